Context: an optimization exercise on an open-source flow, tuned for small area, a short achievable clock period and few clock cycles. The choices shown serve that exercise and are no tape-out recipe. Where RTL was checked, it was by simulation tests only, not by an equivalence proof against the original. Order is by start time. A run may have started before the one above it ended, and the first run may already hold edits. Some runs may be left out. An edit can pass the tests and still lose a function that they never use. For runs 1 and 3 to 7, only the layout was checked, not whether the RTL still works. Power figures rest on the tool's default switching activity, not on a simulated workload.

==> constraint.sdc <==
create_clock -name core_clock -period 10.0 [get_ports {clk}]
set_input_delay 2.0000 -clock core_clock [delete_from_list [all_inputs] [get_ports {clk}]]
set_output_delay 2.0000 -clock core_clock [all_outputs]
set_load 0.01 [all_outputs]
==> run.sh <==
#!/bin/bash
# synth_recipe.tcl (not shown) runs the flow's synth.tcl, then flattens the netlist and writes it again
# the make line also repeats each setting of config.mk as NAME=value (left out here)
make -C /OpenROAD-flow-scripts/flow DESIGN_CONFIG=/design/flow/config.mk WORK_HOME=/design/flow/orfs CLKGATE_MAP_FILE= SYNTH_SCRIPT=/design/flow/synth_recipe.tcl finish
==> config.mk <==
export PLATFORM = sky130hd
export DESIGN_NAME = crack
export DESIGN_NICKNAME = crack
export VERILOG_FILES = /design/flow/design.v
export SDC_FILE = /design/flow/constraint.sdc
export NUM_CORES = 4
export LEC_CHECK = 0
export CAP_MARGIN = 20
export CORE_MARGIN = 2
export CORE_UTILIZATION = 40
export SLEW_MARGIN = 20
==> design.v <==
module s_mem(input logic [7:0] address, input logic clock, input logic [7:0] data,
             input logic wren, output logic [7:0] q);
    logic [7:0] mem [0:255];
    logic [7:0] addr_q;
    always @(posedge clock) begin
        if (wren)
            mem[address] <= data;
        addr_q <= address;
    end
    assign q = mem[addr_q];
endmodule
module init(input logic clk, input logic rst_n,
            input logic en, output logic rdy,
            output logic [7:0] addr, output logic [7:0] wrdata, output logic wren);
logic done;
always @(posedge clk or negedge rst_n) begin
    if (rst_n == 0) begin
        addr <= 0;
        done <= 0;
    end else begin
        if (en == 1 && done == 0) begin
            if (addr == 255)
                done <= 1;
            else
                addr <= addr + 1;
        end
    end
end
assign wren = ~done;
assign wrdata = addr;
assign rdy = done;
endmodule
module ksa(input logic clk, input logic rst_n,
           input logic en, output logic rdy,
           input logic [23:0] key,
           output logic [7:0] addr, input logic [7:0] rddata, output logic [7:0] wrdata, output logic wren);
reg [4:0] seq_flag;
reg addr_plus_flag;
reg write_or_nah;
reg [7:0] j, j_new, temp_addr, si, sj, count;
reg stop;
always @(posedge clk or negedge rst_n) begin 
    if (rst_n == 0) begin
        stop <= 0;
        count =0;
        write_or_nah <=0;
        j <= 0;
        temp_addr <=0;
        si <= 8'b00000000;
        sj <= 8'b00000000;
        addr <= 8'b00000000;
        rdy <= 1'b0;
        wrdata <= 0;
        seq_flag <= 0;
        addr_plus_flag <= 0;
        addr <= 0;
    end else begin
    if (rdy == 1'b1) begin
        if (seq_flag == 31) begin
            seq_flag <= 0;
            addr_plus_flag <= 1;
            if (count == 255) begin
            rdy <= 1'b0;
            stop <= 1;
            write_or_nah <= 0;
            end else begin
            addr <= addr + 1;
            count <= count + 1;
            rdy <= 1'b0;
            write_or_nah <= 0;
            end
        end
        if (seq_flag < 31) begin
            if (seq_flag%5 ==4||seq_flag%5 ==3||seq_flag%5 ==2||seq_flag%5 ==1)
            rdy <= 1'b0;
            else
            rdy <= 1'b1;
            addr_plus_flag <= 0;
            seq_flag <= seq_flag + 1;
        end 
    end else begin
        if (addr <= 255 && en == 1 && stop == 0) begin
           if (seq_flag == 0) begin
           rdy <=1;
           if (en == 1) begin
           seq_flag <= seq_flag + 1;
           write_or_nah <= 0;
           end
           end 
           else if (seq_flag == 5) begin
           rdy <=1;
           if (en == 1) begin
           si <= rddata;
           seq_flag <= seq_flag + 1;
           write_or_nah <= 0;
           end
           end
           else if (seq_flag == 10) begin
           rdy <=1;
           if (en == 1) begin
           if (addr%3 == 0)
                j <= (j + si + key[23:16])%256;
           else if (addr%3 == 1)
                j <= (j + si + key[15:8])%256;
           else  
                j <= (j + si + key[7:0])%256;
           seq_flag <= seq_flag + 1;
           write_or_nah <= 0;
           end
           end
           else if (seq_flag == 15) begin 
           rdy <=1;
           if (en == 1) begin
           temp_addr <= addr;
           addr <= j;
           seq_flag <= seq_flag + 1;
           write_or_nah <= 0;
           end
           end
           else if (seq_flag == 20) begin
           rdy <=1;
           if (en == 1) begin
           sj <= rddata; 
           seq_flag <= seq_flag + 1;
           write_or_nah <= 0;
           end
           end
           else if (seq_flag == 25) begin
           rdy <=1;
           if (en == 1) begin
           wrdata <= si;
           seq_flag <= seq_flag + 1;
           write_or_nah <= 1;
           end
           end
           else if (seq_flag == 30) begin
           rdy <=1;
           if (en == 1) begin
           addr <= temp_addr;
           wrdata <= sj;
           seq_flag <= seq_flag + 1;
           write_or_nah <= 1;
           end
           end
           else if (seq_flag !=30 &&seq_flag !=25&&seq_flag !=20 &&seq_flag !=15 &&seq_flag !=10 &&seq_flag !=5 &&seq_flag !=0) begin
           if (en == 1) begin
           seq_flag <= seq_flag + 1;
           write_or_nah <= 0;
           end
           end
end
end
end
end
always_comb begin
    if ( en == 1'b1 && write_or_nah == 1'b1)
        wren = 1'b1;
    else 
        wren = 1'b0;
end
endmodule
module prga(input logic clk, input logic rst_n,
            input logic en, output logic rdy,
            input logic [23:0] key,
            output logic [7:0] s_addr, input logic [7:0] s_rddata, output logic [7:0] s_wrdata, output logic s_wren,
            output logic [7:0] ct_addr, input logic [7:0] ct_rddata,
            output logic [7:0] pt_addr, input logic [7:0] pt_rddata, output logic [7:0] pt_wrdata, output logic pt_wren);
reg [6:0] seq_flag;
reg write_or_nah_pt, write_or_nah_s;
reg [7:0] i, j, k, temp_addr, comb_addr, si, sj, scomb_add, ciphertext;
reg [7:0] pad;
assign s_wren = write_or_nah_s? 1:0;
assign pt_wren = write_or_nah_pt? 1:0;
always @(posedge clk or negedge rst_n) begin 
    if (rst_n == 0) begin
        rdy <= 1'b0;
        write_or_nah_pt <= 0;
        write_or_nah_s <= 0;
        i <= 8'b00000000;
        j <= 8'b00000000;
        k <= 8'b00000010;
        seq_flag <= 6'b000000;
        temp_addr <= 8'b00000000;
        si <= 8'b00000000;
        sj <= 8'b00000000;
        scomb_add <= 8'b00000000;
        s_addr <= 8'b00000000;
        ct_addr <= 8'b00000001;
        pt_addr <= 8'b00000001;
        comb_addr <= 8'b00000000;
        s_wrdata <= 8'b00000000;
        pt_wrdata <= 8'b00000000;
    end else begin
    if (rdy == 1'b1) begin
        if (seq_flag == 126) begin
            seq_flag <= 0;
            s_addr <= s_addr + 1;
            ct_addr <= ct_addr + 1;
            pt_addr <= pt_addr + 1;
            rdy <= 1'b0;
            write_or_nah_pt <= 0;
            write_or_nah_s <= 0;
        end
        if (seq_flag < 126) begin
            if (seq_flag%5 ==4||seq_flag%5 ==3||seq_flag%5 ==2||seq_flag%5 ==1)
            rdy <= 1'b0;
            else
            rdy <= 1'b1;
            seq_flag <= seq_flag + 1;
        end 
    end else begin
        if (ct_addr <= k && en == 1) begin
           if (seq_flag == 0) begin
           rdy <=1;
           if (en == 1) begin
           temp_addr <= ct_addr;
           seq_flag <= seq_flag + 1;
           write_or_nah_pt <= 0;
           write_or_nah_s <= 0;
           end
           end 
           else if (seq_flag == 5) begin
           rdy <=1;
           if (en == 1) begin
           ct_addr <= 0;
           seq_flag <= seq_flag + 1;
           write_or_nah_pt <= 0;
           write_or_nah_s <= 0;
           end
           end 
           else if (seq_flag == 10) begin
           rdy <=1;
           if (en == 1) begin
           k <= ct_rddata;
           seq_flag <= seq_flag + 1;
           write_or_nah_pt <= 0;
           write_or_nah_s <= 0;
           end
           end 
           else if (seq_flag == 15) begin
           rdy <=1;
           if (en == 1) begin
           ct_addr <= temp_addr;
           i <= (i + 1)%256;
           seq_flag <= seq_flag + 1;
           write_or_nah_pt <= 0;
           write_or_nah_s <= 0;
           end
           end 
           else if (seq_flag == 20) begin
           rdy <=1;
           if (en == 1) begin
           s_addr <= i;
           seq_flag <= seq_flag + 1;
           write_or_nah_pt <= 0;
           write_or_nah_s <= 0;
           end
           end 
           else if (seq_flag == 25) begin
           rdy <=1;
           if (en == 1) begin
           si <= s_rddata;
           seq_flag <= seq_flag + 1;
           write_or_nah_pt <= 0;
           write_or_nah_s <= 0;
           end
           end
           else if (seq_flag == 30) begin
           rdy <=1;
           if (en == 1) begin
           j <= (j + si)%256;
           seq_flag <= seq_flag + 1;
           write_or_nah_pt <= 0;
           write_or_nah_s <= 0;
           end
           end
           else if (seq_flag == 35) begin
           rdy <=1;
           if (en == 1) begin
           s_addr <= j;
           seq_flag <= seq_flag + 1;
           write_or_nah_pt <= 0;
           write_or_nah_s <= 0;
           end
           end 
           else if (seq_flag == 40) begin
           rdy <=1;
           if (en == 1) begin
           sj <= s_rddata;
           seq_flag <= seq_flag + 1;
           write_or_nah_pt <= 0;
           write_or_nah_s <= 0;
           end
           end 
           else if (seq_flag == 45) begin
           rdy <=1;
           if (en == 1) begin
           s_wrdata <= si;
           seq_flag <= seq_flag + 1;
           write_or_nah_pt <= 0;
           write_or_nah_s <= 1;
           end
           end
           else if (seq_flag == 50) begin
           rdy <=1;
           if (en == 1) begin
           s_addr <= i;
           s_wrdata <= sj;
           seq_flag <= seq_flag + 1;
           write_or_nah_pt <= 0;
           write_or_nah_s <= 1;
           end
           end
           else if (seq_flag == 55) begin
           rdy <=1;
           if (en == 1) begin
           ct_addr <= temp_addr;
           seq_flag <= seq_flag + 1;
           write_or_nah_pt <= 0;
           write_or_nah_s <= 0;
           end
           end
           else if (seq_flag == 60) begin
           rdy <=1;
           if (en == 1) begin
           s_addr <= i;
           seq_flag <= seq_flag + 1;
           write_or_nah_pt <= 0;
           write_or_nah_s <= 0;
           end
           end 
           else if (seq_flag == 65) begin
           rdy <=1;
           if (en == 1) begin
           si <= s_rddata;
           seq_flag <= seq_flag + 1;
           write_or_nah_pt <= 0;
           write_or_nah_s <= 0;
           end
           end
           else if (seq_flag == 70) begin
           rdy <=1;
           if (en == 1) begin
           s_addr <= j;
           seq_flag <= seq_flag + 1;
           write_or_nah_pt <= 0;
           write_or_nah_s <= 0;
           end
           end 
           else if (seq_flag == 75) begin
           rdy <=1;
           if (en == 1) begin
           sj <= s_rddata;
           seq_flag <= seq_flag + 1;
           write_or_nah_pt <= 0;
           write_or_nah_s <= 0;
           end
           end
           else if (seq_flag == 80) begin
           rdy <=1;
           if (en == 1) begin
           comb_addr <= si + sj;
           seq_flag <= seq_flag + 1;
           write_or_nah_pt <= 0;
           write_or_nah_s <= 0;
           end
           end
           else if (seq_flag == 85) begin
           rdy <=1;
           if (en == 1) begin
           s_addr <= comb_addr;
           seq_flag <= seq_flag + 1;
           write_or_nah_pt <= 0;
           write_or_nah_s <= 0;
           end
           end
           else if (seq_flag == 90) begin
           rdy <=1;
           if (en == 1) begin
           scomb_add <= s_rddata;
           seq_flag <= seq_flag + 1;
           write_or_nah_pt <= 0;
           write_or_nah_s <= 0;
           end
           end
           else if (seq_flag == 95) begin
           rdy <=1;
           if (en == 1) begin
           ct_addr <= temp_addr;
           pad <= scomb_add;
           seq_flag <= seq_flag + 1;
           write_or_nah_pt <= 0;
           write_or_nah_s <= 0;
           end
           end
           else if (seq_flag == 100) begin
           rdy <=1;
           if (en == 1) begin
           ciphertext <= ct_rddata;
           seq_flag <= seq_flag + 1;
           write_or_nah_pt <= 0;
           write_or_nah_s <= 0;
           end
           end
           else if (seq_flag == 105) begin
           rdy <=1;
           if (en == 1) begin
           pt_wrdata <= pad ^ ciphertext;
           seq_flag <= seq_flag + 1;
           write_or_nah_pt <= 1;
           write_or_nah_s <= 0;
           end
           end
           else if (seq_flag == 110) begin
           rdy <=1;
           if (en == 1) begin
           temp_addr <= pt_addr;
           seq_flag <= seq_flag + 1;
           write_or_nah_pt <= 0;
           write_or_nah_s <= 0;
           end
           end
           else if (seq_flag == 115) begin
           rdy <=1;
           if (en == 1) begin
           ct_addr <= 0;
           pt_addr <= 0;
           seq_flag <= seq_flag + 1;
           write_or_nah_pt <= 0;
           write_or_nah_s <= 0;
           end
           end
           else if (seq_flag == 120) begin
           rdy <=1;
           if (en == 1) begin
           pt_wrdata <= k;
           seq_flag <= seq_flag + 1;
           write_or_nah_pt <= 1;
           write_or_nah_s <= 0;
           end
           end
           else if (seq_flag == 125) begin
           rdy <=1;
           if (en == 1) begin
           pt_addr <= temp_addr;
           ct_addr <= temp_addr;
           seq_flag <= seq_flag + 1;
           write_or_nah_pt <= 0;
           write_or_nah_s <= 0;
           end
           end
           else if (seq_flag !=125 &&
                    seq_flag !=120 && seq_flag !=115 && seq_flag !=110 && seq_flag !=105 &&
                    seq_flag !=100 && seq_flag !=95 && seq_flag !=90 && seq_flag !=85 && seq_flag !=80 &&
                    seq_flag !=75 && seq_flag !=70 && seq_flag !=65 &&
                    seq_flag !=60 && seq_flag !=55 && seq_flag !=50 &&
                    seq_flag !=45 && seq_flag !=40 && seq_flag !=35 &&
                    seq_flag !=30 && seq_flag !=25 && seq_flag !=20 &&
                    seq_flag !=15 && seq_flag !=10 && seq_flag !=5 &&
                    seq_flag !=0) begin
           if (en == 1) begin
           seq_flag <= seq_flag + 1;
           write_or_nah_pt <= 0;
           write_or_nah_s <= 0;
           end
           end
end
end
end
end
endmodule
module arc4(input logic clk, input logic rst_n,
            input logic en, output logic rdy,
            input logic [23:0] key,
            output logic [7:0] ct_addr, input logic [7:0] ct_rddata,
            output logic [7:0] pt_addr, input logic [7:0] pt_rddata, output logic [7:0] pt_wrdata, output logic pt_wren);
    wire ksa_en, prga_en;
    wire [7:0] s_addr, s_wrdata, q;
    wire s_wren;
    wire rdy_init, wren_init;
    wire [7:0] addr_init, wrdata_init;
    wire rdy_ksa, wren_ksa;
    wire [7:0] addr_ksa, wrdata_ksa;
    wire rdy_prga, wren_prga;
    wire [7:0] addr_prga, wrdata_prga;
    wire [9:0] counter_out;
    counter counter1(counter_out, wren_ksa, rst_n, clk);
    s_mem s(s_addr, clk, s_wrdata, s_wren, q);
    init i(clk, rst_n, en, rdy_init, 
           addr_init, wrdata_init, wren_init);
    ksa k(clk, rst_n, ksa_en, rdy_ksa, 
           key, addr_ksa, q, wrdata_ksa, wren_ksa);
    prga p(clk, rst_n, prga_en, 
           rdy_prga, key, addr_prga,
           q, wrdata_prga, wren_prga,
           ct_addr, ct_rddata, pt_addr,
           pt_rddata, pt_wrdata, pt_wren);
    assign ksa_en = wren_init ? 0 : 1;
    assign prga_en = (counter_out > 767)? 1 : 0;
    assign s_addr = (wren_init == 1)? addr_init: ((counter_out > 767)? addr_prga: addr_ksa);
    assign s_wrdata = (wren_init == 1)? wrdata_init: ((counter_out > 767)? wrdata_prga: wrdata_ksa);
    assign s_wren = (wren_init == 1)? wren_init: ((counter_out > 767)? wren_prga: wren_ksa);
endmodule
module counter(out, enable, reset, clk);
input enable, reset, clk;
output reg [9:0] out;
always @(posedge clk) begin
    if (reset == 1'b0) begin
        out <= 10'b0000000000;
    end else begin
        if (enable == 1) begin
        out <= out + 1;
        end 
        end
end
endmodule
module crack(input logic clk, input logic rst_n,
             input logic en, output logic rdy,
             input logic [23:0] key_start,
             output logic [23:0] key, output logic key_valid,
             output logic [7:0] ct_addr, input logic [7:0] ct_rddata);
    logic [7:0] pt_addr, pt_wrdata, pt_rddata, temp_addr;
    logic pt_wren, drop_out, arc_en, we_good, arc_rdy, start_flag, reset_arc;
    logic [10:0] str_len;
    integer maxval;
    assign maxval = 24'b111111111111111111111111;
    reg [3:0] present_state, next_state;
    reg [23:0] key_next;
    reg [10:0] str_len_next;
    assign pt_rddata = 8'b0;
    logic reset_arc_q;
    always@ (posedge clk or negedge rst_n) begin
        if (rst_n == 0)
            reset_arc_q <= 1;
        else
            reset_arc_q <= (next_state != 4'b0010) && (next_state != 4'b0100);
    end
    arc4 a4(clk, (rst_n && reset_arc_q), arc_en, 
            arc_rdy, key, ct_addr, 
            ct_rddata, pt_addr, pt_rddata,
            pt_wrdata, pt_wren);
    always@ (posedge clk or negedge rst_n) begin
    if (rst_n == 0) begin
        present_state <= 4'b0000;
        key <= 0;
        str_len <=0;
    end else begin
        present_state <= next_state;
        key <= key_next;
        str_len <= str_len_next;
end
end
  always@(*) begin
    case (present_state)
            4'b0000: if (en == 1) begin
                        next_state = 4'b0001;
                    end else begin
                        next_state = 4'b0000;
                        end
           4'b0001: if ((pt_addr == 0) && (pt_wren ==1)) begin  
                            next_state = 4'b0010;
                            end else begin
                            next_state = 4'b0001;
                        end
           4'b0010: next_state = 4'b0011;
           4'b0011: if (key == maxval && (pt_wrdata<'h20 || pt_wrdata>'h7E)&&(pt_addr != 0) && (pt_wren ==1)) begin
                            next_state = 4'b0111;
                        end else begin
                        if ((pt_wrdata <'h20 || pt_wrdata>'h7E) && (pt_addr != 0) && (pt_wren ==1)) begin
                            next_state = 4'b0100;
                        end else begin
                        if (pt_addr == str_len && pt_wrdata>='h20 && pt_wrdata<='h7E && (pt_wren ==1)) begin
                            next_state = 4'b0101;
                        end else begin
                            next_state = 4'b0011;
                end
                end
                end
           4'b0100: next_state = 4'b0011;
           4'b0101: if (rst_n == 0)
                        next_state = 4'b0000;
                    else
                        next_state = 4'b0101;
           4'b0111: if (rst_n == 0)
                        next_state = 4'b0000;
                    else
                        next_state = 4'b0111;
            default: next_state = 4'b0000;
    endcase
end
always_comb begin
    case (present_state)
            4'b0000: begin
            rdy = 0;
            arc_en = 0;
            key_valid = 0;
            str_len_next = 0;
            key_next = key_start;
            reset_arc = 1;
            end
            4'b0001: begin
            rdy = 0;
            arc_en = 1;
            key_valid = 0;
            str_len_next = pt_wrdata;
            key_next = key;
            reset_arc = 1;
            end
            4'b0010: begin
            rdy = 0;
            arc_en = 1;
            key_valid = 0;
            str_len_next = str_len;
            key_next = key;
            reset_arc = 0;
            end
           4'b0011: begin
            rdy = 0;
            arc_en = 1;
            key_valid = 0;
            str_len_next = str_len;
            key_next = key;
            reset_arc = 1;
            end
            4'b0100: begin
            rdy = 0;
            arc_en = 0;
            key_valid = 0;
            str_len_next = str_len;
            key_next = key + 1;
            reset_arc = 0;  
            end
           4'b0101: begin
            rdy = 1;
            arc_en = 1;
            key_valid = 1;
            str_len_next = str_len;
            key_next = key;
            reset_arc = 1;
            end
           4'b0111: begin
            rdy = 1;
            arc_en = 1;
            key_valid = 0;
            str_len_next = str_len;
            key_next = key;
            reset_arc = 1;
            end
            default: begin
            rdy = 0;
            arc_en = 0;
            key_valid = 0;
            str_len_next = 0;  
            key_next = 0;
            reset_arc = 1;
            end
    endcase
end
endmodule
==> flow_summary_export.csv, run 1 <==
group,metric,value,unit
run_status,status,"complete, no violations",
global_routing,antenna_found_initial,4,
synth,ys_top_cells_by_area,"edfxtp_1 (65%), mux4_2 (16%), dfrtp_1 (5.7%), nor2_1 (1.7%), nand2_1 (1.0%)",
route,routedWlPerCell,25.4,µm
setup_path,cp_common_cell,"ha_1",
global_routing,grt_pass1_wl,327000,µm
finish,regMostFlops,"a4.s.mem",
timing,max-slew-margin-rel,20.4,%
global_routing,gr-total-overflow,0,
clock_network,clockBufferDepth,3,
clock_network,cts_resized,0,
synth,synth_compound_area_share,3.39,%
synth,synth_fa_ha_area_share,1.01,%
route,vias,48524,
floorplanning,coreArea,238000,µm²
route,drtIter0Drc,4523,
synth,yosys-top-cells-count,"edfxtp_1 (2064), mux4_2 (680), nor2_1 (430)",
clock_network,clk_latency,0.89,ns
clock_network,hold_buffers,0,
timing,rsz0062_at_grt,"no",
setup_path,crit_arrival,8.79,ns
run,max_cap_viol_count,0,
clock_network,cts_max_level,4,
timing,timing.final.crit_share,80.0,%
finish,fin_util,45.2,%
setup_path,start_kind,"flop",
route,firstDrtPassIters,5,
floorplanning,start_util,40.2,%
timing,slew_violations,0,
timing,fmaxAchievable,125,MHz
timing,tns,0,ns
timing,finalSetupViolations,0,
synth,yosysSeqAreaShare,71.2,%
route,antenna_left,0,
timing,min_period,8.00,ns
clock_network,clock_sinks,2305,
finish,reg.largest.list,"a4.s.mem (2048), key (24), a4.counter1.out (10)",
synth,syn_area_per_cell,18.5,µm²
finish,syn2layout_area_growth,12.4,%
synth,synth_edf_count,2064,
floorplanning,num_rows,179,
global_routing,grt_pass1_vias,48474,
clock_network,postCtsSetupBuffers,0,
synth,synth_warnings,6,
synth,yosys.area_share.xor_xnor,0.861,%
timing,worstMarginPinSlew,1.19,ns
clock_network,cts_tree,"done",
finish,finalNetCount,5347,
synth,synth.area.mux_share,17.5,%
synth,ys_ff_latch,2305,
timing,fin_skew,0.0992,ns
setup_path,worst_setup_path_end_kind,"flop",
timing,timing_hold_violations_final,0,
global_routing,grt_max_degree,256,
finish,fillers,19981,
placement,dp_hpwl,132000,µm
synth,yosys.area.top_type,"edfxtp_1",
placement,port_buffers,68,
placement,gp_congestion,0.817,
clock_network,cts-root-buf,"clkbuf_16",
clock_network,clkSlewWorstSetupHoldPaths,0.06,ns
global_routing,global_route.usage.total,17.9,%
setup_path,cp.required,10.79,ns
synth,syn_nets,5259,
synth,synth-main-ff-cell,"edfxtp_1",
route,drc_errors,0,
setup_path,crit_fanout,16,
route,routed_wl,219000,µm
floorplanning,design.die.area,243000,µm²
clock_network,numCtsBuffers,232,
finish,largest_reg_flops,2048,
min_path,min_path_type,"flop to flop",
floorplanning,die_x,493,µm
synth,yosysMostFrequentCell,"edfxtp_1",
route,avgViaCountPerCell,5.64,
synth,synth-simple-area-share,4.67,%
synth,syn_area,95500,µm²
synth,yosysTopAreaCellShare,64.9,%
floorplanning,ioPinCount,69,
synth,ys_types,90,
setup_path,slowest_delay,0.69,ns
timing,worst_hold_slack,0.447,ns
finish,drive_gt1_share,22.4,%
synth,synth_top_family_by_area,"multiplexers",
floorplanning,die_h,493,µm
setup_path,slowest_stage,"dfrtp_1",
synth,async_flop_share,9.67,%
setup_path,worstSetupPathType,"flop to flop",
synth,syn_inst,5149,
==> worst max-delay path: cells and delay by family, from the launching register on <==
family	cells	cell delay, ns
XOR/XNOR	3	0.40
adder cells (fa/ha/maj)	4	1.20
multiplexers	2	0.64
AO/OA/AOI/OAI	14	2.88
flip-flops	1	0.69
buffers and inverters	1	0.09
AND/OR/NAND/NOR	7	2.07
==> metal layers <==
layer  track usage [%]  wire length (µm)  up-vias
met5                 0                26        -
met4              4.33              4710        4
met3              2.42             11400      289
met2              29.2            108000     1468
met1              25.6             94900    25755
li1                  -                 -    21008
==> layout make-up <==
cell class | instances | area [µm²] | share of cell area, %
Inverter | 62 | 240 | 0.224
Clock inverter | 126 | 1190 | 1.11
Multi-Input combinational cell | 2492 | 26300 | 24.5
Sequential cell | 2305 | 67900 | 63.3
Antenna cell | 2 | 5.00 | 0.00466
Tap cell | 3167 | 3960 | 3.69
Timing Repair Buffer | 144 | 1440 | 1.34
Clock buffer | 302 | 6200 | 5.78
==> cell usage in the layout (no fill, tap or decap), types with 40 or more instances in the layout <==
cell type / instances
xnor2_1: 46
o21ai_0: 116
buf_4: 61
clkinv_1: 47
edfxtp_1: 2064
nor3_1: 40
mux2i_1: 44
nor2_1: 430
clkbuf_1: 58
mux2_2: 81
mux4_2: 680
clkinv_2: 43
a21oi_1: 160
nand2_1: 267
dfrtp_1: 218
clkdlybuf4s50_1: 67
a31oi_1: 47
clkbuf_16: 233
ha_1: 71
xor2_1: 46
nand3_1: 71
inv_1: 59
==> cell families after synthesis <==
family | Yosys count
flip-flops | 2305
AO/OA/AOI/OAI | 515
AND/OR/NAND/NOR | 1002
buffers and inverters | 352
XOR/XNOR | 93
multiplexers | 807
adder cells (fa/ha/maj) | 75
==> path summary, 6_finish.rpt <==
| check | startpoint | endpoint | slack, ns | depth (start not counted) |
|---|---|---|---|---|
| worst max-delay path | a4.k.addr[6] | a4.k.j[7] | 2.00 | 31 |
| worst min-delay path | a4.p.scomb_add[6] | a4.p.pad[6] | 0.45 | 0 |
| worst max register to register | a4.k.addr[6] | a4.k.j[7] | 2.00 | 31 |
| worst min register to register | a4.p.scomb_add[6] | a4.p.pad[6] | 0.45 | 0 |
| max in group asynchronous | rst_n | a4.k.addr[2] | 6.23 | 6 |
| min in group asynchronous | reset_arc_q | a4.p.s_addr[6] | 1.08 | 2 |
==> stage by stage <==
| step | worst slack, ns | cell area (µm²) | std cells |
|---|---|---|---|
| 2_1_floorplan | 2.63 | 95500 | 5149 |
| 3_3_place_gp | 2.18 | 99900 | 8168 |
| 3_5_place_dp | 2.09 | 99900 | 8168 |
| 4_1_cts | 2.12 | 107000 | 8596 |
| 5_1_grt | 1.23 | 107000 | 8599 |
| 6_report | 2.00 | 107000 | 8600 |
Power of run 1 is not shown: the default activity estimate is doubtful for this run.
==> run 2: changes to the inputs <==
==> design.v (replaced) <==
module s_mem(input logic clk,
             input logic init,
             input logic [7:0] r,        
             input logic [7:0] u,        
             output logic [7:0] a0,      
             output logic [7:0] a255,    
             output logic [7:0] sj,      
             output logic [7:0] ks);     
    logic [7:0] w [0:255];
    logic [255:0] d, e;
    always_comb begin
        for (int p = 0; p < 256; p++) begin
            d[p] = (r == p[7:0]);
            e[p] = (u == p[7:0]);
        end
    end
    always_comb begin
        sj = 8'h00;
        ks = 8'h00;
        for (int p = 0; p < 256; p++) begin
            sj = sj | ({8{d[p]}} & w[(p + 1) % 256]);
            ks = ks | ({8{e[p]}} & w[p]);
        end
    end
    assign a0 = w[0];
    assign a255 = w[255];
    genvar g;
    generate
        for (g = 0; g < 255; g++) begin : g_word
            always_ff @(posedge clk)
                if (init) w[g] <= g;
                else      w[g] <= d[g] ? w[0] : w[g + 1];
        end
    endgenerate
    always_ff @(posedge clk)
        if (init) w[255] <= 8'd255;
        else      w[255] <= sj;
endmodule
module crack(input logic clk, input logic rst_n,
             input logic en, output logic rdy,
             input logic [23:0] key_start,
             output logic [23:0] key, output logic key_valid,
             output logic [7:0] ct_addr, input logic [7:0] ct_rddata);
    localparam logic [1:0] IDLE = 2'd0, RUN = 2'd1, DONE = 2'd2;
    logic [1:0] state;
    logic [9:0] cnt;
    logic [1:0] m3;              
    logic [7:0] q, v, ksq, ctq;
    logic [9:0] tlast;           
    logic init, rot, ksa, prga, check;
    logic [7:0] si, sj, ks, a255, r, u, kb;
    logic [7:0] pt;
    logic good;
    assign init  = (state == IDLE) || (state == RUN && cnt == 10'd0);
    assign ksa   = (state == RUN) && (cnt >= 10'd1) && (cnt <= 10'd256);
    assign rot   = (cnt == 10'd257);
    assign prga  = (cnt >= 10'd258);
    assign check = (state == RUN) && (cnt >= 10'd260);
    s_mem s(.clk(clk), .init(init), .r(r), .u(u),
            .a0(si), .a255(a255), .sj(sj), .ks(ks));
    assign r = rot ? 8'hFF : q + si;
    assign u = v + a255;
    always_comb begin
        case (m3)
            2'd0:    kb = key[23:16];
            2'd1:    kb = key[15:8];
            default: kb = key[7:0];
        endcase
    end
    assign pt = ksq ^ ctq;
    assign good = (pt >= 8'h20) && (pt <= 8'h7E);
    always_ff @(posedge clk) begin
        ksq <= ks;
        ctq <= ct_rddata;
        v <= si - cnt[7:0];
        if (state == IDLE)
            q <= key_start[23:16] - 8'd1;
        else if (init)
            q <= key[23:16] - 8'd1;
        else if (ksa)
            q <= r + kb - 8'd1;
        else if (rot)
            q <= 8'hFE;
        else
            q <= r - 8'd1;
        if (init)
            m3 <= 2'd1;
        else if (ksa)
            m3 <= (m3 == 2'd2) ? 2'd0 : m3 + 2'd1;
        if (cnt == 10'd100)
            tlast <= {2'b00, ctq} + 10'd259;
        if (cnt >= 10'd257)
            ct_addr <= ct_addr + 8'd1;
        else
            ct_addr <= 8'd0;
    end
    always_ff @(posedge clk or negedge rst_n) begin
        if (!rst_n) begin
            state <= IDLE;
            cnt <= 10'd0;
            key <= 24'd0;
            rdy <= 1'b0;
            key_valid <= 1'b0;
        end else begin
            case (state)
                IDLE: if (en) begin
                    state <= RUN;
                    key <= key_start;
                    cnt <= 10'd1;
                end
                RUN: begin
                    if (check && !good) begin
                        if (key == 24'hFFFFFF) begin
                            state <= DONE;
                            rdy <= 1'b1;
                            key_valid <= 1'b0;
                        end else begin
                            key <= key + 24'd1;
                            cnt <= 10'd0;
                        end
                    end else if (check && cnt == tlast) begin
                        state <= DONE;
                        rdy <= 1'b1;
                        key_valid <= 1'b1;
                    end else begin
                        cnt <= cnt + 10'd1;
                    end
                end
                default: ;
            endcase
        end
    end
endmodule
==> run 2 against run 1 <==
Effect of this change:
- the flow now stops in global routing
- synthesized area is 15% higher
- synthesized cell count grew to 2.9 times the previous value
==> flow_summary_export.csv, run 2 <==
group,metric,value,unit
synth,syn_inst,14764,
floorplanning,start_util,40.3,%
synth,ys_ff_latch,2138,
synth,yosys.area.top_type,"dfxtp_1",
synth,synth_warnings,3,
synth,yosysMostFrequentCell,"nand2_1",
global_routing,global_route.usage.total,121,%
synth,yosysTopAreaCellShare,38.3,%
synth,syn_area,109000,µm²
synth,synth_edf_count,10,
synth,syn_nets,14852,
clock_network,cts_resized,0,
synth,yosys-top-cells-count,"nand2_1 (4407), dfxtp_1 (2090), a21oi_1 (1349)",
synth,synth-simple-area-share,27.4,%
synth,yosys.area_share.xor_xnor,0.620,%
clock_network,numCtsBuffers,223,
clock_network,hold_buffers,0,
synth,ys_types,106,
run_status,status,"aborted with a tool error",
floorplanning,num_rows,191,
synth,synth.area.mux_share,1.56,%
run_status,lastStage,"global routing",
synth,synth_compound_area_share,25.8,%
synth,synth_top_family_by_area,"simple AND/OR/NAND/NOR gates",
placement,gp_congestion,2.07,
synth,syn_area_per_cell,7.40,µm²
placement,placed_cell_area,122000,µm²
synth,synth_fa_ha_area_share,0.634,%
run_status,error,"[ERROR GRT-0116] Global routing finished with congestion. Check the congestion regions in the DRC Viewer.",
synth,ys_top_cells_by_area,"dfxtp_1 (38%), nand2_1 (15%), a21oi_1 (6.2%), a22oi_1 (5.1%), nand3_1 (5.0%)",
floorplanning,ioPinCount,69,
synth,yosysSeqAreaShare,39.4,%
synth,async_flop_share,1.78,%
clock_network,clockBufferDepth,4,
synth,synth-main-ff-cell,"dfxtp_1",
global_routing,grt_pass1_vias,173752,
clock_network,cts_max_level,4,
floorplanning,die_h,527,µm
global_routing,gr-total-overflow,51838,
placement,dp_slack,2.94,ns
floorplanning,die_x,527,µm
clock_network,cts-root-buf,"clkbuf_16",
clock_network,postCtsSetupBuffers,0,
global_routing,grt_pass1_wl,2190000,µm
clock_network,clock_sinks,2138,
global_routing,grt_max_degree,202,
placement,dp_hpwl,1280000,µm
placement,port_buffers,68,
## run 2: routing by layer
metal	global-route usage (%)	GRT overflow
met5	97.0	658
met4	112	5114
met3	108	6975
met2	146	27513
met1	113	11578
## run 2: metrics by stage
stage	utilization [%]	std cells
2_1_floorplan	-	14764
3_3_place_gp	44.7	18333
3_5_place_dp	44.9	18360
4_1_cts	47.7	18768
## run 2: power by group through the flow
stage               combinational [mW]  sequential [mW]  clock, mW
detailed placement                62.3             25.8          0
global placement                  62.3             25.9          0
CTS                               62.5             25.7       8.86
floorplan                         21.5             15.2          0
## run 2: kinds of logic after synthesis
group / Yosys count
DFF: 2138
muxes: 161
and+or+nand+nor: 6987
buffers and inverters: 1280
xor gates and xnor gates: 74
AOI/OAI and AO/OA: 4071
adders and majority gates: 53
## run 2: worst min path at each step
stage               slack, ns        start           to  cells past startpoint
global placement         0.45  s.w[186][6]  s.w[185][6]                      2
CTS                      0.43  s.w[101][3]  s.w[100][3]                      2
floorplan                0.44  s.w[184][6]  s.w[183][6]                      2
detailed placement       0.45  s.w[184][6]  s.w[183][6]                      2
Testbench counts for the RTL of run 2, summed over its fixed seeds: cycles 480,868.
==> run 3: changes to the inputs <==
--- a/design.v
+++ b/design.v
@@ -6,35 +6,51 @@
              output logic [7:0] a255,    
              output logic [7:0] sj,      
              output logic [7:0] ks);     
-    logic [7:0] w [0:255];
-    logic [255:0] d, e;
+    logic [7:0] sw [0:255];
+    logic [255:0] e, f, ne, nf, k;
+    logic [7:0] a0_t, a0_n;
     always_comb begin
         for (int p = 0; p < 256; p++) begin
-            d[p] = (r == p[7:0]);
-            e[p] = (u == p[7:0]);
+            e[p] = (r == p[7:0]) && !init;      
+            f[p] = (r != p[7:0]) && !init;      
+            ne[p] = !e[p];
+            nf[p] = !f[p];
+            k[p] = (u == p[7:0]);
         end
     end
+    logic [7:0] sj_ev, sj_od, ks_ev, ks_od;
     always_comb begin
-        sj = 8'h00;
-        ks = 8'h00;
-        for (int p = 0; p < 256; p++) begin
-            sj = sj | ({8{d[p]}} & w[(p + 1) % 256]);
-            ks = ks | ({8{e[p]}} & w[p]);
+        sj_ev = 8'h00; sj_od = 8'h00;
+        ks_ev = 8'h00; ks_od = 8'h00;
+        for (int p = 0; p < 256; p += 2) begin
+            sj_od = sj_od | ({8{e[p]}} & sw[p + 1]);
+            sj_ev = sj_ev | ({8{e[p + 1]}} & sw[(p + 2) % 256]);
+            ks_ev = ks_ev | ({8{k[p]}} & sw[p]);
+            ks_od = ks_od | ({8{k[p + 1]}} & sw[p + 1]);
         end
     end
-    assign a0 = w[0];
-    assign a255 = w[255];
-    genvar g;
+    assign sj = r[0] ? sj_ev : ~sj_od;
+    assign ks = u[0] ? ~ks_od : ks_ev;
+    assign a0_t = sw[0];
+    assign a0_n = ~sw[0];
+    assign a0 = a0_t;
+    assign a255 = ~sw[255];
+    genvar g, b;
     generate
         for (g = 0; g < 255; g++) begin : g_word
-            always_ff @(posedge clk)
-                if (init) w[g] <= g;
-                else      w[g] <= d[g] ? w[0] : w[g + 1];
+            for (b = 0; b < 8; b++) begin : g_bit
+                localparam bit INIT1 = ((g >> b) & 1) != (g & 1);
+                logic x;
+                assign x = (g & 1) ? a0_t[b] : a0_n[b];
+                always_ff @(posedge clk)
+                    if (INIT1) sw[g][b] <= !((e[g] && x) || (f[g] && sw[g + 1][b]));
+                    else       sw[g][b] <= !((ne[g] || x) && (nf[g] || sw[g + 1][b]));
+            end
         end
     endgenerate
     always_ff @(posedge clk)
-        if (init) w[255] <= 8'd255;
-        else      w[255] <= sj;
+        if (init) sw[255] <= 8'd0;
+        else      sw[255] <= ~sj;
 endmodule
 module crack(input logic clk, input logic rst_n,
              input logic en, output logic rdy,
--- a/config.mk
+++ b/config.mk
@@ -7,5 +7,5 @@
 export LEC_CHECK = 0
 export CAP_MARGIN = 20
 export CORE_MARGIN = 2
-export CORE_UTILIZATION = 40
+export CORE_UTILIZATION = 30
 export SLEW_MARGIN = 20
==> run 3 against run 2 <==
Effect of this change:
- the run again fails in global routing
- synthesized area decreased by 3.7%
- synthesized cell count down 12%
==> flow_summary_export.csv, run 3 <==
group,metric,value,unit
run_status,status,"aborted with a tool error",
run_status,lastStage,"global routing",
run_status,error,"[ERROR GRT-0116] Global routing finished with congestion. Check the congestion regions in the DRC Viewer.",
global_routing,gr-total-overflow,35499,
synth,synth-main-ff-cell,"dfxtp_1",
floorplanning,die_x,596,µm
synth,yosysSeqAreaShare,40.9,%
clock_network,clock_sinks,2138,
global_routing,global_route.usage.total,107,%
synth,ys_top_cells_by_area,"dfxtp_1 (40%), nand2_1 (7.1%), a22oi_1 (6.6%), nor2_1 (4.5%), a211oi_1 (4.4%)",
clock_network,cts_max_level,4,
synth,async_flop_share,1.78,%
synth,syn_inst,12948,
synth,syn_area,105000,µm²
floorplanning,num_rows,217,
synth,yosysTopAreaCellShare,39.8,%
placement,gp_congestion,1.64,
placement,dp_cells,17986,
synth,synth_fa_ha_area_share,0.659,%
floorplanning,die_h,596,µm
synth,synth_edf_count,10,
synth,ys_types,97,
global_routing,grt_max_degree,143,
synth,yosys.area.top_type,"dfxtp_1",
synth,synth_compound_area_share,29.3,%
global_routing,grt_pass1_vias,181383,
synth,synth_top_family_by_area,"compound AO/OA/AOI/OAI gates",
synth,yosys.area_share.xor_xnor,0.657,%
synth,syn_area_per_cell,8.13,µm²
floorplanning,start_util,30.1,%
placement,port_buffers,68,
synth,synth.area.mux_share,4.77,%
clock_network,clockBufferDepth,4,
clock_network,cts-root-buf,"clkbuf_16",
synth,ys_ff_latch,2138,
clock_network,hold_buffers,0,
placement,dp_hpwl,1460000,µm
floorplanning,ioPinCount,69,
clock_network,cts_resized,0,
synth,synth_warnings,3,
synth,yosys-top-cells-count,"dfxtp_1 (2090), nand2_1 (2000), nor2_1 (1249)",
clock_network,numCtsBuffers,240,
synth,syn_nets,13036,
placement,placed_cell_area,122000,µm²
synth,yosysMostFrequentCell,"dfxtp_1",
clock_network,postCtsSetupBuffers,0,
global_routing,grt_pass1_wl,2530000,µm
synth,synth-simple-area-share,19.4,%
run 3: cell types whose count changed after synthesis, moves of 107 or more:
| cell | change |
|---|---|
| o211ai_1 | -401 |
| nor2_1 | +733 |
| a22oi_1 | +183 |
| o21ai_0 | +477 |
| a21oi_1 | -734 |
| nand3_1 | -667 |
| mux2_2 | +347 |
| nand4_1 | -107 |
| clkbuf_1 | -114 |
| o22ai_1 | +248 |
| nand2_1 | -2407 |
| a211oi_1 | +558 |
run 3: cell families after synthesis:
family          Yosys count
simple gates           4661
compound gates         4407
buf+inv                1155
xor+xnor                 79
fa+ha+maj                53
flops                  2138
mux                     455
run 3: how the worst max path moves through the flow:
stage	endpoint	slack (ns)	depth (start not counted)
after floorplan	s.sw[255][3]	5.03	21
after global placement	s.sw[255][2]	2.43	18
after detailed placement	s.sw[255][0]	2.55	18
after CTS	s.sw[255][0]	2.49	18
run 3: stage by stage:
stage	hold slack [ns]	total power, mW	setup slack (ns)
2_1_floorplan	0.419	35.5	5.03
3_3_place_gp	0.431	96.4	2.43
3_5_place_dp	0.434	96.0	2.55
4_1_cts	0.433	106	2.49
run 3: power groups by stage:
stage,logic [mW],registers (mW),clock network (mW)
4_1_cts,69.3,26.7,9.76
3_3_place_gp,69.4,27.0,0
2_1_floorplan,20.4,15.1,0
3_5_place_dp,69.2,26.9,0
run 3: routing by layer:
layer  GRT overflow  track usage [%]
met1           5444              102
met2          20579              125
met3           4016             98.5
met4           5024              104
met5            436             89.7
==> run 4: changes to the inputs <==
--- a/design.v
+++ b/design.v
@@ -1,23 +1,66 @@
 module s_mem(input logic clk,
              input logic init,
-             input logic [7:0] r,        
-             input logic [7:0] u,        
+             input logic rot,
+             input logic [7:0] q,
+             input logic [7:0] v,
              output logic [7:0] a0,      
              output logic [7:0] a255,    
              output logic [7:0] sj,      
              output logic [7:0] ks);     
     logic [7:0] sw [0:255];
-    logic [255:0] e, f, ne, nf, k;
-    logic [7:0] a0_t, a0_n;
+    logic [7:0] s0, s1;
+    logic [3:0] za [0:7];
+    logic [3:0] zb [0:7];
+    logic [15:0] lo_a, lo_b;
+    logic [31:0] hi_a, hi_b;
+    assign s0 = a0;
+    assign s1 = a255;
+    always_comb begin
+        for (int i = 0; i < 8; i++) begin
+            for (int c = 0; c < 4; c++) begin
+                if (i == 0) begin
+                    za[i][c] = (q[0] ^ s0[0] ^ c[1]) == 1'b0;
+                    zb[i][c] = (v[0] ^ s1[0] ^ c[1]) == 1'b0;
+                end else begin
+                    za[i][c] = (q[i] ^ s0[i] ^ c[1]) ==
+                               ((q[i-1] & s0[i-1]) | ((q[i-1] | s0[i-1]) & !c[0]));
+                    zb[i][c] = (v[i] ^ s1[i] ^ c[1]) ==
+                               ((v[i-1] & s1[i-1]) | ((v[i-1] | s1[i-1]) & !c[0]));
+                end
+            end
+        end
+        for (int k = 0; k < 16; k++) begin
+            lo_a[k] = za[0][{k[0], 1'b0}] & za[1][k[1:0]] & za[2][k[2:1]] & za[3][k[3:2]];
+            lo_b[k] = zb[0][{k[0], 1'b0}] & zb[1][k[1:0]] & zb[2][k[2:1]] & zb[3][k[3:2]];
+        end
+        for (int m = 0; m < 32; m++) begin
+            hi_a[m] = za[4][m[1:0]] & za[5][m[2:1]] & za[6][m[3:2]] & za[7][m[4:3]];
+            hi_b[m] = zb[4][m[1:0]] & zb[5][m[2:1]] & zb[6][m[3:2]] & zb[7][m[4:3]];
+        end
+    end
+    logic [15:0] lo_r;
+    logic [31:0] hi_r, hi_e;
+    always_comb begin
+        for (int k = 0; k < 16; k++)
+            lo_r[k] = rot ? (k == 15) : lo_a[k];
+        for (int m = 0; m < 32; m++) begin
+            hi_r[m] = rot ? (m == 31) : hi_a[m];
+            hi_e[m] = hi_r[m] && !init;
+        end
+    end
+    logic [255:0] e, f, ne, nf, k2;
     always_comb begin
         for (int p = 0; p < 256; p++) begin
-            e[p] = (r == p[7:0]) && !init;      
-            f[p] = (r != p[7:0]) && !init;      
+            e[p] = lo_r[p % 16] && hi_e[p >> 3];           
+            f[p] = !(lo_r[p % 16] && hi_r[p >> 3]) && !init;  
             ne[p] = !e[p];
             nf[p] = !f[p];
-            k[p] = (u == p[7:0]);
+            k2[p] = lo_b[p % 16] && hi_b[p >> 3];
         end
     end
+    logic r0, u0;
+    assign r0 = rot | (q[0] ^ s0[0]);
+    assign u0 = v[0] ^ s1[0];
     logic [7:0] sj_ev, sj_od, ks_ev, ks_od;
     always_comb begin
         sj_ev = 8'h00; sj_od = 8'h00;
@@ -25,12 +68,13 @@
         for (int p = 0; p < 256; p += 2) begin
             sj_od = sj_od | ({8{e[p]}} & sw[p + 1]);
             sj_ev = sj_ev | ({8{e[p + 1]}} & sw[(p + 2) % 256]);
-            ks_ev = ks_ev | ({8{k[p]}} & sw[p]);
-            ks_od = ks_od | ({8{k[p + 1]}} & sw[p + 1]);
+            ks_ev = ks_ev | ({8{k2[p]}} & sw[p]);
+            ks_od = ks_od | ({8{k2[p + 1]}} & sw[p + 1]);
         end
     end
-    assign sj = r[0] ? sj_ev : ~sj_od;
-    assign ks = u[0] ? ~ks_od : ks_ev;
+    assign sj = r0 ? sj_ev : ~sj_od;
+    assign ks = u0 ? ~ks_od : ks_ev;
+    logic [7:0] a0_t, a0_n;
     assign a0_t = sw[0];
     assign a0_n = ~sw[0];
     assign a0 = a0_t;
@@ -62,20 +106,22 @@
     logic [9:0] cnt;
     logic [1:0] m3;              
     logic [7:0] q, v, ksq, ctq;
+    logic [7:0] kn0;             
     logic [9:0] tlast;           
-    logic init, rot, ksa, prga, check;
-    logic [7:0] si, sj, ks, a255, r, u, kb;
+    logic init, rot, ksa, check, reject, keymax;
+    logic [7:0] si, sj, ks, a255, kb;
     logic [7:0] pt;
     logic good;
-    assign init  = (state == IDLE) || (state == RUN && cnt == 10'd0);
-    assign ksa   = (state == RUN) && (cnt >= 10'd1) && (cnt <= 10'd256);
-    assign rot   = (cnt == 10'd257);
-    assign prga  = (cnt >= 10'd258);
-    assign check = (state == RUN) && (cnt >= 10'd260);
-    s_mem s(.clk(clk), .init(init), .r(r), .u(u),
+    assign ksa    = (cnt >= 10'd1) && (cnt <= 10'd256);
+    assign rot    = (cnt == 10'd257);
+    assign check  = (state == RUN) && (cnt >= 10'd260);
+    assign pt     = ksq ^ ctq;
+    assign good   = (pt >= 8'h20) && (pt <= 8'h7E);
+    assign keymax = (key == 24'hFFFFFF);
+    assign reject = check && !good && !keymax;
+    assign init   = (state == IDLE) || reject;
+    s_mem s(.clk(clk), .init(init), .rot(rot), .q(q), .v(v),
             .a0(si), .a255(a255), .sj(sj), .ks(ks));
-    assign r = rot ? 8'hFF : q + si;
-    assign u = v + a255;
     always_comb begin
         case (m3)
             2'd0:    kb = key[23:16];
@@ -83,22 +129,21 @@
             default: kb = key[7:0];
         endcase
     end
-    assign pt = ksq ^ ctq;
-    assign good = (pt >= 8'h20) && (pt <= 8'h7E);
     always_ff @(posedge clk) begin
         ksq <= ks;
         ctq <= ct_rddata;
         v <= si - cnt[7:0];
+        kn0 <= key[23:16] + {7'd0, key[15:0] == 16'hFFFF} - 8'd1;
         if (state == IDLE)
             q <= key_start[23:16] - 8'd1;
-        else if (init)
-            q <= key[23:16] - 8'd1;
+        else if (reject)
+            q <= kn0;
         else if (ksa)
-            q <= r + kb - 8'd1;
+            q <= q + si + (kb - 8'd1);
         else if (rot)
             q <= 8'hFE;
         else
-            q <= r - 8'd1;
+            q <= q + si - 8'd1;
         if (init)
             m3 <= 2'd1;
         else if (ksa)
@@ -126,13 +171,13 @@
                 end
                 RUN: begin
                     if (check && !good) begin
-                        if (key == 24'hFFFFFF) begin
+                        if (keymax) begin
                             state <= DONE;
                             rdy <= 1'b1;
                             key_valid <= 1'b0;
                         end else begin
                             key <= key + 24'd1;
-                            cnt <= 10'd0;
+                            cnt <= 10'd1;
                         end
                     end else if (check && cnt == tlast) begin
                         state <= DONE;
==> flow/run.sh (new file) <==
#!/bin/bash
# Own flow: the standard layout, with one change to synthesis: the ABC step
# uses Yosys's default mapping script (see abc.tcl). Everything else, including
# the rest of the synthesis script and all layout steps, is standard.sh's.
set -euo pipefail
W=$(pwd)
cat flow/abc.tcl synth_recipe.tcl > my_synth.tcl
sed "s|SYNTH_SCRIPT=[^ ]*|SYNTH_SCRIPT=$W/my_synth.tcl|" standard.sh > my_standard.sh
grep -q "SYNTH_SCRIPT=$W/my_synth.tcl" my_standard.sh
bash my_standard.sh > flow_make.log 2>&1
==> flow/abc.tcl (new file) <==
# Technology mapping with Yosys's default ABC script (delay target 4 ns) instead of
# ORFS's: same arguments otherwise (liberty, don't-use cells, constraints).
proc abc {args} {
  set out [list]
  for {set i 0} {$i < [llength $args]} {incr i} {
    set a [lindex $args $i]
    if {$a eq "-script" || $a eq "-D"} { incr i; continue }
    lappend out $a
  }
  yosys abc {*}$out -D 4000
}
==> standard.sh (new file) <==
#!/bin/bash
# synth_recipe.tcl (not shown) runs the flow's synth.tcl, then flattens the netlist and writes it again
# the make line also repeats each setting of config.mk as NAME=value (left out here)
make -C /OpenROAD-flow-scripts/flow DESIGN_CONFIG=/design/flow/config.mk WORK_HOME=/design/flow/orfs CLKGATE_MAP_FILE= SYNTH_SCRIPT=/design/flow/synth_recipe.tcl "${@:-finish}"
--- a/config.mk
+++ b/config.mk
@@ -8,4 +8,5 @@
 export CAP_MARGIN = 20
 export CORE_MARGIN = 2
 export CORE_UTILIZATION = 30
+export PLACE_DENSITY = 0.35
 export SLEW_MARGIN = 20
removed: run.sh
==> run 4 against run 3 <==
Effect of this change:
- the run again fails in global routing
- synthesized cell count shrank 20%
- synthesized area shrank 11%
==> flow_summary_export.csv, run 4 <==
group,metric,value,unit
global_routing,gr-total-overflow,12820,
synth,async_flop_share,1.77,%
run_status,status,"aborted with a tool error",
synth,ys_top_cells_by_area,"dfxtp_1 (45%), a22oi_1 (11%), nand4_1 (7.8%), a222oi_1 (7.3%), o22ai_1 (7.3%)",
floorplanning,die_x,563,µm
synth,ys_ff_latch,2146,
synth,ys_types,70,
clock_network,postCtsSetupBuffers,0,
floorplanning,num_rows,205,
synth,yosysMostFrequentCell,"dfxtp_1",
clock_network,hold_buffers,0,
floorplanning,start_util,30.1,%
synth,synth-main-ff-cell,"dfxtp_1",
floorplanning,ioPinCount,69,
clock_network,clock_sinks,2146,
synth,syn_inst,10337,
run_status,error,"[ERROR GRT-0116] Global routing finished with congestion. Check the congestion regions in the DRC Viewer.",
synth,yosys-top-cells-count,"dfxtp_1 (2098), a22oi_1 (1342), nand4_1 (1164)",
placement,dp_cells,14607,
synth,yosys.area.top_type,"dfxtp_1",
clock_network,cts_max_level,4,
clock_network,clockBufferDepth,4,
clock_network,numCtsBuffers,243,
global_routing,grt_pass1_wl,1990000,µm
global_routing,global_route.usage.total,91.7,%
placement,gp_congestion,1.64,
placement,dp_hpwl,1020000,µm
floorplanning,die_h,563,µm
global_routing,grt_pass1_vias,158224,
synth,synth_warnings,5,
global_routing,grt_max_degree,127,
synth,yosysTopAreaCellShare,44.9,%
synth,yosysSeqAreaShare,46.2,%
synth,syn_nets,10441,
placement,port_buffers,68,
placement,placed_cell_area,104000,µm²
synth,syn_area_per_cell,9.05,µm²
synth,syn_area,93600,µm²
run_status,lastStage,"global routing",
clock_network,cts-root-buf,"clkbuf_16",
clock_network,cts_resized,0,
synth,synth_edf_count,10,
==> run 4: cell families after synthesis <==
logic type      Yosys count  synth area share [%]
compound gates         3738                  29.5
simple gates           3338                  18.5
flops                  2146                  46.2
buf+inv                 942                  3.78
xor+xnor                101                  1.07
fa+ha+maj                69                 0.987
mux                       3                0.0348
==> run 4: power by group through the flow <==
stage	Combinational [mW]	Clock (mW)	Sequential, mW
2_1_floorplan	10.1	0	14.9
3_3_place_gp	23.4	0	22.9
3_5_place_dp	23.5	0	22.8
4_1_cts	23.6	9.57	22.7
==> run 4: how the worst max path moves through the flow <==
stage	startpoint	to	slack [ns]	cells past startpoint
2_1_floorplan	key[0]	s.sw[255][2]	5.75	17
3_3_place_gp	cnt[1]	s.sw[255][4]	1.79	14
3_5_place_dp	cnt[1]	s.sw[255][2]	2.25	13
4_1_cts	cnt[1]	s.sw[255][2]	2.23	13
==> run 4: metrics by stage <==
stage	setup WS (ns)	hold slack, ns
4_1_cts	2.23	0.454
3_5_place_dp	2.25	0.448
3_3_place_gp	1.79	0.437
2_1_floorplan	5.75	0.419
==> run 4: metal layers <==
layer,track usage (%),GRT overflow
met1,90.4,932
met2,105,8214
met3,82.3,811
met4,87.9,2763
met5,68.6,100
==> run 5: changes to the inputs <==
--- a/config.mk
+++ b/config.mk
@@ -9,4 +9,5 @@
 export CORE_MARGIN = 2
 export CORE_UTILIZATION = 30
 export PLACE_DENSITY = 0.35
+export SETUP_SLACK_MARGIN = 2
 export SLEW_MARGIN = 20
==> run 5 against run 4 <==
Effect of this change:
- synthesized cell count did not move
- the run again fails in global routing
- synthesized area did not move
==> flow_summary_export.csv, run 5 <==
group,metric,value,unit
placement,port_buffers,68,
synth,syn_area_per_cell,9.05,µm²
global_routing,grt_pass1_vias,158224,
synth,ys_types,70,
floorplanning,start_util,30.1,%
placement,dp_hpwl,1020000,µm
floorplanning,ioPinCount,69,
synth,ys_top_cells_by_area,"dfxtp_1 (45%), a22oi_1 (11%), nand4_1 (7.8%), a222oi_1 (7.3%), o22ai_1 (7.3%)",
clock_network,cts-root-buf,"clkbuf_16",
global_routing,grt_max_degree,127,
run_status,error,"[ERROR GRT-0116] Global routing finished with congestion. Check the congestion regions in the DRC Viewer.",
synth,synth-main-ff-cell,"dfxtp_1",
synth,synth-simple-area-share,18.5,%
global_routing,grt_pass1_wl,1990000,µm
synth,yosys.area_share.xor_xnor,1.07,%
placement,gp_congestion,1.64,
floorplanning,die_x,563,µm
global_routing,global_route.usage.total,91.7,%
run_status,status,"aborted with a tool error",
synth,synth_top_family_by_area,"compound AO/OA/AOI/OAI gates",
synth,yosys-top-cells-count,"dfxtp_1 (2098), a22oi_1 (1342), nand4_1 (1164)",
clock_network,numCtsBuffers,243,
clock_network,hold_buffers,0,
synth,synth_edf_count,10,
clock_network,postCtsSetupBuffers,0,
synth,yosysTopAreaCellShare,44.9,%
synth,synth.area.mux_share,0.0348,%
floorplanning,die_h,563,µm
clock_network,cts_resized,0,
synth,syn_area,93600,µm²
clock_network,clock_sinks,2146,
synth,yosysMostFrequentCell,"dfxtp_1",
clock_network,cts_max_level,4,
clock_network,clockBufferDepth,4,
synth,yosys.area.top_type,"dfxtp_1",
run_status,lastStage,"global routing",
synth,async_flop_share,1.77,%
synth,ys_ff_latch,2146,
global_routing,gr-total-overflow,12820,
synth,synth_compound_area_share,29.5,%
synth,yosysSeqAreaShare,46.2,%
synth,syn_nets,10441,
placement,placed_cell_area,104000,µm²
synth,syn_inst,10337,
synth,synth_fa_ha_area_share,0.987,%
synth,synth_warnings,5,
floorplanning,num_rows,205,
[run 5: cell counts after synthesis]
No cell type changed its count.
[run 5: logic make-up after synthesis]
kind of cell    after synthesis
mux                           3
simple gates               3338
compound gates             3738
flops                      2146
xor+xnor                    101
fa+ha+maj                    69
buf+inv                     942
[run 5: power by group through the flow]
stage | Combinational (mW) | Clock, mW | Sequential [mW]
after global placement | 23.4 | 0 | 22.9
after CTS | 23.6 | 9.57 | 22.7
after floorplan | 10.1 | 0 | 14.9
after detailed placement | 23.5 | 0 | 22.8
[run 5: per-layer routing]
layer | track usage (%) | overflow
met5 | 68.6 | 100
met4 | 87.9 | 2763
met3 | 82.3 | 811
met2 | 105 | 8214
met1 | 90.4 | 932
[run 5: how the worst max path moves through the flow]
stage | end | slack (ns)
floorplan | s.sw[255][2] | 5.75
global placement | s.sw[255][4] | 1.79
detailed placement | s.sw[255][2] | 2.25
CTS | s.sw[255][2] | 2.23
[run 5: through the flow]
stage	setup WS (ns)	cells
floorplan	5.75	10337
global placement	1.79	14535
detailed placement	2.25	14607
CTS	2.23	15050
==> run 6: changes to the inputs <==
==> design.v (replaced) <==
module s_mem(input logic clk,
             input logic init,
             input logic [15:0] rlo, input logic [15:0] rhi, input logic r0,
             input logic [15:0] ulo, input logic [15:0] uhi, input logic u0,
             output logic [7:0] a0,      
             output logic [7:0] a1,      
             output logic [7:0] a255,    
             output logic [7:0] sj,      
             output logic [7:0] ks);     
    logic [7:0] sw [0:255];
    logic [15:0] rhi_e;
    assign rhi_e = rhi & {16{!init}};
    logic [255:0] e, f, ne, nf, k2;
    always_comb begin
        for (int p = 0; p < 256; p++) begin
            e[p] = rlo[p % 16] && rhi_e[p / 16];               
            f[p] = !(rlo[p % 16] && rhi[p / 16]) && !init;     
            ne[p] = !e[p];
            nf[p] = !f[p];
            k2[p] = ulo[p % 16] && uhi[p / 16];
        end
    end
    logic [7:0] sj_ev, sj_od, ks_ev, ks_od;
    always_comb begin
        sj_ev = 8'h00; sj_od = 8'h00;
        ks_ev = 8'h00; ks_od = 8'h00;
        for (int p = 0; p < 256; p += 2) begin
            sj_od = sj_od | ({8{e[p]}} & sw[p + 1]);
            sj_ev = sj_ev | ({8{e[p + 1]}} & sw[(p + 2) % 256]);
            ks_ev = ks_ev | ({8{k2[p]}} & sw[p]);
            ks_od = ks_od | ({8{k2[p + 1]}} & sw[p + 1]);
        end
    end
    assign sj = r0 ? sj_ev : ~sj_od;
    assign ks = u0 ? ~ks_od : ks_ev;
    logic [7:0] a0_t, a0_n;
    assign a0_t = sw[0];
    assign a0_n = ~sw[0];
    assign a0 = a0_t;
    assign a1 = ~sw[1];
    assign a255 = ~sw[255];
    genvar g, b;
    generate
        for (g = 0; g < 255; g++) begin : g_word
            for (b = 0; b < 8; b++) begin : g_bit
                localparam bit INIT1 = ((g >> b) & 1) != (g & 1);
                logic x;
                assign x = (g & 1) ? a0_t[b] : a0_n[b];
                always_ff @(posedge clk)
                    if (INIT1) sw[g][b] <= !((e[g] && x) || (f[g] && sw[g + 1][b]));
                    else       sw[g][b] <= !((ne[g] || x) && (nf[g] || sw[g + 1][b]));
            end
        end
    endgenerate
    always_ff @(posedge clk)
        if (init) sw[255] <= 8'd0;
        else      sw[255] <= ~sj;
endmodule
module crack(input logic clk, input logic rst_n,
             input logic en, output logic rdy,
             input logic [23:0] key_start,
             output logic [23:0] key, output logic key_valid,
             output logic [7:0] ct_addr, input logic [7:0] ct_rddata);
    localparam logic [1:0] IDLE = 2'd0, FIRST = 2'd1, RUN = 2'd2, DONE = 2'd3;
    logic [1:0] state;
    logic [9:0] cnt;
    logic [1:0] m3;              
    logic [7:0] r, v, ksq, ctq;
    logic [15:0] rlo, rhi, ulo, uhi;
    logic u0;
    logic [7:0] kn0;             
    logic [9:0] tlast;           
    logic init, check, reject, keymax;
    logic [7:0] si, s1, sj, ks, a255, kb, rn, u, u2, snext;
    logic [7:0] pt;
    logic good;
    assign check  = (state == RUN) && (cnt >= 10'd261);
    assign pt     = ksq ^ ctq;
    assign good   = (pt >= 8'h20) && (pt <= 8'h7E);
    assign keymax = (key == 24'hFFFFFF);
    assign reject = check && !good && !keymax;
    assign init   = (state == FIRST) || reject;
    s_mem s(.clk(clk), .init(init),
            .rlo(rlo), .rhi(rhi), .r0(r[0]),
            .ulo(ulo), .uhi(uhi), .u0(u0),
            .a0(si), .a1(s1), .a255(a255), .sj(sj), .ks(ks));
    always_comb begin
        case (m3)
            2'd0:    kb = key[23:16];
            2'd1:    kb = key[15:8];
            default: kb = key[7:0];
        endcase
    end
    assign snext = (r == 8'd0) ? si : s1;
    always_comb begin
        if (state == FIRST)
            rn = key[23:16] - 8'd1;
        else if (reject)
            rn = kn0;
        else if (cnt <= 10'd255)
            rn = r + snext + (kb - 8'd1);
        else if (cnt == 10'd256)
            rn = 8'hFF;
        else if (cnt == 10'd257)
            rn = snext + 8'hFE;
        else
            rn = r + snext - 8'd1;
    end
    assign u  = v + a255;
    assign u2 = (u == 8'd0) ? r : (u == r + 8'd1) ? 8'hFF : u - 8'd1;
    always_ff @(posedge clk) begin
        r <= rn;
        for (int k = 0; k < 16; k++) begin
            rlo[k] <= (rn[3:0] == k[3:0]);
            rhi[k] <= (rn[7:4] == k[3:0]);
            ulo[k] <= (u2[3:0] == k[3:0]);
            uhi[k] <= (u2[7:4] == k[3:0]);
        end
        u0 <= u2[0];
        ksq <= ks;
        ctq <= ct_rddata;
        v <= si - cnt[7:0];
        kn0 <= key[23:16] + {7'd0, key[15:0] == 16'hFFFF} - 8'd1;
        if (init)
            m3 <= 2'd1;
        else
            m3 <= (m3 == 2'd2) ? 2'd0 : m3 + 2'd1;
        if (cnt == 10'd100)
            tlast <= {2'b00, ctq} + 10'd260;
        if (cnt >= 10'd258)
            ct_addr <= ct_addr + 8'd1;
        else
            ct_addr <= 8'd0;
    end
    always_ff @(posedge clk or negedge rst_n) begin
        if (!rst_n) begin
            state <= IDLE;
            cnt <= 10'd0;
            key <= 24'd0;
            rdy <= 1'b0;
            key_valid <= 1'b0;
        end else begin
            case (state)
                IDLE: begin
                    key <= key_start;
                    if (en) state <= FIRST;
                end
                FIRST: begin
                    state <= RUN;
                    cnt <= 10'd1;
                end
                RUN: begin
                    if (check && !good) begin
                        if (keymax) begin
                            state <= DONE;
                            rdy <= 1'b1;
                            key_valid <= 1'b0;
                        end else begin
                            key <= key + 24'd1;
                            cnt <= 10'd1;
                        end
                    end else if (check && cnt == tlast) begin
                        state <= DONE;
                        rdy <= 1'b1;
                        key_valid <= 1'b1;
                    end else begin
                        cnt <= cnt + 10'd1;
                    end
                end
                default: ;
            endcase
        end
    end
endmodule
==> flow/run.sh (replaced) <==
#!/bin/bash
# Own flow: the standard layout with two changes:
#  - synthesis maps with Yosys's default ABC script (abc.tcl) instead of ORFS's;
#  - before global placement, place_array.tcl places the state array's flip-flops
#    in a grid (ORFS's PRE_GLOBAL_PLACE_SKIP_IO_TCL hook).
# Everything else is standard.sh's. make's output goes to flow_make.log, and each
# ORFS step keeps its own log under orfs/logs.
set -euo pipefail
W=$(pwd)
cat flow/abc.tcl synth_recipe.tcl > my_synth.tcl
sed -e "s|SYNTH_SCRIPT=[^ ]*|SYNTH_SCRIPT=$W/my_synth.tcl PRE_GLOBAL_PLACE_SKIP_IO_TCL=$W/flow/place_array.tcl|" standard.sh > my_standard.sh
grep -q "SYNTH_SCRIPT=$W/my_synth.tcl" my_standard.sh
bash my_standard.sh > flow_make.log 2>&1
==> flow/place_array.tcl (new file) <==
# Structured placement of the state array's flip-flops, run before global placement.
# The 256 words sit in a 16 x 16 grid of tiles in snake order, so that word p and
# word p+1 (which feeds it) are neighbours; a word's 8 bits are stacked in the
# middle of its tile, one per row. The flip-flops are fixed (FIRM) so that global
# placement puts each bit's logic and the read trees around them.
set block [ord::get_db_block]
set core [$block getCoreArea]
set cx0 [$core xMin]; set cy0 [$core yMin]; set cx1 [$core xMax]; set cy1 [$core yMax]

# rows by y
set rowlist {}
foreach row [$block getRows] {
  set bb [$row getBBox]
  lappend rowlist [list [$bb yMin] [$bb xMin] [$bb xMax] [$row getOrient] [[$row getSite] getWidth] [[$row getSite] getHeight]]
}
set rowlist [lsort -integer -index 0 $rowlist]
set nrows [llength $rowlist]
set sitew [lindex [lindex $rowlist 0] 4]
set rowh [lindex [lindex $rowlist 0] 5]

# occupied sites of each row (tap cells and anything already placed)
array set occ {}
foreach inst [$block getInsts] {
  if {[lsearch {PLACED FIRM LOCKED COVER} [$inst getPlacementStatus]] < 0} { continue }
  set bb [$inst getBBox]
  set ri [expr {([$bb yMin] - [lindex [lindex $rowlist 0] 0]) / $rowh}]
  if {$ri < 0 || $ri >= $nrows} { continue }
  set rx0 [lindex [lindex $rowlist $ri] 1]
  for {set s [expr {([$bb xMin] - $rx0) / $sitew}]} {$s < ([$bb xMax] - $rx0 + $sitew - 1) / $sitew} {incr s} {
    set occ($ri,$s) 1
  }
}

proc free_span {ri s w} {
  global occ
  for {set k 0} {$k < $w} {incr k} {
    if {[info exists occ($ri,[expr {$s + $k}])]} { return 0 }
  }
  return 1
}

set tw [expr {($cx1 - $cx0) / 16.0}]
set th [expr {($cy1 - $cy0) / 16.0}]
set rows_per_tile [expr {int($th / $rowh)}]
set placed 0
foreach inst [$block getInsts] {
  set name [$inst getName]
  if {![regexp {^s\.sw\\?\[([0-9]+)\\?\]\\?\[([0-9]+)\\?\]} $name -> p b]} { continue }
  set R [expr {$p / 16}]
  set C [expr {($R % 2 == 0) ? ($p % 16) : (15 - $p % 16)}]
  set w [expr {([[$inst getMaster] getWidth] + $sitew - 1) / $sitew}]
  # tile origin; bits in rows centred in the tile
  set r0 [expr {int(($cy0 + $R * $th - [lindex [lindex $rowlist 0] 0]) / $rowh) + ($rows_per_tile - 8) / 2}]
  set ri [expr {$r0 + $b}]
  if {$ri >= $nrows} { set ri [expr {$nrows - 1}] }
  set row [lindex $rowlist $ri]
  set rx0 [lindex $row 1]
  set target [expr {int(($cx0 + ($C + 0.5) * $tw - $rx0) / $sitew) - $w / 2}]
  set found -1
  for {set d 0} {$d < 200} {incr d} {
    foreach s [list [expr {$target + $d}] [expr {$target - $d}]] {
      if {$s >= 0 && ($rx0 + ($s + $w) * $sitew) <= [lindex $row 2] && [free_span $ri $s $w]} { set found $s; break }
    }
    if {$found >= 0} { break }
  }
  if {$found < 0} { continue }
  for {set k 0} {$k < $w} {incr k} { set occ($ri,[expr {$found + $k}]) 1 }
  $inst setOrient [lindex $row 3]
  $inst setLocation [expr {$rx0 + $found * $sitew}] [lindex $row 0]
  $inst setPlacementStatus FIRM
  incr placed
}
puts "place_array: fixed $placed state flip-flops in a 16x16 tile grid"
--- a/config.mk
+++ b/config.mk
@@ -7,7 +7,6 @@
 export LEC_CHECK = 0
 export CAP_MARGIN = 20
 export CORE_MARGIN = 2
-export CORE_UTILIZATION = 30
-export PLACE_DENSITY = 0.35
-export SETUP_SLACK_MARGIN = 2
+export CORE_UTILIZATION = 35
+export PLACE_DENSITY = 0.42
 export SLEW_MARGIN = 20
==> run 6 against run 5 <==
Effect of this change:
- synthesized cell count increased by 0.60%
- the flow stops in detailed placement
- synthesized area up 0.92%
==> flow_summary_export.csv, run 6 <==
group,metric,value,unit
synth,yosys.area_share.xor_xnor,0.733,%
synth,ys_types,65,
synth,synth-main-ff-cell,"dfxtp_1",
floorplanning,num_rows,190,
run_status,status,"aborted with a tool error",
floorplanning,ioPinCount,69,
synth,synth_top_family_by_area,"compound AO/OA/AOI/OAI gates",
synth,yosys-top-cells-count,"dfxtp_1 (2163), a22oi_1 (1317), clkbuf_1 (966)",
synth,yosysMostFrequentCell,"dfxtp_1",
synth,syn_inst,10399,
synth,syn_nets,10500,
synth,synth_edf_count,10,
placement,gp_congestion,1.46,
floorplanning,die_h,523,µm
placement,dp_hpwl,1020000,µm
floorplanning,start_util,35.2,%
synth,yosys.area.top_type,"dfxtp_1",
synth,syn_area_per_cell,9.08,µm²
synth,synth_warnings,3,
synth,yosysTopAreaCellShare,45.8,%
synth,ys_ff_latch,2211,
run_status,error,"[ERROR DPL-0033] detailed placement checks failed during check placement.",
synth,ys_top_cells_by_area,"dfxtp_1 (46%), a22oi_1 (10%), a222oi_1 (7.3%), o22ai_1 (6.1%), clkbuf_1 (3.8%)",
synth,yosysSeqAreaShare,47.2,%
placement,port_buffers,68,
synth,syn_area,94500,µm²
synth,async_flop_share,1.72,%
synth,synth_fa_ha_area_share,0.906,%
run_status,lastStage,"detailed placement",
synth,synth_compound_area_share,32.3,%
floorplanning,die_x,523,µm
synth,synth-simple-area-share,14.4,%
synth,synth.area.mux_share,0.0768,%
[run 6: cell types whose count changed after synthesis, moves of 203 or more]
cell / previous run / this run
nand4_1: 1164 / 295
nor3_1: 96 / 299
nor2_1: 815 / 273
a21oi_1: 77 / 478
nand2_1: 610 / 948
nand3_1: 148 / 355
[run 6: stage by stage]
stage             power [mW]  std cells
floorplan               9.02      10399
global placement        9.03      13970
[run 6: how the worst max path moves through the flow]
stage | end | start | slack, ns
2_1_floorplan | rhi[0] | r[0] | 4.65
3_3_place_gp | s.sw[255][2] | cnt[7] | 0.83
[run 6: power by group through the flow]
stage                   Clock [mW]  Combinational, mW  Sequential [mW]
after floorplan                  0            0.00315             9.01
after global placement           0             0.0206             9.01
[run 6: logic make-up after synthesis]
kind of cell               count (synthesis)
AOI/OAI and AO/OA                       4172
DFF                                     2211
xor gates and xnor gates                  79
buffers and inverters                   1133
muxes                                      7
adders and majority gates                 66
and+or+nand+nor                         2731
==> run 7: changes to the inputs <==
--- a/flow/place_array.tcl
+++ b/flow/place_array.tcl
@@ -19,7 +19,7 @@
 set rowh [lindex [lindex $rowlist 0] 5]
 
 # occupied sites of each row (tap cells and anything already placed)
-array set occ {}
+array unset ::occ; array set ::occ {}
 foreach inst [$block getInsts] {
   if {[lsearch {PLACED FIRM LOCKED COVER} [$inst getPlacementStatus]] < 0} { continue }
   set bb [$inst getBBox]
@@ -27,14 +27,14 @@
   if {$ri < 0 || $ri >= $nrows} { continue }
   set rx0 [lindex [lindex $rowlist $ri] 1]
   for {set s [expr {([$bb xMin] - $rx0) / $sitew}]} {$s < ([$bb xMax] - $rx0 + $sitew - 1) / $sitew} {incr s} {
-    set occ($ri,$s) 1
+    set ::occ($ri,$s) 1
   }
 }
 
 proc free_span {ri s w} {
-  global occ
-  for {set k 0} {$k < $w} {incr k} {
-    if {[info exists occ($ri,[expr {$s + $k}])]} { return 0 }
+  # keep one free site on each side
+  for {set k -1} {$k <= $w} {incr k} {
+    if {[info exists ::occ($ri,[expr {$s + $k}])]} { return 0 }
   }
   return 1
 }
@@ -64,7 +64,7 @@
     if {$found >= 0} { break }
   }
   if {$found < 0} { continue }
-  for {set k 0} {$k < $w} {incr k} { set occ($ri,[expr {$found + $k}]) 1 }
+  for {set k 0} {$k < $w} {incr k} { set ::occ($ri,[expr {$found + $k}]) 1 }
   $inst setOrient [lindex $row 3]
   $inst setLocation [expr {$rx0 + $found * $sitew}] [lindex $row 0]
   $inst setPlacementStatus FIRM
==> run 7 against run 6 <==
Effect of this change:
- the run fails in global routing
- synthesized area unchanged
- synthesized cell count is the same
==> flow_summary_export.csv, run 7 <==
group,metric,value,unit
clock_network,postCtsSetupBuffers,0,
synth,yosys.area.top_type,"dfxtp_1",
synth,syn_inst,10399,
global_routing,grt_pass1_wl,1730000,µm
global_routing,grt_pass1_vias,146366,
synth,syn_nets,10500,
synth,ys_top_cells_by_area,"dfxtp_1 (46%), a22oi_1 (10%), a222oi_1 (7.3%), o22ai_1 (6.1%), clkbuf_1 (3.8%)",
run_status,error,"[ERROR GRT-0116] Global routing finished with congestion. Check the congestion regions in the DRC Viewer.",
clock_network,numCtsBuffers,237,
synth,syn_area_per_cell,9.08,µm²
clock_network,cts_max_level,4,
clock_network,clockBufferDepth,4,
run_status,status,"aborted with a tool error",
synth,yosysMostFrequentCell,"dfxtp_1",
clock_network,cts-root-buf,"clkbuf_16",
synth,ys_types,65,
synth,yosysTopAreaCellShare,45.8,%
clock_network,clock_sinks,2211,
floorplanning,start_util,35.2,%
clock_network,cts_resized,0,
synth,synth_warnings,3,
synth,synth-main-ff-cell,"dfxtp_1",
synth,synth_edf_count,10,
floorplanning,num_rows,190,
floorplanning,die_h,523,µm
floorplanning,die_x,523,µm
synth,async_flop_share,1.72,%
global_routing,gr-total-overflow,5033,
clock_network,hold_buffers,0,
placement,dp_hpwl,1010000,µm
synth,yosysSeqAreaShare,47.2,%
synth,syn_area,94500,µm²
global_routing,grt_max_degree,131,
global_routing,global_route.usage.total,94.1,%
placement,port_buffers,68,
run_status,lastStage,"global routing",
synth,ys_ff_latch,2211,
placement,gp_congestion,1.51,
placement,placed_cell_area,105000,µm²
floorplanning,ioPinCount,69,
synth,yosys-top-cells-count,"dfxtp_1 (2163), a22oi_1 (1317), clkbuf_1 (966)",
## run 7: cell counts after synthesis
Identical to the previous run, type by type.
## run 7: through the flow
| stage | util, % | hold WS [ns] | power (mW) | worst slack (ns) | std cells |
|---|---|---|---|---|---|
| 4_1_cts | 42.3 | 0.467 | 18.1 | 2.61 | 14401 |
| 3_5_place_dp | 39.2 | 0.458 | 9.03 | 2.62 | 13965 |
| 3_3_place_gp | 39.1 | 0.452 | 9.03 | 1.50 | 13935 |
| 2_1_floorplan | - | 0.419 | 9.02 | 4.65 | 10399 |
## run 7: cells by family after synthesis
logic type      share of synthesized area, %
buf+inv                                 4.50
mux                                   0.0768
flops                                   47.2
xor+xnor                               0.733
fa+ha+maj                              0.906
simple gates                            14.4
compound gates                          32.3
## run 7: how the worst min path moves through the flow
stage	start	end
floorplan	s.sw[196][7]	s.sw[195][7]
global placement	rdy	rdy
detailed placement	s.sw[181][3]	s.sw[180][3]
CTS	ctq[1]	tlast[1]
## run 7: routing by layer
layer | track usage (%) | GRT overflow
met5 | 78.3 | 90
met4 | 92.1 | 864
met3 | 89.6 | 1099
met2 | 99.2 | 1633
met1 | 94.7 | 1347
## run 7: power groups by stage
stage               clock network [mW]  registers [mW]  logic [mW]
CTS                               9.31            8.82      0.0216
detailed placement                   0            9.01      0.0216
global placement                     0            9.01      0.0211
floorplan                            0            9.01     0.00315
==> run 8: changes to the inputs <==
==> design.v (replaced) <==
module s_mem(input logic clk,
             input logic init,
             input logic [15:0] wlo, input logic [15:0] whi, input logic w0,
             input logic [15:0] ulo, input logic [15:0] uhi, input logic u0,
             output logic [7:0] a0,      
             output logic [7:0] a1,      
             output logic [7:0] a255,    
             output logic [7:0] sj,      
             output logic [7:0] ks);     
    logic [7:0] sw [0:255];
    logic [15:0] whi_e;
    assign whi_e = whi & {16{!init}};
    logic [255:0] e, f, ne, nf;
    always_comb begin
        for (int p = 0; p < 256; p++) begin
            e[p] = wlo[(p + 1) % 16] && whi_e[((p + 1) % 256) / 16];           
            f[p] = !(wlo[(p + 1) % 16] && whi[((p + 1) % 256) / 16]) && !init;  
            ne[p] = !e[p];
            nf[p] = !f[p];
        end
    end
    logic [7:0] ga_ev [0:15];
    logic [7:0] ga_od [0:15];
    logic [7:0] gb_ev [0:15];
    logic [7:0] gb_od [0:15];
    logic [7:0] sj_ev, sj_od, ks_ev, ks_od;
    always_comb begin
        for (int h = 0; h < 16; h++) begin
            ga_ev[h] = 8'h00; ga_od[h] = 8'h00;
            gb_ev[h] = 8'h00; gb_od[h] = 8'h00;
            for (int l = 0; l < 16; l += 2) begin
                ga_ev[h] = ga_ev[h] | ({8{wlo[l]}} & sw[16 * h + l]);
                ga_od[h] = ga_od[h] | ({8{wlo[l + 1]}} & sw[16 * h + l + 1]);
                gb_ev[h] = gb_ev[h] | ({8{ulo[l]}} & sw[16 * h + l]);
                gb_od[h] = gb_od[h] | ({8{ulo[l + 1]}} & sw[16 * h + l + 1]);
            end
        end
        sj_ev = 8'h00; sj_od = 8'h00;
        ks_ev = 8'h00; ks_od = 8'h00;
        for (int h = 0; h < 16; h++) begin
            sj_ev = sj_ev | ({8{whi[h]}} & ga_ev[h]);
            sj_od = sj_od | ({8{whi[h]}} & ga_od[h]);
            ks_ev = ks_ev | ({8{uhi[h]}} & gb_ev[h]);
            ks_od = ks_od | ({8{uhi[h]}} & gb_od[h]);
        end
    end
    assign sj = w0 ? ~sj_od : sj_ev;
    assign ks = u0 ? ~ks_od : ks_ev;
    logic [7:0] a0_t, a0_n;
    assign a0_t = sw[0];
    assign a0_n = ~sw[0];
    assign a0 = a0_t;
    assign a1 = ~sw[1];
    assign a255 = ~sw[255];
    genvar g, b;
    generate
        for (g = 0; g < 255; g++) begin : g_word
            for (b = 0; b < 8; b++) begin : g_bit
                localparam bit INIT1 = ((g >> b) & 1) != (g & 1);
                logic x;
                assign x = (g & 1) ? a0_t[b] : a0_n[b];
                always_ff @(posedge clk)
                    if (INIT1) sw[g][b] <= !((e[g] && x) || (f[g] && sw[g + 1][b]));
                    else       sw[g][b] <= !((ne[g] || x) && (nf[g] || sw[g + 1][b]));
            end
        end
    endgenerate
    always_ff @(posedge clk)
        if (init) sw[255] <= 8'd0;
        else      sw[255] <= ~sj;
endmodule
module crack(input logic clk, input logic rst_n,
             input logic en, output logic rdy,
             input logic [23:0] key_start,
             output logic [23:0] key, output logic key_valid,
             output logic [7:0] ct_addr, input logic [7:0] ct_rddata);
    localparam logic [1:0] IDLE = 2'd0, RUN = 2'd2, DONE = 2'd3;
    logic [1:0] state;
    logic [9:0] cnt;
    logic [1:0] m3;              
    logic [7:0] w, vm, ksq, ctq;
    logic [7:0] kbm;             
    logic [15:0] wlo, whi, ulo, uhi;
    logic u0;
    logic [9:0] tlast;           
    logic chk, last, keymax;     
    logic wspec;                 
    logic init, reject, initn;
    logic [7:0] si, s1, sj, ks, a255, kbn, wn, wsum, us, wm1, u2;
    logic [7:0] pt;
    logic good;
    logic [1:0] m3n;
    logic [9:0] cntn;
    logic [1:0] staten;
    assign pt     = ksq ^ ctq;
    assign good   = (pt >= 8'h20) && (pt <= 8'h7E);
    assign reject = chk && !good && !keymax;
    assign initn  = ((state == IDLE) && en) || reject;
    s_mem s(.clk(clk), .init(init),
            .wlo(wlo), .whi(whi), .w0(w[0]),
            .ulo(ulo), .uhi(uhi), .u0(u0),
            .a0(si), .a1(s1), .a255(a255), .sj(sj), .ks(ks));
    always_comb begin
        staten = state;
        cntn = cnt;
        case (state)
            IDLE: if (en) begin staten = RUN; cntn = 10'd0; end
            RUN: begin
                if (chk && !good) begin
                    if (keymax) staten = DONE;
                    else cntn = 10'd0;
                end else if (last) begin
                    staten = DONE;
                end else begin
                    cntn = cnt + 10'd1;
                end
            end
            default: ;
        endcase
    end
    assign m3n = init ? 2'd1 : (m3 == 2'd2) ? 2'd0 : m3 + 2'd1;
    always_comb begin
        if (cntn <= 10'd255) begin
            case (m3n)
                2'd0:    kbn = key[23:16] - 8'd1;
                2'd1:    kbn = key[15:8] - 8'd1;
                default: kbn = key[7:0] - 8'd1;
            endcase
        end else
            kbn = 8'hFF;
    end
    assign wsum = (w == 8'd1) ? (w + kbm + si) : (w + kbm + s1);
    always_comb begin
        if (init)
            wn = key[23:16];
        else if (wspec)
            wn = 8'h00;
        else
            wn = wsum;
    end
    assign us  = vm + a255;
    assign wm1 = w - 8'd1;
    assign u2  = (us == 8'hFF) ? wm1 : (us == wm1) ? 8'hFF : us;
    always_ff @(posedge clk) begin
        w <= wn;
        for (int k = 0; k < 16; k++) begin
            wlo[k] <= (wn[3:0] == k[3:0]);
            whi[k] <= (wn[7:4] == k[3:0]);
            ulo[k] <= (u2[3:0] == k[3:0]);
            uhi[k] <= (u2[7:4] == k[3:0]);
        end
        u0 <= u2[0];
        ksq <= ks;
        ctq <= ct_rddata;
        vm <= si - cnt[7:0] - 8'd1;
        keymax <= (key == 24'hFFFFFF);
        m3 <= m3n;
        kbm <= kbn;
        wspec <= (cntn == 10'd256);
        chk <= (staten == RUN) && (cntn >= 10'd261);
        last <= (staten == RUN) && (cntn >= 10'd261) && (cntn == tlast);
        if (cnt == 10'd100)
            tlast <= {2'b00, ctq} + 10'd260;
        if (cnt >= 10'd258)
            ct_addr <= ct_addr + 8'd1;
        else
            ct_addr <= 8'd0;
    end
    always_ff @(posedge clk or negedge rst_n) begin
        if (!rst_n) begin
            state <= IDLE;
            cnt <= 10'd0;
            key <= 24'd0;
            init <= 1'b0;
            rdy <= 1'b0;
            key_valid <= 1'b0;
        end else begin
            state <= staten;
            cnt <= cntn;
            init <= initn;
            if (state == IDLE)
                key <= key_start;
            else if (reject)
                key <= key + 24'd1;
            if (state == RUN && staten == DONE) begin
                rdy <= 1'b1;
                key_valid <= good;
            end
        end
    end
endmodule
==> flow/run.sh (replaced) <==
#!/bin/bash
# Own flow: the standard layout with three changes:
#  - synthesis maps with Yosys's default ABC script (abc.tcl) instead of ORFS's;
#  - repair_timing aims for 6 ns of slack at the 10 ns clock (a 4 ns target);
#  - before global placement, place_array.tcl places the state array's flip-flops
#    in a grid (ORFS's PRE_GLOBAL_PLACE_SKIP_IO_TCL hook).
# Everything else is standard.sh's. make's output goes to flow_make.log, and each
# ORFS step keeps its own log under orfs/logs.
set -euo pipefail
W=$(pwd)
cat flow/abc.tcl synth_recipe.tcl > my_synth.tcl
sed -e "s|SYNTH_SCRIPT=[^ ]*|SYNTH_SCRIPT=$W/my_synth.tcl PRE_GLOBAL_PLACE_SKIP_IO_TCL=$W/flow/place_array.tcl SETUP_SLACK_MARGIN=6|" standard.sh > my_standard.sh
grep -q "SYNTH_SCRIPT=$W/my_synth.tcl" my_standard.sh
bash my_standard.sh > flow_make.log 2>&1
==> flow/abc.tcl (replaced) <==
# Technology mapping with Yosys's default ABC script (delay target 2.5 ns) instead of
# ORFS's: same arguments otherwise (liberty, don't-use cells, constraints).
proc abc {args} {
  set out [list]
  for {set i 0} {$i < [llength $args]} {incr i} {
    set a [lindex $args $i]
    if {$a eq "-script" || $a eq "-D"} { incr i; continue }
    lappend out $a
  }
  yosys abc {*}$out -D 2500
}
--- a/flow/place_array.tcl
+++ b/flow/place_array.tcl
@@ -1,6 +1,7 @@
 # Structured placement of the state array's flip-flops, run before global placement.
-# The 256 words sit in a 16 x 16 grid of tiles in snake order, so that word p and
-# word p+1 (which feeds it) are neighbours; a word's 8 bits are stacked in the
+# The 256 words sit in a 16 x 16 grid of tiles: 16 blocks of 4 x 4, one per upper
+# address nibble (the read ports' first level), in snake order, so that word p and
+# word p+1 (which feeds it) are mostly neighbours; a word's 8 bits are stacked in the
 # middle of its tile, one per row. The flip-flops are fixed (FIRM) so that global
 # placement puts each bit's logic and the read trees around them.
 set block [ord::get_db_block]
@@ -46,8 +47,13 @@
 foreach inst [$block getInsts] {
   set name [$inst getName]
   if {![regexp {^s\.sw\\?\[([0-9]+)\\?\]\\?\[([0-9]+)\\?\]} $name -> p b]} { continue }
-  set R [expr {$p / 16}]
-  set C [expr {($R % 2 == 0) ? ($p % 16) : (15 - $p % 16)}]
+  # 16 blocks of 4 x 4 tiles, one block per upper address nibble; snake order
+  # within a block and from block to block
+  set h [expr {$p / 16}]; set l [expr {$p % 16}]
+  set br [expr {$h / 4}]; set bc [expr {($br % 2 == 0) ? ($h % 4) : (3 - $h % 4)}]
+  set lr [expr {$l / 4}]; set lc [expr {($lr % 2 == 0) ? ($l % 4) : (3 - $l % 4)}]
+  set R [expr {4 * $br + $lr}]
+  set C [expr {4 * $bc + $lc}]
   set w [expr {([[$inst getMaster] getWidth] + $sitew - 1) / $sitew}]
   # tile origin; bits in rows centred in the tile
   set r0 [expr {int(($cy0 + $R * $th - [lindex [lindex $rowlist 0] 0]) / $rowh) + ($rows_per_tile - 8) / 2}]
--- a/config.mk
+++ b/config.mk
@@ -6,7 +6,12 @@
 export NUM_CORES = 4
 export LEC_CHECK = 0
 export CAP_MARGIN = 20
+export CELL_PAD_IN_SITES_DETAIL_PLACEMENT = 1
+export CELL_PAD_IN_SITES_GLOBAL_PLACEMENT = 1
 export CORE_MARGIN = 2
-export CORE_UTILIZATION = 35
-export PLACE_DENSITY = 0.42
+export CORE_UTILIZATION = 30
+export CTS_BUF_LIST = sky130_fd_sc_hd__clkbuf_4 sky130_fd_sc_hd__clkbuf_8
+export CTS_CLUSTER_DIAMETER = 80
+export CTS_CLUSTER_SIZE = 20
+export PLACE_DENSITY = 0.36
 export SLEW_MARGIN = 20
==> run 8 against run 7 <==
Effect of this change:
- synthesized area down 2.6%
- synthesized cell count down 5.7%
- the run fails in detailed placement
==> flow_summary_export.csv, run 8 <==
group,metric,value,unit
synth,yosys-top-cells-count,"dfxtp_1 (2167), o22ai_1 (1098), a222oi_1 (1088)",
synth,synth-main-ff-cell,"dfxtp_1",
synth,ys_ff_latch,2216,
synth,synth_warnings,7,
placement,port_buffers,68,
synth,syn_inst,9802,
placement,gp_congestion,1.09,
placement,dp_hpwl,558000,µm
synth,synth_edf_count,10,
synth,yosys.area.top_type,"dfxtp_1",
synth,ys_types,84,
synth,yosysTopAreaCellShare,47.2,%
run_status,error,"[ERROR DPL-0033] detailed placement checks failed during check placement.",
run_status,lastStage,"detailed placement",
floorplanning,die_h,558,µm
run_status,status,"aborted with a tool error",
synth,async_flop_share,1.76,%
floorplanning,ioPinCount,69,
synth,yosysSeqAreaShare,48.5,%
floorplanning,die_x,558,µm
synth,syn_nets,9878,
synth,ys_top_cells_by_area,"dfxtp_1 (47%), a222oi_1 (12%), o22ai_1 (7.5%), a22oi_1 (7.4%), a21oi_1 (4.0%)",
synth,syn_area_per_cell,9.39,µm²
floorplanning,num_rows,203,
synth,yosysMostFrequentCell,"dfxtp_1",
floorplanning,start_util,30.1,%
synth,syn_area,92000,µm²
## run 8: cell families after synthesis
| logic type | share of synthesized area [%] |
|---|---|
| buffers and inverters | 4.46 |
| and+or+nand+nor | 10.8 |
| DFF | 48.5 |
| AOI/OAI and AO/OA | 35.0 |
| xor gates and xnor gates | 0.575 |
| adders and majority gates | 0.590 |
## run 8: how the worst max path moves through the flow
stage / start / to / slack, ns / cells past startpoint
after global placement: wlo[2] / s.sw[255][6] / 4.75 / 8
after floorplan: en / last / 6.43 / 7
## run 8: metrics by stage
| step | worst slack, ns | cells | power [mW] |
|---|---|---|---|
| floorplan | 6.43 | 9802 | 24.8 |
| global placement | 4.75 | 13216 | 39.3 |
## run 8: power groups by stage
stage / Sequential, mW / Clock, mW / Combinational [mW]
2_1_floorplan: 15.7 / 0 / 9.01
3_3_place_gp: 21.5 / 0 / 17.8
Testbench counts for the RTL of run 8, summed over its fixed seeds: cycles 482,772.
==> run 9: changes to the inputs <==
==> flow/run.sh (replaced) <==
#!/bin/bash
# Own flow: the standard layout with four changes:
#  - synthesis maps with Yosys's ABC mapping script less its buffering (abc.tcl);
#  - repair_timing aims for 6.3 ns of slack at the 10 ns clock (a 3.7 ns target);
#  - before global placement, place_array.tcl places the state array's flip-flops
#    in a grid (ORFS's PRE_GLOBAL_PLACE_SKIP_IO_TCL hook);
#  - global routing is offered less of met1 and met2 (fastroute.tcl).
# Everything else is standard.sh's. make's output goes to flow_make.log, and each
# ORFS step keeps its own log under orfs/logs.
set -euo pipefail
W=$(pwd)
cat flow/abc.tcl synth_recipe.tcl > my_synth.tcl
sed -e "s|SYNTH_SCRIPT=[^ ]*|SYNTH_SCRIPT=$W/my_synth.tcl PRE_GLOBAL_PLACE_SKIP_IO_TCL=$W/flow/place_array.tcl SETUP_SLACK_MARGIN=6.3 FASTROUTE_TCL=$W/flow/fastroute.tcl|" standard.sh > my_standard.sh
grep -q "SYNTH_SCRIPT=$W/my_synth.tcl" my_standard.sh
bash my_standard.sh > flow_make.log 2>&1
==> flow/abc.tcl (replaced) <==
# Technology mapping with Yosys's ABC mapping script (delay target 2.5 ns) without its
# buffering and sizing steps (the resizer does those later) instead of ORFS's script;
# same arguments otherwise (liberty, don't-use cells, constraints).
proc abc {args} {
  set out [list]
  for {set i 0} {$i < [llength $args]} {incr i} {
    set a [lindex $args $i]
    if {$a eq "-script" || $a eq "-D"} { incr i; continue }
    lappend out $a
  }
  yosys abc -script "+strash;&get,-n;&fraig,-x;&put;scorr;dc2;dretime;strash;&get,-n;&dch,-f;&nf,{D};&put" {*}$out -D 2500
}
==> flow/fastroute.tcl (new file) <==
# Global routing layers as the platform's fastroute.tcl sets them, but with less of
# met1 and met2 offered to the global router, so that more of the routing goes to
# met3 and met4 and the cell pins on met1 stay reachable for the detailed router.
set_global_routing_layer_adjustment $::env(MIN_ROUTING_LAYER)-$::env(MAX_ROUTING_LAYER) 0.2
set_global_routing_layer_adjustment met1 0.65
set_global_routing_layer_adjustment met2 0.45

set_routing_layers -clock $::env(MIN_CLK_ROUTING_LAYER)-$::env(MAX_ROUTING_LAYER)
set_routing_layers -signal $::env(MIN_ROUTING_LAYER)-$::env(MAX_ROUTING_LAYER)
--- a/flow/place_array.tcl
+++ b/flow/place_array.tcl
@@ -33,8 +33,8 @@
 }
 
 proc free_span {ri s w} {
-  # keep one free site on each side
-  for {set k -1} {$k <= $w} {incr k} {
+  # keep two free sites on each side
+  for {set k -2} {$k <= $w + 1} {incr k} {
     if {[info exists ::occ($ri,[expr {$s + $k}])]} { return 0 }
   }
   return 1
--- a/config.mk
+++ b/config.mk
@@ -6,12 +6,11 @@
 export NUM_CORES = 4
 export LEC_CHECK = 0
 export CAP_MARGIN = 20
-export CELL_PAD_IN_SITES_DETAIL_PLACEMENT = 1
 export CELL_PAD_IN_SITES_GLOBAL_PLACEMENT = 1
 export CORE_MARGIN = 2
-export CORE_UTILIZATION = 30
+export CORE_UTILIZATION = 32
 export CTS_BUF_LIST = sky130_fd_sc_hd__clkbuf_4 sky130_fd_sc_hd__clkbuf_8
 export CTS_CLUSTER_DIAMETER = 80
 export CTS_CLUSTER_SIZE = 20
-export PLACE_DENSITY = 0.36
+export PLACE_DENSITY = 0.38
 export SLEW_MARGIN = 20
==> run 9 against run 8 <==
Effect of this change:
- the run fails in global routing
- synthesized area is 4.2% lower
- synthesized cell count is 10% lower
==> flow_summary_export.csv, run 9 <==
group,metric,value,unit
global_routing,grt_pass1_wl,1120000,µm
placement,placed_cell_area,96100,µm²
synth,yosysMostFrequentCell,"dfxtp_1",
synth,ys_top_cells_by_area,"dfxtp_1 (49%), a222oi_1 (12%), o22ai_1 (7.8%), a22oi_1 (7.7%), a21oi_1 (4.2%)",
synth,syn_area,88100,µm²
synth,async_flop_share,1.76,%
global_routing,gr-total-overflow,22,
floorplanning,num_rows,192,
synth,ys_types,61,
floorplanning,die_h,529,µm
placement,gp_congestion,1.22,
global_routing,global_route.usage.total,81.1,%
synth,yosysTopAreaCellShare,49.2,%
floorplanning,die_x,529,µm
synth,yosysSeqAreaShare,50.7,%
synth,yosys.area.top_type,"dfxtp_1",
placement,dp_cells,12758,
run_status,status,"aborted with a tool error",
clock_network,cts_max_level,4,
synth,synth-main-ff-cell,"dfxtp_1",
clock_network,numCtsBuffers,151,
clock_network,clock_sinks,2216,
run_status,error,"[ERROR GRT-0116] Global routing finished with congestion. Check the congestion regions in the DRC Viewer.",
global_routing,grt_pass1_vias,127693,
synth,yosys-top-cells-count,"dfxtp_1 (2167), o22ai_1 (1099), a222oi_1 (1088)",
placement,dp_slack,4.91,ns
placement,port_buffers,68,
clock_network,clockBufferDepth,3,
synth,syn_nets,8873,
synth,syn_area_per_cell,10.0,µm²
clock_network,hold_buffers,0,
global_routing,grt_max_degree,158,
placement,dp_hpwl,578000,µm
synth,syn_inst,8797,
floorplanning,start_util,32.2,%
synth,synth_warnings,7,
run_status,lastStage,"global routing",
clock_network,cts-root-buf,"clkbuf_8",
synth,ys_ff_latch,2216,
floorplanning,ioPinCount,69,
synth,synth_edf_count,10,
-- run 9: power groups by stage --
stage	combinational, mW	clock, mW	sequential [mW]
after floorplan	7.69	0	16.9
after global placement	18.1	0	21.7
after detailed placement	18.0	0	21.5
after CTS	18.8	5.15	21.2
-- run 9: worst min path at each step --
| stage | slack (ns) | endpoint | start |
|---|---|---|---|
| 4_1_cts | 0.43 | s.sw[189][3] | s.sw[190][3] |
| 2_1_floorplan | 0.42 | s.sw[14][6] | s.sw[15][6] |
| 3_3_place_gp | 0.45 | ct_addr[0] | ct_addr[0] |
| 3_5_place_dp | 0.46 | s.sw[36][1] | s.sw[37][1] |
-- run 9: repair_timing --
| action | in CTS |
|---|---|
| endpoints found under the hold margin | 0 |
| gates cloned | 13 |
| pin swaps | 44 |
| buffers inserted | 90 |
| gates resized for setup | 342 |
| endpoints found under the setup margin | 122 |
-- run 9: layer usage --
layer,GRT overflow,global-route usage (%)
met5,2,60.0
met4,7,75.3
met3,6,79.2
met2,5,89.2
met1,2,82.7
-- run 9: cell families after synthesis --
| kind of cell | Yosys count | share of synthesized area, % |
|---|---|---|
| adder cells (fa/ha/maj) | 41 | 0.616 |
| AO/OA/AOI/OAI | 4342 | 36.5 |
| XOR/XNOR | 58 | 0.592 |
| flip-flops | 2216 | 50.7 |
| AND/OR/NAND/NOR | 2059 | 11.3 |
| buffers and inverters | 81 | 0.345 |
==> run 10: changes to the inputs <==
==> flow/run.sh (replaced) <==
#!/bin/bash
# Own flow: the standard layout with four changes:
#  - synthesis maps with Yosys's ABC mapping script less its buffering (abc.tcl);
#  - repair_timing aims for 6.4 ns of slack at the 10 ns clock (a 3.6 ns target);
#  - before global placement, place_array.tcl places the state array's flip-flops
#    in a grid (ORFS's PRE_GLOBAL_PLACE_SKIP_IO_TCL hook);
#  - global routing is offered less of met1 and met2 (fastroute.tcl).
# Everything else is standard.sh's. make's output goes to flow_make.log, and each
# ORFS step keeps its own log under orfs/logs.
set -euo pipefail
W=$(pwd)
cat flow/abc.tcl synth_recipe.tcl > my_synth.tcl
sed -e "s|SYNTH_SCRIPT=[^ ]*|SYNTH_SCRIPT=$W/my_synth.tcl PRE_GLOBAL_PLACE_SKIP_IO_TCL=$W/flow/place_array.tcl SETUP_SLACK_MARGIN=6.4 FASTROUTE_TCL=$W/flow/fastroute.tcl|" standard.sh > my_standard.sh
grep -q "SYNTH_SCRIPT=$W/my_synth.tcl" my_standard.sh
bash my_standard.sh > flow_make.log 2>&1
==> flow/fastroute.tcl (replaced) <==
# Global routing layers as the platform's fastroute.tcl sets them, but with less of
# met1 and met2 offered to the global router, so that more of the routing goes to
# met3 and met4 and the cell pins on met1 stay reachable for the detailed router.
set_global_routing_layer_adjustment $::env(MIN_ROUTING_LAYER)-$::env(MAX_ROUTING_LAYER) 0.2
set_global_routing_layer_adjustment met1 0.6
set_global_routing_layer_adjustment met2 0.4

set_routing_layers -clock $::env(MIN_CLK_ROUTING_LAYER)-$::env(MAX_ROUTING_LAYER)
set_routing_layers -signal $::env(MIN_ROUTING_LAYER)-$::env(MAX_ROUTING_LAYER)
==> config.mk (replaced) <==
export PLATFORM = sky130hd
export DESIGN_NAME = crack
export DESIGN_NICKNAME = crack
export VERILOG_FILES = /design/flow/design.v
export SDC_FILE = /design/flow/constraint.sdc
export NUM_CORES = 4
export LEC_CHECK = 0
export CAP_MARGIN = 20
export CELL_PAD_IN_SITES_GLOBAL_PLACEMENT = 1
export CORE_MARGIN = 2
export CORE_UTILIZATION = 25
export PLACE_DENSITY = 0.31
export SLEW_MARGIN = 20
==> run 10 against run 9 <==
Effect of this change:
- the run now finishes clean
- synthesized cell count unchanged
- synthesized area unchanged
==> flow_summary_export.csv, run 10 <==
group,metric,value,unit
route,antenna_left,0,
timing,max-slew-margin-rel,8.31,%
finish,regMostFlops,"s.sw",
route,vias,106430,
finish,syn2layout_area_growth,28.7,%
clock_network,numCtsBuffers,269,
power,ir_drop,0.000420,V
finish,final_common_cell,"dfxtp_1",
timing,timing.final.crit_share,43.4,%
timing,rsz0062_at_grt,"yes",
clock_network,clk_latency,1.01,ns
synth,yosys.area.top_type,"dfxtp_1",
global_routing,antenna_found_initial,189,
global_routing,met1_usage,68.2,%
setup_path,worst_setup_path_end_kind,"flop",
run_status,status,"complete, no violations",
min_path,holdPathEnd,"s.sw[181][0]",
route,routed_wl,879000,µm
synth,yosysSeqAreaShare,50.7,%
min_path,hp-start,"s.sw[182][0]",
floorplanning,num_rows,217,
global_routing,gr-total-overflow,0,
min_path,min_path_type,"flop to flop",
setup_path,cp.required,10.79,ns
setup_path,rr_endpoint,"s.sw[255][1]",
setup_path,crit_fanout,6,
synth,syn_nets,8873,
route,drc_errors,0,
placement,dp_hpwl,600000,µm
timing,tns,0,ns
global_routing,use_met3,55.3,%
synth,synth-main-ff-cell,"dfxtp_1",
synth,yosysTopAreaCellShare,49.2,%
min_path,whs_path_depth,1,
timing,worst_hold_slack,0.467,ns
floorplanning,start_util,25.2,%
power,p_leak,43.4,nW
synth,ys_ff_latch,2216,
timing,fin_skew,0.0644,ns
synth,ys_top_cells_by_area,"dfxtp_1 (49%), a222oi_1 (12%), o22ai_1 (7.8%), a22oi_1 (7.7%), a21oi_1 (4.2%)",
setup_path,r2r-start,"wlo[2]",
global_routing,grt_util_met2,73.7,%
setup_path,r2r_cells,8,
timing,worstMarginPinSlew,1.37,ns
timing,slew_violations,0,
floorplanning,design.die.area,357000,µm²
timing,timing_hold_violations_final,0,
global_routing,global_route.usage.total,62.4,%
finish,drive_gt1_share,13.9,%
clock_network,cts_tree,"done",
global_routing,grt_pass1_vias,111238,
timing,min_period,4.34,ns
setup_path,worstSetupPathType,"flop to flop",
global_routing,busiest_layer,"met2",
finish,finalNetCount,9829,
clock_network,clkSlewWorstSetupHoldPaths,0.06,ns
synth,async_flop_share,1.76,%
global_routing,grt_pass1_wl,1100000,µm
route,routedWlPerCell,59.5,µm
floorplanning,ioPinCount,69,
floorplanning,coreArea,350000,µm²
finish,reg.largest.list,"s.sw (2048), key (24)",
run,max_cap_viol_count,0,
clock_network,clockBufferDepth,4,
floorplanning,die_h,598,µm
synth,synth_edf_count,10,
synth,yosys-top-cells-count,"dfxtp_1 (2167), o22ai_1 (1099), a222oi_1 (1088)",
setup_path,rrSetupSlack,5.66,ns
synth,syn_area_per_cell,10.0,µm²
timing,finalSetupViolations,0,
placement,port_buffers,68,
clock_network,cts_max_level,5,
finish,final_cell_mix,"dfxtp_1 (2091), o22ai_1 (1099), a222oi_1 (1088)",
synth,syn_area,88100,µm²
setup_path,start_kind,"flop",
synth,yosysMostFrequentCell,"dfxtp_1",
power,p_per_area,483,nW/µm²
floorplanning,die_x,598,µm
global_routing,grt_max_degree,156,
power,design_power_total,54.8,mW
route,avgViaCountPerCell,7.20,
setup_path,crit_arrival,5.13,ns
route,drtIter0Drc,13053,
synth,synth_warnings,7,
synth,syn_inst,8797,
finish,largest_reg_flops,2048,
placement,gp_congestion,1.14,
route,firstDrtPassIters,14,
timing,fmaxAchievable,230,MHz
clock_network,clock_sinks,2216,
clock_network,cts-root-buf,"clkbuf_16",
synth,ys_types,61,
==> run 10: cell counts after synthesis <==
No cell type changed its count.
==> run 10: how the worst max path moves through the flow <==
stage | from | endpoint | slack, ns | depth (start not counted)
3_5_place_dp | en | last | 5.18 | 6
3_3_place_gp | w[6] | whi[0] | 4.15 | 14
4_1_cts | wlo[2] | s.sw[255][6] | 5.98 | 9
6_report | wlo[2] | s.sw[255][1] | 5.66 | 8
5_1_grt | wlo[2] | s.sw[255][1] | 5.89 | 8
2_1_floorplan | init | s.sw[38][1] | 3.71 | 4
==> run 10: per-stage QoR <==
stage | util, % | instances | cell area [µm²] | setup slack, ns
after floorplan | - | 8797 | 88200 | 3.71
after global placement | 27.8 | 13758 | 97400 | 4.15
after detailed placement | 27.8 | 13766 | 97500 | 5.18
after CTS | 31.4 | 14384 | 110000 | 5.98
after global routing | 32.4 | 14718 | 113000 | 5.89
final | 32.4 | 14781 | 113000 | 5.66
==> run 10: layout make-up <==
| type | instances | area [µm²] |
|---|---|---|
| Antenna cell | 234 | 586 |
| Fill cell | 35615 | 237000 |
| Tap cell | 4599 | 5750 |
| Sequential cell | 2216 | 44900 |
| Clock buffer | 366 | 7780 |
| Timing Repair Buffer | 684 | 8290 |
| Clock inverter | 100 | 1360 |
| Inverter | 81 | 362 |
| Multi-Input combinational cell | 6501 | 44400 |
==> run 10: timing repair <==
item                                   4_1_cts  5_1_grt
endpoints found under the hold margin        0        0
setup buffers                              125      135
hold buffers                                 0        0
gates resized for setup                    466      195
pin swaps                                  103      140
cloned                                      27       22
setup endpoints to repair                  175      100
==> run 10: cell families (layout without fill, tap and decap cells) <==
logic type,Yosys count,after routing,share of synthesized area (%)
AO/OA/AOI/OAI,4342,4343,36.5
other,0,234,0
buffers and inverters,81,1231,0.345
flip-flops,2216,2216,50.7
XOR/XNOR,58,58,0.592
AND/OR/NAND/NOR,2059,2059,11.3
adder cells (fa/ha/maj),41,41,0.616
==> run 10: critical path, cell delays in order (launching register included) <==
cell      delay [ns]
dfxtp_4         0.40
buf_16          0.18
a222oi_1        0.52
nand3_2         0.56
a222oi_1        1.10
nand4_1         0.28
a221oi_2        0.24
nand2_1         0.13
a21oi_4         0.63
==> run 10: routing by layer <==
| layer | share of wire (%) | routed length [µm] | vias to the layer above |
|---|---|---|---|
| met4 | 14 | 119000 | 295 |
| met5 | 1.5 | 13300 | - |
| met1 | 28 | 242000 | 48566 |
| met3 | 22 | 196000 | 4679 |
| met2 | 35 | 308000 | 12749 |
| li1 | - | - | 40141 |
==> run 10: power breakdown <==
part	internal [mW]	switching [mW]	total, mW
Clock	6.16	4.00	10.2
Combinational	5.84	16.3	22.1
Sequential	13.3	9.24	22.5
Total	25.3	29.5	54.8
==> run 11: changes to the inputs <==
==> flow/run.sh (replaced) <==
#!/bin/bash
# Own flow: the standard layout with four changes:
#  - synthesis maps with Yosys's ABC mapping script less its buffering (abc.tcl);
#  - repair_timing aims for 6 ns of slack at the 10 ns clock (a 4 ns target);
#  - before global placement, place_array.tcl places the state array's flip-flops
#    in a grid (ORFS's PRE_GLOBAL_PLACE_SKIP_IO_TCL hook);
#  - global routing is offered less of met1 and met2 (fastroute.tcl).
# Everything else is standard.sh's. make's output goes to flow_make.log, and each
# ORFS step keeps its own log under orfs/logs.
set -euo pipefail
W=$(pwd)
cat flow/abc.tcl synth_recipe.tcl > my_synth.tcl
sed -e "s|SYNTH_SCRIPT=[^ ]*|SYNTH_SCRIPT=$W/my_synth.tcl PRE_GLOBAL_PLACE_SKIP_IO_TCL=$W/flow/place_array.tcl SETUP_SLACK_MARGIN=6 FASTROUTE_TCL=$W/flow/fastroute.tcl|" standard.sh > my_standard.sh
grep -q "SYNTH_SCRIPT=$W/my_synth.tcl" my_standard.sh
bash my_standard.sh > flow_make.log 2>&1
==> run 11 against run 10 <==
Effect of this change:
- still clean
- flip-flop and latch count stayed put
- non-clock buffer count is 221 lower
- critical path depth is 1 higher
- total power is 2.7% lower
- clock power hardly changed
- synthesized area stayed put
- setup slack better by 0.014 ns
==> flow_summary_export.csv, run 11 <==
group,metric,value,unit
run_status,status,"complete, no violations",
synth,ys_ff_latch,2216,
floorplanning,die_h,598,µm
synth,syn_inst,8797,
route,vias,103147,
synth,ys_types,61,
floorplanning,num_rows,217,
timing,finalSetupViolations,0,
route,drc_errors,0,
setup_path,cp.required,10.80,ns
global_routing,global_route.usage.total,60.3,%
clock_network,clk_latency,0.99,ns
global_routing,grt_max_degree,156,
setup_path,crit_arrival,5.13,ns
route,routedWlPerCell,57.6,µm
floorplanning,ioPinCount,69,
floorplanning,design.die.area,357000,µm²
placement,port_buffers,68,
timing,worstMarginPinSlew,1.43,ns
floorplanning,die_x,598,µm
clock_network,cts_tree,"done",
route,drtIter0Drc,12111,
floorplanning,coreArea,350000,µm²
timing,max-slew-margin-rel,4.19,%
setup_path,rr_endpoint,"s.sw[255][6]",
synth,synth-main-ff-cell,"dfxtp_1",
global_routing,met1_usage,67.9,%
synth,syn_nets,8873,
power,clkPwrFrac,19.0,%
synth,async_flop_share,1.76,%
setup_path,rrSetupSlack,5.67,ns
global_routing,grt_pass1_vias,109784,
route,routed_wl,835000,µm
clock_network,hold_buffers,0,
placement,placed_cell_area,97500,µm²
clock_network,cts_max_level,5,
setup_path,worstSetupStartpoint,"wlo[8]",
timing,rsz0062_at_grt,"yes",
global_routing,antenna_found_initial,174,
setup_path,cp_cell_sequence,"buf_12, a222oi_1, and2_0, nand2_2, a222oi_1, nand4_1, a221oi_2, nand2_1, a21oi_4",
power,switchingPower,28.6,mW
synth,synth_edf_count,10,
timing,tns,0,ns
placement,gp_congestion,1.14,
placement,dp_hpwl,600000,µm
global_routing,grt_util_met2,71.9,%
timing,timing.final.crit_share,43.3,%
min_path,hp-start,"s.sw[182][0]",
finish,syn2layout_area_growth,24.1,%
synth,yosysTopAreaCellShare,49.2,%
power,p_per_area,488,nW/µm²
power,netSwitchingFraction,53.6,%
power,p_leak,41.4,nW
timing,timing_hold_violations_final,0,
global_routing,busiest_layer,"met2",
synth,yosys.area.top_type,"dfxtp_1",
finish,drive_gt1_share,10.7,%
route,avgViaCountPerCell,7.12,
synth,yosysSeqAreaShare,50.7,%
clock_network,clkSlewWorstSetupHoldPaths,0.06,ns
min_path,holdPathEnd,"s.sw[181][0]",
setup_path,cp_common_cell,"a222oi_1",
route,firstDrtPassIters,12,
clock_network,clock_sinks,2216,
clock_network,cts-root-buf,"clkbuf_16",
clock_network,clockBufferDepth,4,
finish,finalNetCount,9607,
setup_path,worst_setup_path_end_kind,"flop",
finish,fin_util,31.2,%
global_routing,use_met3,52.5,%
setup_path,slowest_delay,1.11,ns
synth,syn_area,88100,µm²
timing,fin_skew,0.0585,ns
global_routing,gr-total-overflow,0,
finish,reg.largest.list,"s.sw (2048), key (24)",
min_path,whs_path_depth,1,
timing,min_period,4.33,ns
finish,largest_reg_flops,2048,
clock_network,numCtsBuffers,269,
floorplanning,start_util,25.2,%
setup_path,r2r-start,"wlo[8]",
setup_path,crit_fanout,70,
synth,yosysMostFrequentCell,"dfxtp_1",
finish,final_cell_mix,"dfxtp_1 (2102), o22ai_1 (1099), a222oi_1 (1088)",
finish,final_common_cell,"dfxtp_1",
global_routing,grt_pass1_wl,1070000,µm
setup_path,slowest_stage,"a222oi_1",
power,internal_power,24.8,mW
synth,syn_area_per_cell,10.0,µm²
run,max_cap_viol_count,0,
setup_path,start_kind,"flop",
timing,worst_hold_slack,0.456,ns
synth,ys_top_cells_by_area,"dfxtp_1 (49%), a222oi_1 (12%), o22ai_1 (7.8%), a22oi_1 (7.7%), a21oi_1 (4.2%)",
timing,slew_violations,0,
setup_path,r2r_cells,9,
power,seqPwrFrac,42.2,%
power,p_comb_share,38.8,%
finish,regMostFlops,"s.sw",
route,antenna_left,0,
synth,synth_warnings,7,
min_path,min_path_type,"flop to flop",
power,ir_drop,0.000423,V
synth,yosys-top-cells-count,"dfxtp_1 (2167), o22ai_1 (1099), a222oi_1 (1088)",
power,design_power_total,53.3,mW
setup_path,worstSetupPathType,"flop to flop",
timing,fmaxAchievable,231,MHz
finish,design_area,109000,µm²
## run 11: cell types whose count changed in the layout (fill, tap and decap cells not counted), sizes merged
cell           before  now
dlygate4sd2         0   20
bufbuf             25    7
clkinv            117  116
clkinvlp           13   14
o21a                6    5
diode             234  172
clkbuf            391  378
clkdlybuf4s50      33   47
buf               601  377
## run 11: area by class of cell
class | count | area, µm²
diodes | 172 | 430
repair buffers | 463 | 4930
clock inverters | 100 | 1360
clock buffers | 366 | 7780
flip-flops and latches | 2216 | 44900
inverters | 81 | 357
multi-input cells | 6500 | 43800
well taps | 4599 | 5750
fillers | 35865 | 241000
## run 11: worst max-delay path, delay by kind of cell, from the launching register on
kind	cells	cell delay (ns)
buf+inv	1	0.26
simple gates	4	1.00
compound gates	4	2.28
flops	1	0.45
## run 11: stage by stage
stage                     worst slack [ns]  cells
after global placement                4.15  13758
after floorplan                       3.71   8797
after detailed placement              5.18  13766
after global routing                  5.69  14439
final                                 5.67  14497
after CTS                             5.85  14277
## run 11: kinds of logic after synthesis
group | share of synthesized area, %
and+or+nand+nor | 11.3
adders and majority gates | 0.616
DFF | 50.7
buffers and inverters | 0.345
xor gates and xnor gates | 0.592
AOI/OAI and AO/OA | 36.5
## run 11: power by group through the flow
stage | Clock (mW) | Combinational [mW] | Sequential [mW]
5_1_grt | 10.5 | 21.2 | 22.3
4_1_cts | 10.2 | 19.0 | 21.6
2_1_floorplan | 0 | 7.69 | 16.9
3_5_place_dp | 0 | 18.5 | 21.8
6_report | 10.1 | 20.7 | 22.5
3_3_place_gp | 0 | 18.6 | 22.0
## run 11: worst max-delay path by stage
stage,endpoint,cells past startpoint
floorplan,s.sw[38][1],4
global placement,whi[0],14
detailed placement,last,6
CTS,s.sw[255][6],9
global route,s.sw[255][3],8
finish,s.sw[255][6],9
## run 11: routing by layer
metal  routed length [µm]  vias to the layer above
met5                11200                        -
met4               110000                      260
met3               185000                     4270
met2               296000                    11802
met1               233000                    47250
li1                     -                    39565
## run 11: timing repair
action	in CTS	in global routing
setup endpoints to repair	99	70
gates cloned	7	8
pin swaps	39	59
resized for setup	148	116
buffers inserted	38	33

-- separate check: timing with driven ports --
How much do the figures lean on ideal ports? The routed layouts below were timed once more, with nothing changed but the port constraints.
Step 1, drivers: a clkbuf_16 drives clk and a buf_2 each remaining input, both assumed.
Step 2 times the ports against the registers' clock, not the clock port: input delays grow and output delays shrink by t, the midpoint of the rising clock arrivals with the driver on.
Three values: ideal, step 1, step 2; two values: the first two.
run	t (ns)	setup WS [ns]	worst setup path at the end	clock arrival spread, ns	worst slew at a driven data input, ns
run 1	0.931	2.004 / 2.004 / 2.004	register to register	0.100 / 0.100	0.04
run 10	1.109	5.660 / 5.660 / 5.602	input to register	0.068 / 0.068	0.14
run 11	1.082	5.674 / 5.674 / 5.501	input to register	0.068 / 0.068	0.15
After both steps setup and hold are still met in every run listed. The setup slack of run 11, which loses most, moves by 0.000 ns with the drivers and by -0.173 ns with both steps.
